Source: an optimization exercise on an open RTL-to-GDS flow (aim: small area and a short achievable clock period). Production flows keep margins and buffers that such runs may drop.
At most, simulation tests tie the RTL to the original design; equivalence was not proved.
Runs are listed by start time; runs that overlapped did not see each other's results, and the first one shown may already differ from the original design.
The series may have gaps, and a smaller design here may also do less where the tests do not look.
Only the layout flow was run in run 1; the RTL was not checked for function there.
Power is estimated from default activity; no workload was simulated.

[design.v]
module rcore_iu_alu(
    clk,
    rst_n,
    idu_iu_pipe_sel,
    idu_iu_inst_opcode,
    idu_iu_inst_src0,
    idu_iu_inst_src1,
    idu_iu_inst_src2,
    idu_iu_inst_dstid,
    iu_rb_dstid,
    iu_rb_data_vld,
    iu_rb_data
);
input                       clk;
input                       rst_n;
input                       idu_iu_pipe_sel;
input           [7  :0]     idu_iu_inst_opcode;
input           [63 :0]     idu_iu_inst_src0;
input           [63 :0]     idu_iu_inst_src1;
input           [63 :0]     idu_iu_inst_src2;
input           [7  :0]     idu_iu_inst_dstid;
output          [7  :0]     iu_rb_dstid;
output          [63 :0]     iu_rb_data;
output                      iu_rb_data_vld;  
wire                        idu_iu_pipe_sel;
wire            [7  :0]     idu_iu_inst_opcode;
wire            [63 :0]     idu_iu_inst_src0;
wire            [63 :0]     idu_iu_inst_src1;
wire            [63 :0]     idu_iu_inst_src2;
wire            [7  :0]     idu_iu_inst_dstid;
wire            [7  :0]     iu_rb_dstid;
wire            [63 :0]     iu_rb_data;
wire                        iu_rb_data_vld;  
reg             [7  :0]     inst_opcode_r;
reg             [63 :0]     inst_src0_r;
reg             [63 :0]     inst_src1_r;
reg             [63 :0]     inst_src2_r;
reg             [7  :0]     inst_dstid_r;
reg             [63 :0]     result_data_r;
reg                         result_data_vld_r;
wire            [63:0]      adder_dataout_add64;
wire            [63:0]      adder_dataout_sub64;
wire            [31:0]      adder_dataout_add32;
wire            [31:0]      adder_dataout_sub32;
reg             [63:0]      result_data_adder;
always @(posedge clk or negedge rst_n)
begin
    if (!rst_n) begin
        result_data_vld_r       <= 1'b0;
    end
    else begin
        result_data_vld_r       <= idu_iu_pipe_sel;
    end
end
always @(posedge clk or negedge rst_n)
begin
    if (!rst_n) begin
        inst_opcode_r[7:0]      <= 8'b0;
        inst_src0_r[63:0]       <= 64'b0;
        inst_src1_r[63:0]       <= 64'b0;
        inst_src2_r[63:0]       <= 64'b0;
        inst_dstid_r[7:0]       <= 8'b0;
    end
    else if (idu_iu_pipe_sel) begin
        inst_opcode_r[7:0]      <= idu_iu_inst_opcode[7:0];
        inst_src0_r[63:0]       <= idu_iu_inst_src0[63:0];
        inst_src1_r[63:0]       <= idu_iu_inst_src1[63:0];
        inst_src2_r[63:0]       <= idu_iu_inst_src2[63:0];
        inst_dstid_r[7:0]       <= idu_iu_inst_dstid[7:0];
    end
    else begin
        inst_opcode_r[7:0]      <= inst_opcode_r[7:0];
        inst_src0_r[63:0]       <= inst_src0_r[63:0];
        inst_src1_r[63:0]       <= inst_src1_r[63:0];
        inst_src2_r[63:0]       <= inst_src2_r[63:0];
        inst_dstid_r[7:0]       <= inst_dstid_r[7:0];
    end
end
assign adder_dataout_add64[63:0]    = inst_src0_r[63:0] + inst_src1_r[63:0];
assign adder_dataout_add32[31:0]    = inst_src0_r[31:0] + inst_src1_r[31:0];
assign adder_dataout_sub64[63:0]    = inst_src0_r[63:0] - inst_src1_r[63:0];
assign adder_dataout_sub32[31:0]    = inst_src0_r[31:0] - inst_src1_r[31:0];
always @( inst_opcode_r[3:0]
       or adder_dataout_add64[63:0]
       or adder_dataout_add32[31:0]
       or adder_dataout_sub64[63:0]
       or adder_dataout_sub32[31:0])
begin
    case (inst_opcode_r[3:0])
    8'h01:    result_data_adder[63:0] = adder_dataout_add64[63:0];
    8'h02:    result_data_adder[63:0] = {{32{adder_dataout_add32[31]}}, adder_dataout_add32[31:0]};
    8'h03:    result_data_adder[63:0] = adder_dataout_sub64[63:0];
    8'h04:    result_data_adder[63:0] = {{32{adder_dataout_sub32[31]}}, adder_dataout_sub32[31:0]};
    default:          result_data_adder[63:0] = {64{1'bx}};
    endcase
end
assign result_data_r[63:0]      = result_data_adder[63:0];
assign iu_rb_data_vld           = result_data_vld_r;
assign iu_rb_dstid[7:0]         = inst_dstid_r;
assign iu_rb_data[63:0]         = result_data_r[63:0];
endmodule
module rcore_iu_top(
    clk,
    rst_n,
    idu_iu_pipe_sel,
    idu_iu_inst_opcode,
    idu_iu_inst_src0,
    idu_iu_inst_src1,
    idu_iu_inst_src2,
    idu_iu_inst_dstid,
    iu_rb_dstid,
    iu_rb_data_vld,
    iu_rb_data
);
input                       clk;
input                       rst_n;
input           [4  :0]     idu_iu_pipe_sel;
input           [7  :0]     idu_iu_inst_opcode;
input           [63 :0]     idu_iu_inst_src0;
input           [63 :0]     idu_iu_inst_src1;
input           [63 :0]     idu_iu_inst_src2;
input           [7  :0]     idu_iu_inst_dstid;
output          [7  :0]     iu_rb_dstid;
output          [63 :0]     iu_rb_data;
output                      iu_rb_data_vld;
wire            [7  :0]     idu_iu_inst_opcode_w;
wire            [63 :0]     idu_iu_inst_src0_w;
wire            [63 :0]     idu_iu_inst_src1_w;
wire            [63 :0]     idu_iu_inst_src2_w;
wire            [7  :0]     idu_iu_inst_dstid_w;
wire                        idu_iu_pipe_sel_alu;
rcore_iu_alu x_rcore_iu_alu (
  .clk                      (clk),
  .rst_n                    (rst_n),
  .idu_iu_pipe_sel          (idu_iu_pipe_sel_alu),
  .idu_iu_inst_opcode       (idu_iu_inst_opcode_w),
  .idu_iu_inst_src0         (idu_iu_inst_src0_w),
  .idu_iu_inst_src1         (idu_iu_inst_src1_w),
  .idu_iu_inst_src2         (idu_iu_inst_src2_w),
  .idu_iu_inst_dstid        (idu_iu_inst_dstid_w),
  .iu_rb_dstid              (iu_rb_dstid),
  .iu_rb_data_vld           (iu_rb_data_vld),
  .iu_rb_data               (iu_rb_data)
);
assign idu_iu_inst_opcode_w[7:0] = idu_iu_inst_opcode[7:0];
assign idu_iu_inst_src0_w[63:0]  = idu_iu_inst_src0[63 :0];
assign idu_iu_inst_src1_w[63:0]  = idu_iu_inst_src1[63:0];
assign idu_iu_inst_src2_w[63:0]  = idu_iu_inst_src2[63:0];
assign idu_iu_inst_dstid_w[7:0]  = idu_iu_inst_dstid[7:0];
assign idu_iu_pipe_sel_alu       = idu_iu_pipe_sel[0];
endmodule
[run.sh]
#!/bin/bash
# synth_recipe.tcl (not shown) runs the flow's synth.tcl, then flattens the netlist and writes it again
# the make line also repeats each setting of config.mk as NAME=value (left out here)
make -C /OpenROAD-flow-scripts/flow DESIGN_CONFIG=/design/flow/config.mk WORK_HOME=/design/flow/orfs CLKGATE_MAP_FILE= SYNTH_SCRIPT=/design/flow/synth_recipe.tcl finish
[config.mk]
export PLATFORM = sky130hd
export DESIGN_NAME = rcore_iu_top
export DESIGN_NICKNAME = rcore_iu_top
export VERILOG_FILES = /design/flow/design.v
export SDC_FILE = /design/flow/constraint.sdc
export NUM_CORES = 4
export LEC_CHECK = 0
export CAP_MARGIN = 20
export CORE_MARGIN = 2
export CORE_UTILIZATION = 40
export SLEW_MARGIN = 20
[constraint.sdc]
create_clock -name core_clock -period 8.0 [get_ports {clk}]
set_input_delay 1.6000 -clock core_clock [delete_from_list [all_inputs] [get_ports {clk}]]
set_output_delay 1.6000 -clock core_clock [all_outputs]
set_load 0.01 [all_outputs]
==> metrics.md, run 1 <==
| Metric | Value |
|---|---|
| Effective utilization at floorplan | 40.6% |
| Overall die width | ~190 µm |
| Number of standard cells after synthesis | approximately 1700 |
| CP endpoint kind | output port |
| Max clock buf depth | 2 |
| GPL Wtd Cong | between 0.9 and 1 |
| Clock tree root driver cell | sky130_fd_sc_hd__clkbuf_16 |
| Number of port buffers | around 220 |
| WHS Path Cells | 1 |
| Number of pins with negative max-slew slack in the final report | 0 |
| Most common flop cell mapped by yosys | sky130_fd_sc_hd__dfrtp_1 |
| Number of detailed-route iterations in the first pass | 5 |
| Final setup violating endpoints | 0 |
| Count of H-tree levels built during CTS | 4 |
| Path type of the worst min-delay path | reg2reg |
| Worst reg2reg endpoint | x_rcore_iu_alu.inst_src1_r[27] |
| Final core utilization | roughly 51% |
| CTS Buf Count | 17 |
| Fraction of layout cells with a size suffix above 1 | 13.2% |
| Critical Path AT | 6.20 ns |
| Share of the clock period used by the worst path after layout | between 90 and 100% |
| Row count | roughly 70 |
| Part of the total power dissipated in sequential elements | 22.2% |
| Post-Synthesis Cell Area | approximately 14000 µm² |
| Post-Place Cell Area | 16800 µm² |
| Via count | 13872 |
| DRT iter0 DRCs | around 1200 |
| Worst clock skew on the final layout | 0 ns |
| Total of warnings raised by yosys | 2 |
| Antenna violations before repair | 2 |
| Post-Layout Inst Area | 17600 µm² |
| Max-cap viol count | 0 |
| Number of synthesized flops with an enable pin | 0 |
| Max-slew headroom at the worst pin | 32.3% |
| Routed wire length | between 40000 and 50000 µm |
| Area added between synthesis and finish | 25.2% |
| Worst setup slack for register-to-register paths | slightly above 7 ns |
| Fin Hold WS | just over 0.5 ns |
| Floorplan core area | between 30000 and 40000 µm² |
| DIE AREA | 36600 µm² |
| Worst VDD drop | a little under 0.0002 V |
| Clock period minus worst slack | between 7 and 8 ns |
| Synthesized area divided by synthesized cell count | approximately 8.3 µm² |
| Required time of the critical path | between 6 and 7 ns |
| Part of the power in combinational logic | between 50% and 60% |
| Post-detailed-placement half-perimeter wirelength | between 30000 and 40000 µm |
| Setup TNS after final layout | 0 ns |
| Reg2Reg Depth | 3 |
| Number of register bits inferred by synthesis | 141 |
| Final-stage net count | 2242 |
| CP startpoint kind | flop |
| CTS Sinks | approximately 140 |
| DR DRC count | 0 |
| Clock Power Share | a little over a fifth |
| Actual slew at the worst max-slew pin | just over 1 ns |
| Number of unique standard cell types used by synthesis | 74 |
| GRT Resource Usage Total | 26.2% |
| Clock latency at the later pin of the worst-skew pair | approximately 0.45 ns |
| Floorplan die height | 191 µm |
| Category of the critical setup timing path | reg2out |
| Clock tree from TritonCTS | done |
| First element of the critical path | x_rcore_iu_alu.inst_src1_r[4] |
| Max frequency | around 130 MHz |
| Share of total power consumed by net switching | a little over two fifths |
| Number of top-level pins | about 290 |
| Vias per cell | between 5 and 6 |
| Detail-routed net length per standard cell | ~20 µm |
| Termination of the worst setup path | iu_rb_data[63] |
| Launch instance of the worst register-to-register path | x_rcore_iu_alu.inst_src1_r[27] |
| Commonest non-fill, non-tap cell in the layout | sky130_fd_sc_hd__clkdlybuf4s50_1 |
| First-pass GRT wire length | approximately 75000 µm |
| Hold-fix buffers at CTS | 0 |
| FFs w/ async S/R, synth | between 90% and 100% |
| Maximum number of pins on one net before global-route repair | 90 |
| Internal | ~2300 µW |
| Hold Fails Final Rpt | 0 |
| Sequential-to-total area share from yosys stat | 25.2% |
| Power per cell area | ~220 nW/µm² |
| Switch Pwr | about 1600 µW |
| Syn Nets | 2040 |
| Remaining antenna violation count after routing | 0 |
| Leakage | ~0.0073 µW |
| Vias in the first global route | approximately 13000 |
| Global route total overflow | 0 |
| Highest-count cells in the layout ignoring fill and taps | sky130_fd_sc_hd__clkdlybuf4s50_1 (199), sky130_fd_sc_hd__a21oi_1 (155), sky130_fd_sc_hd__o21ai_0 (141), sky130_fd_sc_hd__dfrtp_1 (141), sky130_fd_sc_hd__nand2_1 (136) |
| Status | complete, no violations |
| Critical path peak fanout | 5 |
| Clock transition at the registers of the reported paths | ~0.070 ns |
## cell usage after synthesis, types with 4 or more instances
| cell | n | area (µm²) |
|---|---|---|
| sky130_fd_sc_hd__clkbuf_1 | 77 | 289 |
| sky130_fd_sc_hd__a21o_1 | 31 | 233 |
| sky130_fd_sc_hd__xor2_1 | 47 | 412 |
| sky130_fd_sc_hd__a31o_2 | 6 | 52.6 |
| sky130_fd_sc_hd__ha_1 | 125 | 1560 |
| sky130_fd_sc_hd__nor4_1 | 13 | 81.3 |
| sky130_fd_sc_hd__o41ai_1 | 8 | 70.1 |
| sky130_fd_sc_hd__o211ai_1 | 11 | 82.6 |
| sky130_fd_sc_hd__nand3_1 | 21 | 105 |
| sky130_fd_sc_hd__o221ai_1 | 7 | 61.3 |
| sky130_fd_sc_hd__or2_2 | 4 | 25.0 |
| sky130_fd_sc_hd__nor2b_1 | 15 | 93.8 |
| sky130_fd_sc_hd__inv_1 | 90 | 338 |
| sky130_fd_sc_hd__o31a_1 | 6 | 52.6 |
| sky130_fd_sc_hd__o22ai_1 | 33 | 206 |
| sky130_fd_sc_hd__o221a_2 | 8 | 90.1 |
| sky130_fd_sc_hd__a221o_1 | 9 | 90.1 |
| sky130_fd_sc_hd__or4_1 | 7 | 52.6 |
| sky130_fd_sc_hd__or3_1 | 19 | 119 |
| sky130_fd_sc_hd__a211oi_1 | 13 | 97.6 |
| sky130_fd_sc_hd__dfrtp_1 | 141 | 3530 |
| sky130_fd_sc_hd__and2_1 | 12 | 75.1 |
| sky130_fd_sc_hd__o21ai_0 | 150 | 751 |
| sky130_fd_sc_hd__nor3_1 | 29 | 145 |
| sky130_fd_sc_hd__o31ai_1 | 16 | 120 |
| sky130_fd_sc_hd__a31oi_1 | 13 | 81.3 |
| sky130_fd_sc_hd__and4_1 | 4 | 35.0 |
| sky130_fd_sc_hd__a221oi_1 | 18 | 158 |
| sky130_fd_sc_hd__mux2_2 | 106 | 1190 |
| sky130_fd_sc_hd__nand2_1 | 138 | 518 |
| sky130_fd_sc_hd__a211o_1 | 6 | 52.6 |
| sky130_fd_sc_hd__a21oi_1 | 157 | 786 |
| sky130_fd_sc_hd__nand2b_1 | 17 | 106 |
| sky130_fd_sc_hd__nand4_1 | 26 | 163 |
| sky130_fd_sc_hd__nor2_1 | 116 | 435 |
| sky130_fd_sc_hd__o311ai_0 | 4 | 35.0 |
| sky130_fd_sc_hd__and3_1 | 9 | 56.3 |
| sky130_fd_sc_hd__o21a_1 | 10 | 75.1 |
| sky130_fd_sc_hd__o21bai_1 | 31 | 233 |
| sky130_fd_sc_hd__a22oi_1 | 6 | 45.0 |
| sky130_fd_sc_hd__xnor2_1 | 78 | 683 |
## state kept, by name, indices dropped and copies added, names as in the netlist
| signal | cells |
|---|---|
| x_rcore_iu_alu.inst_opcode_r | 4 |
| x_rcore_iu_alu.result_data_vld_r | 1 |
| x_rcore_iu_alu.inst_src1_r | 64 |
| x_rcore_iu_alu.inst_src0_r | 64 |
| x_rcore_iu_alu.inst_dstid_r | 8 |
## logic make-up (layout without fill, tap and decap cells)
kind of cell / Yosys count / in the layout / synth area share [%]
AO/OA/AOI/OAI: 572 / 572 / 26.0
XOR/XNOR: 125 / 125 / 7.81
adder cells (fa/ha/maj): 128 / 128 / 11.6
buffers and inverters: 172 / 387 / 4.63
flip-flops: 141 / 141 / 25.2
multiplexers: 108 / 108 / 8.66
other: 0 / 1 / 0
AND/OR/NAND/NOR: 451 / 451 / 16.2
## metal layers
metal,vias to the layer above,track usage (%),part of all wire [%]
li1,6653,-,-
met1,6669,35.5,46
met2,457,41.4,45
met3,91,5.31,6.0
met4,2,9.53,3.0
met5,-,0,0.023
## through the flow
| step | worst slack [ns] | std cells | total power [µW] |
|---|---|---|---|
| 2_1_floorplan | 1.13 | 1697 | 2150 |
| 3_3_place_gp | 0.00515 | 2327 | 3010 |
| 3_5_place_dp | 0.0127 | 2327 | 3010 |
| 4_1_cts | 0.00838 | 2360 | 3890 |
| 5_1_grt | -0.0297 | 2368 | 4150 |
| 6_report | 0.196 | 2368 | 3900 |
## critical path, stage by stage, from the launching register on
cell	delay [ns]
sky130_fd_sc_hd__dfrtp_1	0.38
sky130_fd_sc_hd__or4_4	0.60
sky130_fd_sc_hd__nor3_4	0.16
sky130_fd_sc_hd__nand3_2	0.15
sky130_fd_sc_hd__or4_4	0.53
sky130_fd_sc_hd__or3_4	0.42
sky130_fd_sc_hd__nand2b_4	0.18
sky130_fd_sc_hd__buf_4	0.17
sky130_fd_sc_hd__o31ai_2	0.27
sky130_fd_sc_hd__xor2_1	0.20
sky130_fd_sc_hd__ha_1	0.31
sky130_fd_sc_hd__inv_2	0.09
sky130_fd_sc_hd__o21bai_2	0.10
sky130_fd_sc_hd__or4_4	0.54
sky130_fd_sc_hd__a2111oi_4	0.32
sky130_fd_sc_hd__o21ai_2	0.13
sky130_fd_sc_hd__buf_4	0.16
sky130_fd_sc_hd__o21ai_2	0.14
sky130_fd_sc_hd__a21oi_1	0.11
sky130_fd_sc_hd__or3_1	0.40
sky130_fd_sc_hd__nand3_1	0.10
sky130_fd_sc_hd__dlygate4sd2_1	0.28
## power groups by stage
stage,logic (µW),registers [µW],clock network (µW)
global placement,2140,877,0
global route,2380,877,887
detailed placement,2130,878,0
floorplan,1300,852,0
finish,2200,867,839
CTS,2160,867,859
## cell type report
class,count,area (µm²)
Clock inverter,12,161
Sequential cell,141,3530
Antenna cell,1,2.50
Tap cell,455,569
Inverter,90,338
Multi-Input combinational cell,1384,9990
Timing Repair Buffer,265,2530
Fill cell,3391,17000
Clock buffer,20,437
## worst min-delay path by stage
stage                                endpoint                            from  slack (ns)
5_1_grt        x_rcore_iu_alu.inst_dstid_r[0]  x_rcore_iu_alu.inst_dstid_r[0]        0.53
3_3_place_gp   x_rcore_iu_alu.inst_dstid_r[1]  x_rcore_iu_alu.inst_dstid_r[1]        0.49
4_1_cts        x_rcore_iu_alu.inst_dstid_r[0]  x_rcore_iu_alu.inst_dstid_r[0]        0.51
3_5_place_dp   x_rcore_iu_alu.inst_dstid_r[0]  x_rcore_iu_alu.inst_dstid_r[0]        0.50
2_1_floorplan  x_rcore_iu_alu.inst_src0_r[41]  x_rcore_iu_alu.inst_src0_r[41]        0.49
6_report       x_rcore_iu_alu.inst_dstid_r[6]  x_rcore_iu_alu.inst_dstid_r[6]        0.50
## repair_timing
item,CTS,global route
endpoints found under the setup margin,14,20
buffers inserted,1,7
resized for setup,21,41
pin swaps,3,12
==> run 2: changes to the inputs <==
==> design.v (replaced) <==
module rcore_iu_alu(
    clk,
    rst_n,
    idu_iu_pipe_sel,
    idu_iu_inst_opcode,
    idu_iu_inst_src0,
    idu_iu_inst_src1,
    idu_iu_inst_src2,
    idu_iu_inst_dstid,
    iu_rb_dstid,
    iu_rb_data_vld,
    iu_rb_data
);
input                       clk;
input                       rst_n;
input                       idu_iu_pipe_sel;
input           [7  :0]     idu_iu_inst_opcode;
input           [63 :0]     idu_iu_inst_src0;
input           [63 :0]     idu_iu_inst_src1;
input           [63 :0]     idu_iu_inst_src2;
input           [7  :0]     idu_iu_inst_dstid;
output          [7  :0]     iu_rb_dstid;
output          [63 :0]     iu_rb_data;
output                      iu_rb_data_vld;
reg                         result_data_vld_r;
reg             [7  :0]     inst_dstid_r;
reg             [63 :0]     result_sum_r;
reg                         result_w32_r;
wire            [3  :0]     op = idu_iu_inst_opcode[3:0];
wire                        op_sub = op[2] | (op[1] & op[0]);
wire                        op_w32 = ~op[0];
wire            [63 :0]     src1_inv = idu_iu_inst_src1 ^ {64{op_sub}};
wire            [63 :0]     sum      = idu_iu_inst_src0 + src1_inv + {63'b0, op_sub};
always @(posedge clk or negedge rst_n)
begin
    if (!rst_n)
        result_data_vld_r <= 1'b0;
    else
        result_data_vld_r <= idu_iu_pipe_sel;
end
always @(posedge clk)
begin
    inst_dstid_r[7:0]  <= idu_iu_inst_dstid[7:0];
    result_sum_r[63:0] <= sum[63:0];
    result_w32_r       <= op_w32;
end
assign iu_rb_data_vld    = result_data_vld_r;
assign iu_rb_dstid[7:0]  = inst_dstid_r[7:0];
assign iu_rb_data[31:0]  = result_sum_r[31:0];
assign iu_rb_data[63:32] = result_w32_r ? {32{result_sum_r[31]}} : result_sum_r[63:32];
endmodule
module rcore_iu_top(
    clk,
    rst_n,
    idu_iu_pipe_sel,
    idu_iu_inst_opcode,
    idu_iu_inst_src0,
    idu_iu_inst_src1,
    idu_iu_inst_src2,
    idu_iu_inst_dstid,
    iu_rb_dstid,
    iu_rb_data_vld,
    iu_rb_data
);
input                       clk;
input                       rst_n;
input           [4  :0]     idu_iu_pipe_sel;
input           [7  :0]     idu_iu_inst_opcode;
input           [63 :0]     idu_iu_inst_src0;
input           [63 :0]     idu_iu_inst_src1;
input           [63 :0]     idu_iu_inst_src2;
input           [7  :0]     idu_iu_inst_dstid;
output          [7  :0]     iu_rb_dstid;
output          [63 :0]     iu_rb_data;
output                      iu_rb_data_vld;
wire            [7  :0]     idu_iu_inst_opcode_w;
wire            [63 :0]     idu_iu_inst_src0_w;
wire            [63 :0]     idu_iu_inst_src1_w;
wire            [63 :0]     idu_iu_inst_src2_w;
wire            [7  :0]     idu_iu_inst_dstid_w;
wire                        idu_iu_pipe_sel_alu;
rcore_iu_alu x_rcore_iu_alu (
  .clk                      (clk),
  .rst_n                    (rst_n),
  .idu_iu_pipe_sel          (idu_iu_pipe_sel_alu),
  .idu_iu_inst_opcode       (idu_iu_inst_opcode_w),
  .idu_iu_inst_src0         (idu_iu_inst_src0_w),
  .idu_iu_inst_src1         (idu_iu_inst_src1_w),
  .idu_iu_inst_src2         (idu_iu_inst_src2_w),
  .idu_iu_inst_dstid        (idu_iu_inst_dstid_w),
  .iu_rb_dstid              (iu_rb_dstid),
  .iu_rb_data_vld           (iu_rb_data_vld),
  .iu_rb_data               (iu_rb_data)
);
assign idu_iu_inst_opcode_w[7:0] = idu_iu_inst_opcode[7:0];
assign idu_iu_inst_src0_w[63:0]  = idu_iu_inst_src0[63 :0];
assign idu_iu_inst_src1_w[63:0]  = idu_iu_inst_src1[63:0];
assign idu_iu_inst_src2_w[63:0]  = idu_iu_inst_src2[63:0];
assign idu_iu_inst_dstid_w[7:0]  = idu_iu_inst_dstid[7:0];
assign idu_iu_pipe_sel_alu       = idu_iu_pipe_sel[0];
endmodule
==> run 2 against run 1 <==
  * Die area down 52%
  * Clock-buffer cell count down 9
  * Cell area down 49%
==> metrics.md, run 2 <==
| Metric | Value |
|---|---|
| Setup TNS after final layout | 0 ns (unchanged) |
| Pre-CTS setup slack | 1.90 ns (+1.89 ns) |
| Delay of the slowest critical-path stage | 0.71 ns (+0.11 ns) |
| Detail-routed net length per standard cell | 15.9 µm (-22%) |
| CTS-repair resized insts | 0 (-100%) |
| Worst VDD drop | 0.000106 V (-46%) |
| Number of standard cells after synthesis | 845 (-50%) |
| Syn Nets | 1129 (-45%) |
| Antenna violations before repair | 0 (-2) |
| Clock Power Share | 21.2% (-0.3 points) |
| Internal | 1260 µW (-44%) |
| Part of the power in combinational logic | 52.2% (-4.1 points) |
| Number of synthesized flops with an enable pin | 0 (unchanged) |
| Maximum number of pins on one net before global-route repair | 34 (-62%) |
| Most numerous cell types in the synthesized netlist | sky130_fd_sc_hd__xnor2_1 (103), sky130_fd_sc_hd__a21oi_1 (75), sky130_fd_sc_hd__dfxtp_1 (73), sky130_fd_sc_hd__ha_1 (68), sky130_fd_sc_hd__o21ai_0 (66) |
| First element of the critical path | idu_iu_inst_opcode[0] |
| Vias in the first global route | 6087 (-55%) |
| Register bank with the most flops | x_rcore_iu_alu.result_sum_r |
| Row count | 46 (-32%) |
| Floorplan die height | 132 µm (-31%) |
| Count of H-tree levels built during CTS | 3 (-1) |
| CP endpoint kind | flop |
| Total power | 1970 µW (-49%) |
| FFs w/ async S/R, synth | 1.35% (-99 points) |
| DRT iter0 DRCs | 450 (-63%) |
| DIE AREA | 17500 µm² (-52%) |
| Biggest registers after layout | x_rcore_iu_alu.result_sum_r (64), x_rcore_iu_alu.inst_dstid_r (8) |
| Max frequency | 173 MHz (+35%) |
| Postcts setup bufs | 0 (-1) |
| Post-detailed-placement half-perimeter wirelength | 15900 µm (-56%) |
| Area added between synthesis and finish | 35.7% |
| Number of pins with negative max-slew slack in the final report | 0 (unchanged) |
| Hold-fix buffers at CTS | 0 (unchanged) |
| Required time of the critical path | 8.25 ns (+1.85 ns) |
| GRT Resource Usage Total | 22.1% (-4.1 points) |
| Leakage | 0.00379 µW (-48%) |
| CTS Sinks | 74 (-48%) |
| Number of detailed-route iterations in the first pass | 5 (unchanged) |
| Critical path peak fanout | 27 (+22) |
| Critical path cell sequence | clkdlybuf4s50_1, a21oi_4, buf_4, xnor2_1, ha_1, a211oi_1, o21ai_0, a31oi_1, o21ai_0, a21oi_1, o221ai_1, a41o_1, a221oi_1, xnor2_1 |
| Clock transition at the registers of the reported paths | 0.06 ns (about the same) |
| Fraction of layout cells with a size suffix above 1 | 2.99% (-10 points) |
| Max-cap viol count | 0 (unchanged) |
| Critical Path AT | 6.03 ns (-0.17 ns) |
| Setup repair after global routing missed its margin | false |
| Cell with the biggest individual delay on the critical path | sky130_fd_sc_hd__a21oi_4 |
| Post-Synthesis Cell Area | 6600 µm² (-53%) |
| Number of buffers and inverters on the critical path | 2 (-2) |
| Clock tree root driver cell | sky130_fd_sc_hd__clkbuf_16 |
| Number of port buffers | 214 (-0.47%) |
| Number of top-level pins | 288 (unchanged) |
| Proportion of netlist area held by the largest area contributor | 22.1% (-3.0 points) |
| Library cell with the largest summed area after synthesis | sky130_fd_sc_hd__dfxtp_1 |
| Commonest non-fill, non-tap cell in the layout | sky130_fd_sc_hd__clkdlybuf4s50_1 |
| Vias per cell | 5.16 (-12%) |
| First-pass GRT wire length | 31300 µm (-58%) |
| Share of the clock period used by the worst path after layout | 72.2% (-25 points) |
| Final core utilization | 56.0% (+5.2 points) |
| Clock period minus worst slack | 5.78 ns (-2.03 ns) |
| Path type of the worst min-delay path | in2async |
| Highest-count cells in the layout ignoring fill and taps | sky130_fd_sc_hd__clkdlybuf4s50_1 (214), sky130_fd_sc_hd__xnor2_1 (103), sky130_fd_sc_hd__a21oi_1 (74) |
| Remaining antenna violation count after routing | 0 (unchanged) |
| Share of total power consumed by net switching | 36.0% (-6.0 points) |
| Main area contributors after synthesis | sky130_fd_sc_hd__dfxtp_1 (22%), sky130_fd_sc_hd__xnor2_1 (14%), sky130_fd_sc_hd__ha_1 (13%) |
| CP startpoint kind | input pin |
| Effective utilization at floorplan | 41.2% (+0.67 points) |
| Total of warnings raised by yosys | 1 (-1) |
| Crit path max-delay family | compound AO/OA/AOI/OAI gates |
| Part of the total power dissipated in sequential elements | 26.6% (+4.4 points) |
| GPL Wtd Cong | 0.887 (-3.9%) |
| Max clock buf depth | 2 (unchanged) |
| Via count | 6299 (-55%) |
| Final-stage net count | 1284 (-43%) |
| Most common flop cell mapped by yosys | sky130_fd_sc_hd__dfxtp_1 |
| Number of unique standard cell types used by synthesis | 65 (-12%) |
| Max-slew headroom at the worst pin | 40.9% (+8.6 points) |
| Routed wire length | 19500 µm (-60%) |
| Clock tree from TritonCTS | done |
| Status | complete, no violations |
| Number of flip-flops under the largest register name | 64 |
| Switch Pwr | 710 µW (-57%) |
| Category of the critical setup timing path | in2reg |
| Power per cell area | 220 nW/µm² (-0.95%) |
| Actual slew at the worst max-slew pin | 0.885 ns (-0.128 ns) |
| CTS Buf Count | 9 (-8) |
| Sequential-to-total area share from yosys stat | 22.5% (-2.7 points) |
| Synthesized area divided by synthesized cell count | 7.81 µm² (-5.4%) |
| Global route total overflow | 0 (unchanged) |
| Hold Fails Final Rpt | 0 (unchanged) |
| Number of register bits inferred by synthesis | 74 (-48%) |
| DR DRC count | 0 (unchanged) |
| Floorplan core area | 16000 µm² (-54%) |
| Overall die width | 132 µm (-31%) |
| Post-route worst setup slack | 2.22 ns (+2.03 ns) |
| Most used standard cell by instance count after synthesis | sky130_fd_sc_hd__xnor2_1 |
| Final setup violating endpoints | 0 (unchanged) |
| Number of diodes | 0 (-1) |
-- run 2: final cells by class --
class / count / area, µm²
Timing Repair Buffer: 217 / 2160
Clock inverter: 5 / 52.6
Clock buffer: 11 / 253
Multi-Input combinational cell: 643 / 4520
Tap cell: 216 / 270
Fill cell: 1588 / 7040
Sequential cell: 74 / 1490
Inverter: 55 / 206
-- run 2: path summary, 6_finish.rpt --
| path | end | cells past startpoint |
|---|---|---|
| setup / recovery | x_rcore_iu_alu.result_sum_r[62] | 14 |
| hold / removal | x_rcore_iu_alu.result_data_vld_r | 1 |
| max in group asynchronous | x_rcore_iu_alu.result_data_vld_r | 1 |
| min in group core_clock | x_rcore_iu_alu.result_data_vld_r | 1 |
-- run 2: metal layers --
layer | GRT usage, % | share of wire [%] | up-vias
met5 | 0 | 0 | -
met4 | 8.18 | 2.3 | 0
met3 | 3.60 | 4.6 | 27
met2 | 36.0 | 45 | 193
met1 | 29.5 | 48 | 2843
li1 | - | - | 3236
-- run 2: kinds of logic after synthesis --
group                      count (synthesis)  share of synthesized area (%)
and+or+nand+nor                          191                           13.8
DFF                                       74                           22.5
xor gates and xnor gates                 125                           16.6
adders and majority gates                 69                           13.2
buffers and inverters                    128                           9.10
AOI/OAI and AO/OA                        258                           24.8
-- run 2: power groups by stage --
stage               Sequential [µW]  Combinational [µW]  Clock [µW]
finish                          525                1030         418
global route                    536                1130         446
CTS                             526                1030         431
detailed placement              533                1030           0
global placement                533                1030           0
floorplan                       526                 668           0
-- run 2: stage by stage --
| step | std cells | hold WS (ns) | cell area, µm² |
|---|---|---|---|
| 4_1_cts | 1221 | 1.39 | 8960 |
| 2_1_floorplan | 845 | 1.30 | 6600 |
| 6_report | 1221 | 1.40 | 8960 |
| 3_3_place_gp | 1205 | 1.75 | 8650 |
| 3_5_place_dp | 1205 | 1.76 | 8650 |
| 5_1_grt | 1221 | 1.39 | 8960 |
==> run 3: changes to the inputs <==
==> flow/run.sh (new file) <==
#!/bin/bash
# Standard ORFS layout, with the ports buffered by the smallest plain buffer
# instead of the delay buffer buffer_ports picks by default.
set -euo pipefail
export BUFFER_PORTS_ARGS="-buffer_cell sky130_fd_sc_hd__buf_1"
bash standard.sh > standard.log 2>&1
==> standard.sh (new file) <==
#!/bin/bash
# synth_recipe.tcl (not shown) runs the flow's synth.tcl, then flattens the netlist and writes it again
# the make line also repeats each setting of config.mk as NAME=value (left out here)
make -C /OpenROAD-flow-scripts/flow DESIGN_CONFIG=/design/flow/config.mk WORK_HOME=/design/flow/orfs CLKGATE_MAP_FILE= SYNTH_SCRIPT=/design/flow/synth_recipe.tcl "${@:-finish}"
removed: run.sh
==> run 3 against run 2 <==
  * Cell area is 15% lower
  * Die area stayed put
  * Total power is 9.7% lower
  * Maximum frequency up 10%
  * Still clean on timing, DRC and antenna
  * Synthesized cell count is the same
  * Highest routed layer unchanged
  * Wire length down 7.2%
  * Combinational power decreased by 19%
  * Clock-buffer cell count is the same
  * Critical path type unchanged
==> metrics.md, run 3 <==
| Metric | Value |
|---|---|
| Post-detailed-placement half-perimeter wirelength | 14700 µm (-7.2%) |
| Critical path peak fanout | 33 (+22%) |
| Post-Place Cell Area | 7310 µm² (-16%) |
| Maximum number of pins on one net before global-route repair | 34 (unchanged) |
| Most common flop cell mapped by yosys | sky130_fd_sc_hd__dfxtp_1 |
| DR DRC count | 0 (unchanged) |
| Category of the critical setup timing path | in2reg |
| Area added between synthesis and finish | 15.3% |
| Effective utilization at floorplan | 41.2% (unchanged) |
| Register bank with the most flops | x_rcore_iu_alu.result_sum_r |
| Share of the clock period used by the worst path after layout | 65.4% (-6.8 points) |
| Total of warnings raised by yosys | 1 (unchanged) |
| Power per cell area | 234 nW/µm² (+6.3%) |
| Fraction of layout cells with a size suffix above 1 | 2.89% (-0.097 points) |
| GRT Resource Usage Total | 20.1% (-2.0 points) |
| Clock tree root driver cell | sky130_fd_sc_hd__clkbuf_16 |
| Clock period minus worst slack | 5.23 ns (-0.546 ns) |
| Count of H-tree levels built during CTS | 3 (unchanged) |
| Postcts setup bufs | 0 (unchanged) |
| Vias per cell | 5.18 (+0.40%) |
| Number of pins with negative max-slew slack in the final report | 0 (unchanged) |
| Number of port buffers | 214 (unchanged) |
| Number of top-level pins | 288 (unchanged) |
| Required time of the critical path | 8.25 ns (about the same) |
| Overall die width | 132 µm (unchanged) |
| Setup TNS after final layout | 0 ns (unchanged) |
| CP endpoint kind | flop |
| Routed wire length | 18100 µm (-7.2%) |
| Max frequency | 191 MHz (+10%) |
| Most numerous cell types in the synthesized netlist | sky130_fd_sc_hd__xnor2_1 (103), sky130_fd_sc_hd__a21oi_1 (75), sky130_fd_sc_hd__dfxtp_1 (73), sky130_fd_sc_hd__ha_1 (68), sky130_fd_sc_hd__o21ai_0 (66) |
| Post-Layout Inst Area | 7610 µm² (-15%) |
| FFs w/ async S/R, synth | 1.35% (unchanged) |
| Critical Path AT | 5.49 ns (-0.54 ns) |
| CP startpoint kind | input pin |
| GPL Wtd Cong | 0.870 (-1.9%) |
| Proportion of netlist area held by the largest area contributor | 22.1% (unchanged) |
| Path type of the worst min-delay path | in2async |
| Hold-fix buffers at CTS | 0 (unchanged) |
| Main area contributors after synthesis | sky130_fd_sc_hd__dfxtp_1 (22%), sky130_fd_sc_hd__xnor2_1 (14%), sky130_fd_sc_hd__ha_1 (13%) |
| Actual slew at the worst max-slew pin | 1.01 ns (+0.126 ns) |
| Syn Nets | 1129 (unchanged) |
| Number of unique standard cell types used by synthesis | 65 (unchanged) |
| Max-cap viol count | 0 (unchanged) |
| Final setup violating endpoints | 0 (unchanged) |
| Post-Synthesis Cell Area | 6600 µm² (unchanged) |
| Detail-routed net length per standard cell | 14.8 µm (-7.1%) |
| Library cell with the largest summed area after synthesis | sky130_fd_sc_hd__dfxtp_1 |
| Max clock buf depth | 2 (unchanged) |
| Hold Fails Final Rpt | 0 (unchanged) |
| Row count | 46 (unchanged) |
| Global route total overflow | 0 (unchanged) |
| Number of synthesized flops with an enable pin | 0 (unchanged) |
| Final core utilization | 47.6% (-8.4 points) |
| CTS Buf Count | 9 (unchanged) |
| Leakage | 0.00320 µW (-15%) |
| Status | complete, no violations |
| Clock tree from TritonCTS | done |
| First-pass GRT wire length | 28500 µm (-8.9%) |
| Number of diodes | 0 (unchanged) |
| Via count | 6319 (+0.32%) |
| Layout fillers | 1722 (+8.4%) |
| Number of register bits inferred by synthesis | 74 (unchanged) |
| CTS Sinks | 74 (unchanged) |
| Clock transition at the registers of the reported paths | 0.06 ns (about the same) |
| Synthesized area divided by synthesized cell count | 7.81 µm² (unchanged) |
| Biggest registers after layout | x_rcore_iu_alu.result_sum_r (64), x_rcore_iu_alu.inst_dstid_r (8) |
| Highest-count cells in the layout ignoring fill and taps | sky130_fd_sc_hd__buf_1 (214), sky130_fd_sc_hd__xnor2_1 (103), sky130_fd_sc_hd__a21oi_1 (74) |
| DIE AREA | 17500 µm² (unchanged) |
| Number of flip-flops under the largest register name | 64 (unchanged) |
| Sequential-to-total area share from yosys stat | 22.5% (unchanged) |
| Final-stage net count | 1283 (-0.078%) |
| Setup repair after global routing missed its margin | false |
| CTS-repair resized insts | 0 (unchanged) |
| Floorplan die height | 132 µm (unchanged) |
| Worst VDD drop | 0.000107 V (+0.65%) |
| Max-slew headroom at the worst pin | 32.5% (-8.3 points) |
| Remaining antenna violation count after routing | 0 (unchanged) |
| DRT iter0 DRCs | 294 (-35%) |
| Most used standard cell by instance count after synthesis | sky130_fd_sc_hd__xnor2_1 |
| Commonest non-fill, non-tap cell in the layout | sky130_fd_sc_hd__buf_1 |
| Floorplan core area | 16000 µm² (unchanged) |
| Antenna violations before repair | 0 (unchanged) |
| Number of detailed-route iterations in the first pass | 5 (unchanged) |
| Vias in the first global route | 5725 (-5.9%) |
| Number of standard cells after synthesis | 845 (unchanged) |
==> run 3: cell count changes in the layout (fill, tap and decap cells not counted) <==
cell,delta
sky130_fd_sc_hd__buf_4,-1
sky130_fd_sc_hd__clkdlybuf4s50_1,-214
sky130_fd_sc_hd__buf_1,+214
==> run 3: layout make-up <==
| type | instances | area (µm²) | share of cell area (%) |
|---|---|---|---|
| Clock buffer | 11 | 253 | 3.32 |
| Sequential cell | 74 | 1490 | 19.5 |
| Clock inverter | 5 | 52.6 | 0.690 |
| Timing Repair Buffer | 216 | 818 | 10.8 |
| Tap cell | 216 | 270 | 3.55 |
| Multi-Input combinational cell | 643 | 4520 | 59.4 |
| Inverter | 55 | 206 | 2.71 |
==> run 3: where the power goes <==
| group | internal, µW | switching [µW] | total (µW) |
|---|---|---|---|
| clock | 257 | 166 | 423 |
| sequential | 494 | 34.7 | 528 |
| combinational | 329 | 501 | 831 |
| total | 1080 | 703 | 1780 |
==> run 3: final timing paths <==
kind	startpoint	end	slack [ns]
max in group asynchronous	rst_n	x_rcore_iu_alu.result_data_vld_r	6.90
setup / recovery	idu_iu_inst_opcode[1]	x_rcore_iu_alu.result_sum_r[62]	2.77
hold / removal	rst_n	x_rcore_iu_alu.result_data_vld_r	1.00
min in group core_clock	idu_iu_inst_dstid[0]	x_rcore_iu_alu.inst_dstid_r[0]	1.34
==> run 3: worst max-delay path, stage by stage <==
cell and delay, ns:
sky130_fd_sc_hd__buf_1 0.11, sky130_fd_sc_hd__a21oi_4 0.43, sky130_fd_sc_hd__buf_4 0.54, sky130_fd_sc_hd__xnor2_1 0.13, sky130_fd_sc_hd__ha_1 0.40, sky130_fd_sc_hd__a211oi_1 0.25
sky130_fd_sc_hd__o21ai_0 0.17, sky130_fd_sc_hd__a31oi_1 0.33, sky130_fd_sc_hd__o21ai_0 0.17, sky130_fd_sc_hd__a21oi_1 0.22, sky130_fd_sc_hd__o221ai_1 0.20, sky130_fd_sc_hd__a41o_1 0.34
sky130_fd_sc_hd__a221oi_1 0.33, sky130_fd_sc_hd__xnor2_1 0.19
==> run 3: layer usage <==
layer	part of all wire (%)	track usage (%)	up-vias
met5	0	0	-
met4	1.9	6.39	0
met3	5.1	3.60	28
met2	45	32.2	208
met1	48	27.3	2848
li1	-	-	3235
==> run 3: metrics by stage <==
stage / hold WS (ns) / total power [µW] / setup slack, ns / cells
final: 1.00 / 1780 / 2.77 / 1220
after global routing: 0.994 / 1910 / 2.48 / 1220
after CTS: 0.986 / 1800 / 2.83 / 1220
after detailed placement: 1.36 / 1370 / 2.47 / 1204
after global placement: 1.36 / 1360 / 2.49 / 1204
after floorplan: 1.30 / 1190 / 2.94 / 845
==> run 3: cells by family (layout without fill, tap and decap cells) <==
kind of cell | after synthesis | after routing | synth area share, %
AO/OA/AOI/OAI | 258 | 258 | 24.8
AND/OR/NAND/NOR | 191 | 191 | 13.8
buffers and inverters | 128 | 287 | 9.10
XOR/XNOR | 125 | 125 | 16.6
flip-flops | 74 | 74 | 22.5
adder cells (fa/ha/maj) | 69 | 69 | 13.2
==> run 4: changes to the inputs <==
==> run.sh (new file) <==
#!/bin/bash
# synth_recipe.tcl (not shown) runs the flow's synth.tcl, then flattens the netlist and writes it again
# the make line also repeats each setting of config.mk as NAME=value (left out here)
make -C /OpenROAD-flow-scripts/flow DESIGN_CONFIG=/design/flow/config.mk WORK_HOME=/design/flow/orfs CLKGATE_MAP_FILE= SYNTH_SCRIPT=/design/flow/synth_recipe.tcl finish
--- a/config.mk
+++ b/config.mk
@@ -10,2 +10,3 @@
 export CORE_UTILIZATION = 40
+export SETUP_SLACK_MARGIN = 4
 export SLEW_MARGIN = 20
removed: flow/run.sh
removed: standard.sh
==> run 4 against run 3 <==
  * Still clean on timing, DRC and antenna
  * Die area stayed put
  * Total power is 23% higher
  * Cell area is 40% higher
  * Maximum frequency is 22% higher
  * Combinational power is 54% higher
  * First-iteration DRC count is 36% higher
  * Clock-buffer cell count is 1 higher
  * Wire length is 21% higher
  * Worst hold slack better by 0.39 ns
  * Critical path depth is 2 lower
  * Critical endpoint is now x_rcore_iu_alu.result_sum_r[60]
==> metrics.md, run 4 <==
| Metric | Value |
|---|---|
| Status | complete, no violations |
| Post-detailed-placement half-perimeter wirelength | 15700 µm (+6.5%) |
| Max frequency | 234 MHz (+22%) |
| Detail-routed net length per standard cell | 16.9 µm (+14%) |
| Floorplan core area | 16000 µm² (unchanged) |
| Area added between synthesis and finish | 61.5% |
| Number of diodes | 0 (unchanged) |
| Critical path peak fanout | 4 (-88%) |
| Clock period minus worst slack | 4.28 ns (-0.954 ns) |
| FFs w/ async S/R, synth | 1.35% (unchanged) |
| Number of detailed-route iterations in the first pass | 5 (unchanged) |
| CP startpoint kind | input pin |
| CTS Buf Count | 9 (unchanged) |
| Required time of the critical path | 8.21 ns (-0.04 ns) |
| Max-cap viol count | 0 (unchanged) |
| Path type of the worst min-delay path | in2async |
| Critical path cell sequence | clkdlybuf4s50_1, xnor2_2, ha_1, o21a_1, o311a_1, a31o_4, o2bb2ai_4, o41a_1, a31o_4, a31o_4, a41oi_2, a311oi_2 |
| Final setup violating endpoints | 0 (unchanged) |
| Category of the critical setup timing path | in2reg |
| Layout fillers | 1432 (-17%) |
| Number of synthesized flops with an enable pin | 0 (unchanged) |
| Syn Nets | 1129 (unchanged) |
| Clock tree from TritonCTS | done |
| Leakage | 0.00445 µW (+39%) |
| DIE AREA | 17500 µm² (unchanged) |
| Power per cell area | 206 nW/µm² (-12%) |
| Maximum number of pins on one net before global-route repair | 34 (unchanged) |
| Overall die width | 132 µm (unchanged) |
| Main area contributors after synthesis | sky130_fd_sc_hd__dfxtp_1 (22%), sky130_fd_sc_hd__xnor2_1 (14%), sky130_fd_sc_hd__ha_1 (13%) |
| GRT Resource Usage Total | 23.8% (+3.8 points) |
| Actual slew at the worst max-slew pin | 0.696 ns (-0.315 ns) |
| Count of H-tree levels built during CTS | 3 (unchanged) |
| Fraction of layout cells with a size suffix above 1 | 22.1% (+19 points) |
| Total of warnings raised by yosys | 1 (unchanged) |
| Max-slew headroom at the worst pin | 53.1% (+21 points) |
| Remaining antenna violation count after routing | 0 (unchanged) |
| Library cell with the largest summed area after synthesis | sky130_fd_sc_hd__dfxtp_1 |
| Register bank with the most flops | x_rcore_iu_alu.result_sum_r |
| Effective utilization at floorplan | 41.2% (unchanged) |
| Number of pins with negative max-slew slack in the final report | 0 (unchanged) |
| Clock tree root driver cell | sky130_fd_sc_hd__clkbuf_16 |
| CTS Sinks | 74 (unchanged) |
| Setup repair after global routing missed its margin | true |
| Number of register bits inferred by synthesis | 74 (unchanged) |
| Hold-fix buffers at CTS | 0 (unchanged) |
| Cell with the biggest individual delay on the critical path | sky130_fd_sc_hd__clkdlybuf4s50_1 |
| Number of standard cells after synthesis | 845 (unchanged) |
| Total area of sequential cells | 1490 µm² (unchanged) |
| Highest-count cells in the layout ignoring fill and taps | sky130_fd_sc_hd__clkdlybuf4s50_1 (206), sky130_fd_sc_hd__xnor2_1 (87), sky130_fd_sc_hd__dfxtp_1 (73) |
| Commonest non-fill, non-tap cell in the layout | sky130_fd_sc_hd__clkdlybuf4s50_1 |
| Number of flip-flops under the largest register name | 64 (unchanged) |
| Max clock buf depth | 2 (unchanged) |
| Clock transition at the registers of the reported paths | 0.06 ns (about the same) |
| Most used standard cell by instance count after synthesis | sky130_fd_sc_hd__xnor2_1 |
| Final core utilization | 66.6% (+19 points) |
| Vias in the first global route | 6493 (+13%) |
| Number of top-level pins | 288 (unchanged) |
| Hold Fails Final Rpt | 0 (unchanged) |
| Proportion of netlist area held by the largest area contributor | 22.1% (unchanged) |
| Most common flop cell mapped by yosys | sky130_fd_sc_hd__dfxtp_1 |
| GPL Wtd Cong | 0.869 (-0.14%) |
| DRT iter0 DRCs | 401 (+36%) |
| Routed wire length | 21900 µm (+21%) |
| Critical Path AT | 4.48 ns (-1.01 ns) |
| Share of the clock period used by the worst path after layout | 53.5% (-12 points) |
| Biggest registers after layout | x_rcore_iu_alu.result_sum_r (64), x_rcore_iu_alu.inst_dstid_r (8) |
| Most numerous cell types in the synthesized netlist | sky130_fd_sc_hd__xnor2_1 (103), sky130_fd_sc_hd__a21oi_1 (75), sky130_fd_sc_hd__dfxtp_1 (73), sky130_fd_sc_hd__ha_1 (68), sky130_fd_sc_hd__o21ai_0 (66) |
| Sequential-to-total area share from yosys stat | 22.5% (unchanged) |
| Delay of the slowest critical-path stage | 0.44 ns (-0.10 ns) |
| Antenna violations before repair | 0 (unchanged) |
| Via count | 6763 (+7.0%) |
| Post-Synthesis Cell Area | 6600 µm² (unchanged) |
| Row count | 46 (unchanged) |
| CP endpoint kind | flop |
| Vias per cell | 5.21 (+0.67%) |
| Number of unique standard cell types used by synthesis | 65 (unchanged) |
| Multi-input gate area | 5510 µm² (+22%) |
| Global route total overflow | 0 (unchanged) |
| Number of port buffers | 214 (unchanged) |
| Floorplan die height | 132 µm (unchanged) |
| Setup TNS after final layout | 0 ns (unchanged) |
| Final-stage net count | 1361 (+6.1%) |
| DR DRC count | 0 (unchanged) |
| Worst VDD drop | 0.000108 V (+1.2%) |
| Total power | 2200 µW (+23%) |
| Synthesized area divided by synthesized cell count | 7.81 µm² (unchanged) |
| First-pass GRT wire length | 33700 µm (+18%) |
| Most prevalent standard cell on the critical path | sky130_fd_sc_hd__a31o_4 |
-- run 4: area by class of cell --
class | count | area share (%)
Sequential cell | 74 | 13.9
Clock buffer | 12 | 2.22
Tap cell | 216 | 2.54
Timing Repair Buffer | 293 | 27.3
Multi-Input combinational cell | 644 | 51.7
Clock inverter | 3 | 0.399
Inverter | 55 | 1.94
-- run 4: what timing repair did --
item | CTS | global route
gates cloned | 2 | 0
pin swaps | 67 | 39
resized for setup | 169 | 67
setup endpoints to repair | 91 | 34
buffers inserted | 56 | 19
-- run 4: worst max-delay path, delay by kind of cell --
family,cells,cell delay (ns)
AO/OA/AOI/OAI,9,1.95
XOR/XNOR,1,0.15
buffers and inverters,1,0.44
adder cells (fa/ha/maj),1,0.34
-- run 4: final timing paths --
kind / slack (ns) / endpoint / start / depth (start not counted)
max in group asynchronous: 6.51 / x_rcore_iu_alu.result_data_vld_r / rst_n / 1
min: 1.39 / x_rcore_iu_alu.result_data_vld_r / rst_n / 1
min in group core_clock: 1.57 / x_rcore_iu_alu.result_w32_r / idu_iu_inst_opcode[0] / 3
max: 3.72 / x_rcore_iu_alu.result_sum_r[60] / idu_iu_inst_src1[3] / 12
-- run 4: metal layers --
metal,vias up,GRT usage (%),share of wire [%]
li1,3395,-,-
met1,3113,31.0,45
met2,230,39.1,47
met3,25,6.25,6.7
met4,0,6.51,1.8
met5,-,0,0
-- run 4: power breakdown --
part | internal (µW) | switching (µW)
logic | 658 | 620
clock network | 240 | 156
registers | 494 | 30.0
total | 1390 | 806
-- run 4: logic make-up after synthesis --
kind of cell    count (synthesis)  share of synthesized area, %
buf+inv                       128                          9.10
flops                          74                          22.5
xor+xnor                      125                          16.6
simple gates                  191                          13.8
compound gates                258                          24.8
fa+ha+maj                      69                          13.2
-- run 4: through the flow --
step | cells | hold slack (ns) | instance area, µm² | setup WS (ns)
final | 1297 | 1.39 | 10700 | 3.72
after CTS | 1278 | 1.38 | 10100 | 3.68
after detailed placement | 1205 | 1.75 | 8710 | 1.85
after global placement | 1205 | 1.75 | 8710 | 1.91
after floorplan | 845 | 1.30 | 6720 | 3.51
after global routing | 1297 | 1.38 | 10700 | 3.68
==> run 5: changes to the inputs <==
==> flow/run.sh (new file) <==
#!/bin/bash
# The standard ORFS layout (standard.sh) with these changes:
#  - ports buffered by sky130_fd_sc_hd__buf_1 instead of the delay buffer buffer_ports picks;
#  - extra ORFS settings given on the make command line: ADDER_MAP_FILE= SETUP_SLACK_MARGIN=4.5
set -euo pipefail
export BUFFER_PORTS_ARGS="-buffer_cell sky130_fd_sc_hd__buf_1"
bash standard.sh ADDER_MAP_FILE= SETUP_SLACK_MARGIN=4.5 finish > standard.log 2>&1
==> standard.sh (new file) <==
#!/bin/bash
# synth_recipe.tcl (not shown) runs the flow's synth.tcl, then flattens the netlist and writes it again
# the make line also repeats each setting of config.mk as NAME=value (left out here)
make -C /OpenROAD-flow-scripts/flow DESIGN_CONFIG=/design/flow/config.mk WORK_HOME=/design/flow/orfs CLKGATE_MAP_FILE= SYNTH_SCRIPT=/design/flow/synth_recipe.tcl "${@:-finish}"
--- a/config.mk
+++ b/config.mk
@@ -10,3 +10,2 @@
 export CORE_UTILIZATION = 40
-export SETUP_SLACK_MARGIN = 4
 export SLEW_MARGIN = 20
removed: run.sh
==> run 5 against run 4 <==
  * Critical path depth increased by 2
  * First-iteration DRC count is 110% higher
  * Clock-buffer cell count fell by 3
  * Worst setup slack better by 0.12 ns
  * Core utilization down 11 points
  * Sequential power down 1%
  * Synthesized area rose by 61%
  * Combinational power up 6%
  * Total power is 4.3% higher
  * Via count increased by 73%
==> metrics.md, run 5 <==
| Metric | Value |
|---|---|
| Most numerous cell types in the synthesized netlist | sky130_fd_sc_hd__xnor2_1 (199), sky130_fd_sc_hd__nand2_1 (135), sky130_fd_sc_hd__nor2_1 (106), sky130_fd_sc_hd__o21ai_0 (88), sky130_fd_sc_hd__nand3_1 (83) |
| Vias per cell | 5.72 (+9.7%) |
| GRT Resource Usage Total | 24.6% (+0.75 points) |
| Synthesized area divided by synthesized cell count | 7.24 µm² (-7.3%) |
| DIE AREA | 28000 µm² (+59%) |
| Sequential-to-total area share from yosys stat | 14.0% (-8.6 points) |
| Antenna violations before repair | 1 (+1) |
| DR DRC count | 0 (unchanged) |
| Final-stage net count | 1915 (+41%) |
| Delay of the slowest critical-path stage | 0.37 ns (-0.07 ns) |
| Number of port buffers | 214 (unchanged) |
| Critical path cell sequence | buf_12, a21oi_4, buf_8, buf_12, buf_4, nor4_1, a22oi_2, nor3b_1, and2_1, nand2_1, o21ai_4, a31oi_4, o41ai_2, xor2_1 |
| Clock period minus worst slack | 4.16 ns (-0.121 ns) |
| Share of the clock period used by the worst path after layout | 52.0% (-1.5 points) |
| CP startpoint kind | input pin |
| Biggest registers after layout | x_rcore_iu_alu.result_sum_r (64), x_rcore_iu_alu.inst_dstid_r (8) |
| Via count | 11672 (+73%) |
| DRT iter0 DRCs | 852 (+110%) |
| Most used standard cell by instance count after synthesis | sky130_fd_sc_hd__xnor2_1 |
| Library cell with the largest summed area after synthesis | sky130_fd_sc_hd__xnor2_1 |
| Global route total overflow | 0 (unchanged) |
| Setup TNS after final layout | 0 ns (unchanged) |
| First-pass GRT wire length | 55800 µm (+66%) |
| Commonest non-fill, non-tap cell in the layout | sky130_fd_sc_hd__buf_1 |
| Fraction of layout cells with a size suffix above 1 | 26.3% (+4.2 points) |
| Vias in the first global route | 10614 (+63%) |
| Count of H-tree levels built during CTS | 3 (unchanged) |
| Remaining antenna violation count after routing | 0 (unchanged) |
| Internal | 1290 µW (-7.0%) |
| Register bank with the most flops | x_rcore_iu_alu.result_sum_r |
| Number of synthesized flops with an enable pin | 0 (unchanged) |
| Number of standard cells after synthesis | 1472 (+74%) |
| Number of top-level pins | 288 (unchanged) |
| Clock Power Share | 18.0% (about the same) |
| Overall die width | 167 µm (+26%) |
| Number of pins with negative max-slew slack in the final report | 0 (unchanged) |
| Clock transition at the registers of the reported paths | 0.07 ns (about the same) |
| Max-cap viol count | 0 (unchanged) |
| Total of warnings raised by yosys | 1 (unchanged) |
| Required time of the critical path | 8.27 ns (+0.06 ns) |
| Floorplan die height | 167 µm (+26%) |
| Part of the power in combinational logic | 59.5% (+1.3 points) |
| Effective utilization at floorplan | 40.8% (-0.48 points) |
| Post-detailed-placement half-perimeter wirelength | 23400 µm (+49%) |
| Number of flip-flops under the largest register name | 64 (unchanged) |
| Routed wire length | 37100 µm (+70%) |
| FFs w/ async S/R, synth | 1.35% (unchanged) |
| Proportion of netlist area held by the largest area contributor | 16.4% (-5.8 points) |
| Number of unique standard cell types used by synthesis | 96 (+48%) |
| Hold-fix buffers at CTS | 0 (unchanged) |
| Setup repair after global routing missed its margin | true |
| Number of buffers and inverters on the critical path | 4 (+3) |
| Syn Nets | 1687 (+49%) |
| Critical Path AT | 4.43 ns (-0.05 ns) |
| Maximum number of pins on one net before global-route repair | 34 (unchanged) |
| Share of total power consumed by net switching | 43.5% (+6.8 points) |
| Most prevalent standard cell on the critical path | sky130_fd_sc_hd__buf_12 |
| Post-Synthesis Cell Area | 10700 µm² (+61%) |
| Part of the total power dissipated in sequential elements | 22.6% (-1.2 points) |
| Clock tree root driver cell | sky130_fd_sc_hd__clkbuf_16 |
| Number of detailed-route iterations in the first pass | 18 (+13) |
| Worst VDD drop | 0.0000891 V (-17%) |
| Critical path peak fanout | 6 (+2) |
| Path type of the worst min-delay path | in2async |
| Main area contributors after synthesis | sky130_fd_sc_hd__xnor2_1 (16%), sky130_fd_sc_hd__dfxtp_1 (14%), sky130_fd_sc_hd__xor2_1 (6.6%) |
| Actual slew at the worst max-slew pin | 0.675 ns (-0.0207 ns) |
| Most common flop cell mapped by yosys | sky130_fd_sc_hd__dfxtp_1 |
| Highest-count cells in the layout ignoring fill and taps | sky130_fd_sc_hd__buf_1 (177), sky130_fd_sc_hd__xnor2_1 (155), sky130_fd_sc_hd__nand2_1 (127) |
| Switch Pwr | 997 µW (+24%) |
| Final setup violating endpoints | 0 (unchanged) |
| Number of register bits inferred by synthesis | 74 (unchanged) |
| Pre-CTS setup slack | 2.31 ns (+0.460 ns) |
| Max-slew headroom at the worst pin | 54.6% (+1.5 points) |
| CP endpoint kind | flop |
| Area added between synthesis and finish | 36.7% |
| GPL Wtd Cong | 0.857 (-1.3%) |
| Status | complete, no violations |
| Post-route worst setup slack | 3.84 ns (+0.121 ns) |
| Detail-routed net length per standard cell | 18.2 µm (+7.8%) |
| Row count | 59 (+28%) |
| Category of the critical setup timing path | in2reg |
| CTS Buf Count | 9 (unchanged) |
| Cell with the biggest individual delay on the critical path | sky130_fd_sc_hd__nor4_1 |
| Max clock buf depth | 2 (unchanged) |
| Floorplan core area | 26100 µm² (+63%) |
| Power per cell area | 157 nW/µm² (-24%) |
| Clock tree from TritonCTS | done |
| CTS Sinks | 74 (unchanged) |
| Hold Fails Final Rpt | 0 (unchanged) |
| Number of diodes | 0 (unchanged) |
| Crit path max-delay family | simple AND/OR/NAND/NOR gates |
| Leakage | 0.00562 µW (+27%) |
| Max frequency | 241 MHz (+2.9%) |
run 5: what timing repair did:
item | CTS | global route
pin swaps | 98 | 77
cloned | 15 | 2
endpoints found under the setup margin | 89 | 58
setup buffers | 92 | 37
gates resized for setup | 233 | 125
run 5: metal layers:
layer | vias to the layer above | GRT usage, % | wire length [µm]
met5 | - | 0 | 0
met1 | 5546 | 31.4 | 15900
met3 | 72 | 2.29 | 1950
met2 | 454 | 43.9 | 18200
met4 | 0 | 7.26 | 1100
li1 | 5600 | - | -
run 5: cell families after synthesis:
group                    after synthesis  share of synthesized area, %
adder cells (fa/ha/maj)                2                         0.188
buffers and inverters                208                          11.2
AND/OR/NAND/NOR                      488                          22.1
AO/OA/AOI/OAI                        401                          27.4
flip-flops                            74                          14.0
XOR/XNOR                             283                          23.7
multiplexers                          16                          1.56
run 5: metrics by stage:
| step | util [%] | instances | hold WS [ns] | cell area, µm² | power [µW] |
|---|---|---|---|---|---|
| final | 55.7 | 2040 | 0.993 | 14600 | 2290 |
| after global routing | 55.7 | 2040 | 0.994 | 14600 | 2420 |
| after CTS | 52.1 | 2001 | 0.983 | 13600 | 2160 |
| after detailed placement | 42.6 | 1878 | 1.36 | 11100 | 1530 |
| after global placement | 42.6 | 1878 | 1.36 | 11100 | 1510 |
| after floorplan | - | 1472 | 1.30 | 10900 | 1340 |
run 5: power groups by stage:
stage                     Clock (µW)  Sequential, µW  Combinational [µW]
final                            412             517                1360
after global routing             434             527                1460
after CTS                        420             518                1220
after detailed placement           0             524                1000
after global placement             0             523                 990
after floorplan                    0             510                 828
run 5: worst max path at each step:
| stage | slack (ns) | startpoint | end | depth (start not counted) |
|---|---|---|---|---|
| 2_1_floorplan | 3.78 | idu_iu_inst_opcode[1] | x_rcore_iu_alu.result_sum_r[63] | 14 |
| 3_3_place_gp | 2.40 | idu_iu_inst_opcode[0] | x_rcore_iu_alu.result_sum_r[58] | 13 |
| 3_5_place_dp | 2.31 | idu_iu_inst_opcode[0] | x_rcore_iu_alu.result_sum_r[58] | 13 |
| 4_1_cts | 3.86 | idu_iu_inst_opcode[1] | x_rcore_iu_alu.result_sum_r[58] | 13 |
| 5_1_grt | 3.73 | idu_iu_inst_opcode[1] | x_rcore_iu_alu.result_sum_r[61] | 15 |
| 6_report | 3.84 | idu_iu_inst_opcode[1] | x_rcore_iu_alu.result_sum_r[58] | 14 |
run 5: area by class of cell:
cell class / instances / area (µm²)
fillers: 2413 / 11600
multi-input cells: 1194 / 9560
repair buffers: 361 / 2580
flip-flops and latches: 74 / 1490
well taps: 335 / 419
clock buffers: 9 / 225
inverters: 60 / 225
clock inverters: 7 / 60.1
==> run 6: changes to the inputs <==
==> flow/run.sh (replaced) <==
#!/bin/bash
# The standard ORFS layout (standard.sh) with these changes:
#  - ports buffered by sky130_fd_sc_hd__buf_1 instead of the delay buffer buffer_ports picks;
#  - extra ORFS settings given on the make command line: SETUP_SLACK_MARGIN=4.5
set -euo pipefail
export BUFFER_PORTS_ARGS="-buffer_cell sky130_fd_sc_hd__buf_1"
bash standard.sh SETUP_SLACK_MARGIN=4.5 finish > standard.log 2>&1
==> run 6 against run 5 <==
  * Critical path depth increased by 1
  * Critical path type unchanged
  * Largest power group unchanged
  * Global-route usage decreased by 1.8 points
  * Cell area decreased by 34%
  * Sequential share of layout area increased by 5.2 points
  * Worst setup slack got worse by 0.14 ns
  * Critical endpoint is now x_rcore_iu_alu.result_sum_r[60]
==> metrics.md, run 6 <==
| Metric | Value |
|---|---|
| Clock Power Share | 22.8% (+4.8 points) |
| Setup TNS after final layout | 0 ns (unchanged) |
| FFs w/ async S/R, synth | 1.35% (unchanged) |
| Floorplan die height | 132 µm (-21%) |
| Routed wire length | 21000 µm (-43%) |
| Clock period minus worst slack | 4.30 ns (+0.143 ns) |
| Number of pins with negative max-slew slack in the final report | 0 (unchanged) |
| DR DRC count | 0 (unchanged) |
| Number of unique standard cell types used by synthesis | 65 (-32%) |
| Max clock buf depth | 2 (unchanged) |
| Commonest non-fill, non-tap cell in the layout | sky130_fd_sc_hd__buf_1 |
| Count of H-tree levels built during CTS | 3 (unchanged) |
| Placed insts | 1205 (-36%) |
| Remaining antenna violation count after routing | 0 (unchanged) |
| CP endpoint kind | flop |
| Number of detailed-route iterations in the first pass | 5 (-13) |
| Vias per cell | 5.25 (-8.2%) |
| Setup repair after global routing missed its margin | true |
| Sequential-to-total area share from yosys stat | 22.5% (+8.6 points) |
| Category of the critical setup timing path | in2reg |
| Row count | 46 (-22%) |
| Final setup violating endpoints | 0 (unchanged) |
| Library cell with the largest summed area after synthesis | sky130_fd_sc_hd__dfxtp_1 |
| Post-Place Cell Area | 7380 µm² (-34%) |
| Most numerous cell types in the synthesized netlist | sky130_fd_sc_hd__xnor2_1 (103), sky130_fd_sc_hd__a21oi_1 (75), sky130_fd_sc_hd__dfxtp_1 (73), sky130_fd_sc_hd__ha_1 (68), sky130_fd_sc_hd__o21ai_0 (66) |
| Antenna violations before repair | 0 (-1) |
| CTS Buf Count | 9 (unchanged) |
| Number of port buffers | 214 (unchanged) |
| Post-Synthesis Cell Area | 6600 µm² (-38%) |
| CP startpoint kind | input pin |
| Number of synthesized flops with an enable pin | 0 (unchanged) |
| Required time of the critical path | 8.21 ns (-0.06 ns) |
| Part of the total power dissipated in sequential elements | 24.5% (+1.9 points) |
| Main area contributors after synthesis | sky130_fd_sc_hd__dfxtp_1 (22%), sky130_fd_sc_hd__xnor2_1 (14%), sky130_fd_sc_hd__ha_1 (13%) |
| Clock transition at the registers of the reported paths | 0.06 ns (about the same) |
| CTS Sinks | 74 (unchanged) |
| Detail-routed net length per standard cell | 16.0 µm (-12%) |
| Maximum number of pins on one net before global-route repair | 34 (unchanged) |
| Number of standard cells after synthesis | 845 (-43%) |
| Clock tree from TritonCTS | done |
| Total of warnings raised by yosys | 1 (unchanged) |
| Number of diodes | 0 (unchanged) |
| Worst VDD drop | 0.000122 V (+37%) |
| Total area of sequential cells | 1490 µm² (-0.25%) |
| Clock tree root driver cell | sky130_fd_sc_hd__clkbuf_16 |
| Effective utilization at floorplan | 41.2% (+0.48 points) |
| Share of the clock period used by the worst path after layout | 53.7% (+1.8 points) |
| Multi-input gate area | 5560 µm² (-42%) |
| GRT Resource Usage Total | 22.8% (-1.8 points) |
| Final core utilization | 60.3% (+4.5 points) |
| Number of flip-flops under the largest register name | 64 (unchanged) |
| Highest-count cells in the layout ignoring fill and taps | sky130_fd_sc_hd__buf_1 (211), sky130_fd_sc_hd__xnor2_1 (91), sky130_fd_sc_hd__dfxtp_1 (73) |
| Actual slew at the worst max-slew pin | 0.594 ns (-0.0815 ns) |
| Overall die width | 132 µm (-21%) |
| Path type of the worst min-delay path | in2async |
| Number of top-level pins | 288 (unchanged) |
| Share of total power consumed by net switching | 38.4% (-5.1 points) |
| Proportion of netlist area held by the largest area contributor | 22.1% (+5.8 points) |
| Leakage | 0.00396 µW (-30%) |
| GPL Wtd Cong | 0.937 (+9.3%) |
| Max-cap viol count | 0 (unchanged) |
| Biggest registers after layout | x_rcore_iu_alu.result_sum_r (64), x_rcore_iu_alu.inst_dstid_r (8) |
| Area added between synthesis and finish | 46.1% |
| Part of the power in combinational logic | 52.6% (-6.9 points) |
| Critical Path AT | 4.51 ns (+0.08 ns) |
| Hold-fix buffers at CTS | 0 (unchanged) |
| Vias in the first global route | 6477 (-39%) |
| Internal | 1310 µW (+1.4%) |
| Most used standard cell by instance count after synthesis | sky130_fd_sc_hd__xnor2_1 |
| Layout fillers | 1450 (-40%) |
| Via count | 6903 (-41%) |
| Fraction of layout cells with a size suffix above 1 | 24.6% (-1.7 points) |
| Post-Layout Inst Area | 9640 µm² (-34%) |
| Post-detailed-placement half-perimeter wirelength | 14500 µm (-38%) |
| Max-slew headroom at the worst pin | 60.1% (+5.5 points) |
| Global route total overflow | 0 (unchanged) |
| Synthesized area divided by synthesized cell count | 7.81 µm² (+7.9%) |
| Status | complete, no violations |
| Fin Hold WS | 0.997 ns (+0.00358 ns) |
| DRT iter0 DRCs | 418 (-51%) |
| Most common flop cell mapped by yosys | sky130_fd_sc_hd__dfxtp_1 |
| Floorplan core area | 16000 µm² (-39%) |
| Switch Pwr | 820 µW (-18%) |
| Critical path peak fanout | 4 (-2) |
| Syn Nets | 1129 (-33%) |
| DIE AREA | 17500 µm² (-37%) |
| First-pass GRT wire length | 32400 µm (-42%) |
| Hold Fails Final Rpt | 0 (unchanged) |
| Power per cell area | 221 nW/µm² (+41%) |
| Register bank with the most flops | x_rcore_iu_alu.result_sum_r |
| Max frequency | 233 MHz (-3.3%) |
| Number of register bits inferred by synthesis | 74 (unchanged) |
| Number of cells in the finished layout apart from fillers | 1314 (-36%) |
| Final-stage net count | 1377 (-28%) |
==> run 6: area by class of cell <==
type                       count  share of cell area (%)
tap                          216                    2.80
multi-input combinational    644                    57.7
inverter                      55                    2.14
clock buffer                  11                    2.62
timing repair buffer         309                    18.3
clock inverter                 5                    1.04
sequential                    74                    15.4
==> run 6: through the flow <==
step | total power (µW) | setup WS [ns]
after floorplan | 1210 | 3.51
after global placement | 1370 | 2.26
after detailed placement | 1370 | 2.23
after CTS | 2040 | 3.68
after global routing | 2260 | 3.59
final | 2130 | 3.70
==> run 6: timing repair <==
| action | 4_1_cts | 5_1_grt |
|---|---|---|
| buffers inserted | 67 | 24 |
| gates resized for setup | 158 | 88 |
| setup endpoints to repair | 92 | 70 |
| gates cloned | 2 | 0 |
| pin swaps | 86 | 68 |
==> run 6: path summary, 6_finish.rpt <==
kind,from,end,slack (ns),depth (start not counted)
worst max-delay path,idu_iu_inst_opcode[0],x_rcore_iu_alu.result_sum_r[60],3.70,15
worst min-delay path,rst_n,x_rcore_iu_alu.result_data_vld_r,1.0,1
max in group asynchronous,rst_n,x_rcore_iu_alu.result_data_vld_r,6.91,1
min in group core_clock,idu_iu_inst_dstid[6],x_rcore_iu_alu.inst_dstid_r[6],1.34,1
==> run 6: cell families after synthesis <==
group                    count (synthesis)  synth area share (%)
adder cells (fa/ha/maj)                 69                  13.2
XOR/XNOR                               125                  16.6
AND/OR/NAND/NOR                        191                  13.8
AO/OA/AOI/OAI                          258                  24.8
flip-flops                              74                  22.5
buffers and inverters                  128                  9.10
==> run 6: metal layers <==
metal	part of all wire, %	global-route usage [%]
met4	2.0	7.59
met5	0	0
met2	48	37.6
met3	4.4	2.84
met1	46	30.9
==> run 6: critical path, stage by stage <==
cell and delay [ns]:
sky130_fd_sc_hd__buf_12 0.11, sky130_fd_sc_hd__a21oi_4 0.16, sky130_fd_sc_hd__buf_12 0.14, sky130_fd_sc_hd__buf_6 0.11
sky130_fd_sc_hd__xnor2_1 0.06, sky130_fd_sc_hd__ha_1 0.36, sky130_fd_sc_hd__o21a_1 0.24, sky130_fd_sc_hd__o311a_1 0.16
sky130_fd_sc_hd__a31o_4 0.24, sky130_fd_sc_hd__o2bb2ai_4 0.15, sky130_fd_sc_hd__o41a_1 0.39, sky130_fd_sc_hd__a31o_4 0.28
sky130_fd_sc_hd__a31o_4 0.28, sky130_fd_sc_hd__a41oi_2 0.15, sky130_fd_sc_hd__a311oi_2 0.06
==> run 6: power by group through the flow <==
| stage | Combinational [µW] | Clock [µW] | Sequential [µW] |
|---|---|---|---|
| detailed placement | 840 | 0 | 531 |
| global placement | 839 | 0 | 531 |
| finish | 1120 | 487 | 523 |
| global route | 1220 | 510 | 535 |
| CTS | 1020 | 499 | 524 |
| floorplan | 682 | 0 | 526 |
==> run 7: changes to the inputs <==
--- a/design.v
+++ b/design.v
@@ -24,2 +24,252 @@
 output                      iu_rb_data_vld;
+wire            [3  :0]     op = idu_iu_inst_opcode[3:0];
+wire                        op_sub = op[2] | (op[1] & op[0]);
+wire                        op_w32 = ~op[0];
+wire            [63 :0]     a = idu_iu_inst_src0;
+wire            [63 :0]     b = idu_iu_inst_src1 ^ {64{op_sub}};
+wire            [63 :0]     p0 = a ^ b;
+wire            [63 :0]     g0 = a & b;
+wire c_g0 = g0[0] | (p0[0] & op_sub);
+wire g1_1 = g0[1] | (p0[1] & c_g0);
+wire p1_1 = p0[1] & p0[0];
+wire g1_3 = g0[3] | (p0[3] & g0[2]);
+wire p1_3 = p0[3] & p0[2];
+wire g1_5 = g0[5] | (p0[5] & g0[4]);
+wire p1_5 = p0[5] & p0[4];
+wire g1_7 = g0[7] | (p0[7] & g0[6]);
+wire p1_7 = p0[7] & p0[6];
+wire g1_9 = g0[9] | (p0[9] & g0[8]);
+wire p1_9 = p0[9] & p0[8];
+wire g1_11 = g0[11] | (p0[11] & g0[10]);
+wire p1_11 = p0[11] & p0[10];
+wire g1_13 = g0[13] | (p0[13] & g0[12]);
+wire p1_13 = p0[13] & p0[12];
+wire g1_15 = g0[15] | (p0[15] & g0[14]);
+wire p1_15 = p0[15] & p0[14];
+wire g1_17 = g0[17] | (p0[17] & g0[16]);
+wire p1_17 = p0[17] & p0[16];
+wire g1_19 = g0[19] | (p0[19] & g0[18]);
+wire p1_19 = p0[19] & p0[18];
+wire g1_21 = g0[21] | (p0[21] & g0[20]);
+wire p1_21 = p0[21] & p0[20];
+wire g1_23 = g0[23] | (p0[23] & g0[22]);
+wire p1_23 = p0[23] & p0[22];
+wire g1_25 = g0[25] | (p0[25] & g0[24]);
+wire p1_25 = p0[25] & p0[24];
+wire g1_27 = g0[27] | (p0[27] & g0[26]);
+wire p1_27 = p0[27] & p0[26];
+wire g1_29 = g0[29] | (p0[29] & g0[28]);
+wire p1_29 = p0[29] & p0[28];
+wire g1_31 = g0[31] | (p0[31] & g0[30]);
+wire p1_31 = p0[31] & p0[30];
+wire g1_33 = g0[33] | (p0[33] & g0[32]);
+wire p1_33 = p0[33] & p0[32];
+wire g1_35 = g0[35] | (p0[35] & g0[34]);
+wire p1_35 = p0[35] & p0[34];
+wire g1_37 = g0[37] | (p0[37] & g0[36]);
+wire p1_37 = p0[37] & p0[36];
+wire g1_39 = g0[39] | (p0[39] & g0[38]);
+wire p1_39 = p0[39] & p0[38];
+wire g1_41 = g0[41] | (p0[41] & g0[40]);
+wire p1_41 = p0[41] & p0[40];
+wire g1_43 = g0[43] | (p0[43] & g0[42]);
+wire p1_43 = p0[43] & p0[42];
+wire g1_45 = g0[45] | (p0[45] & g0[44]);
+wire p1_45 = p0[45] & p0[44];
+wire g1_47 = g0[47] | (p0[47] & g0[46]);
+wire p1_47 = p0[47] & p0[46];
+wire g1_49 = g0[49] | (p0[49] & g0[48]);
+wire p1_49 = p0[49] & p0[48];
+wire g1_51 = g0[51] | (p0[51] & g0[50]);
+wire p1_51 = p0[51] & p0[50];
+wire g1_53 = g0[53] | (p0[53] & g0[52]);
+wire p1_53 = p0[53] & p0[52];
+wire g1_55 = g0[55] | (p0[55] & g0[54]);
+wire p1_55 = p0[55] & p0[54];
+wire g1_57 = g0[57] | (p0[57] & g0[56]);
+wire p1_57 = p0[57] & p0[56];
+wire g1_59 = g0[59] | (p0[59] & g0[58]);
+wire p1_59 = p0[59] & p0[58];
+wire g1_61 = g0[61] | (p0[61] & g0[60]);
+wire p1_61 = p0[61] & p0[60];
+wire g1_63 = g0[63] | (p0[63] & g0[62]);
+wire p1_63 = p0[63] & p0[62];
+wire g2_3 = g1_3 | (p1_3 & g1_1);
+wire p2_3 = p1_3 & p1_1;
+wire g2_7 = g1_7 | (p1_7 & g1_5);
+wire p2_7 = p1_7 & p1_5;
+wire g2_11 = g1_11 | (p1_11 & g1_9);
+wire p2_11 = p1_11 & p1_9;
+wire g2_15 = g1_15 | (p1_15 & g1_13);
+wire p2_15 = p1_15 & p1_13;
+wire g2_19 = g1_19 | (p1_19 & g1_17);
+wire p2_19 = p1_19 & p1_17;
+wire g2_23 = g1_23 | (p1_23 & g1_21);
+wire p2_23 = p1_23 & p1_21;
+wire g2_27 = g1_27 | (p1_27 & g1_25);
+wire p2_27 = p1_27 & p1_25;
+wire g2_31 = g1_31 | (p1_31 & g1_29);
+wire p2_31 = p1_31 & p1_29;
+wire g2_35 = g1_35 | (p1_35 & g1_33);
+wire p2_35 = p1_35 & p1_33;
+wire g2_39 = g1_39 | (p1_39 & g1_37);
+wire p2_39 = p1_39 & p1_37;
+wire g2_43 = g1_43 | (p1_43 & g1_41);
+wire p2_43 = p1_43 & p1_41;
+wire g2_47 = g1_47 | (p1_47 & g1_45);
+wire p2_47 = p1_47 & p1_45;
+wire g2_51 = g1_51 | (p1_51 & g1_49);
+wire p2_51 = p1_51 & p1_49;
+wire g2_55 = g1_55 | (p1_55 & g1_53);
+wire p2_55 = p1_55 & p1_53;
+wire g2_59 = g1_59 | (p1_59 & g1_57);
+wire p2_59 = p1_59 & p1_57;
+wire g2_63 = g1_63 | (p1_63 & g1_61);
+wire p2_63 = p1_63 & p1_61;
+wire g3_7 = g2_7 | (p2_7 & g2_3);
+wire p3_7 = p2_7 & p2_3;
+wire g3_15 = g2_15 | (p2_15 & g2_11);
+wire p3_15 = p2_15 & p2_11;
+wire g3_23 = g2_23 | (p2_23 & g2_19);
+wire p3_23 = p2_23 & p2_19;
+wire g3_31 = g2_31 | (p2_31 & g2_27);
+wire p3_31 = p2_31 & p2_27;
+wire g3_39 = g2_39 | (p2_39 & g2_35);
+wire p3_39 = p2_39 & p2_35;
+wire g3_47 = g2_47 | (p2_47 & g2_43);
+wire p3_47 = p2_47 & p2_43;
+wire g3_55 = g2_55 | (p2_55 & g2_51);
+wire p3_55 = p2_55 & p2_51;
+wire g3_63 = g2_63 | (p2_63 & g2_59);
+wire p3_63 = p2_63 & p2_59;
+wire g4_15 = g3_15 | (p3_15 & g3_7);
+wire p4_15 = p3_15 & p3_7;
+wire g4_31 = g3_31 | (p3_31 & g3_23);
+wire p4_31 = p3_31 & p3_23;
+wire g4_47 = g3_47 | (p3_47 & g3_39);
+wire p4_47 = p3_47 & p3_39;
+wire g4_63 = g3_63 | (p3_63 & g3_55);
+wire p4_63 = p3_63 & p3_55;
+wire g5_31 = g4_31 | (p4_31 & g4_15);
+wire p5_31 = p4_31 & p4_15;
+wire g5_63 = g4_63 | (p4_63 & g4_47);
+wire p5_63 = p4_63 & p4_47;
+wire g6_63 = g5_63 | (p5_63 & g5_31);
+wire p6_63 = p5_63 & p5_31;
+wire g7_47 = g4_47 | (p4_47 & g5_31);
+wire p7_47 = p4_47 & p5_31;
+wire g8_23 = g3_23 | (p3_23 & g4_15);
+wire p8_23 = p3_23 & p4_15;
+wire g8_39 = g3_39 | (p3_39 & g5_31);
+wire p8_39 = p3_39 & p5_31;
+wire g8_55 = g3_55 | (p3_55 & g7_47);
+wire p8_55 = p3_55 & p7_47;
+wire g9_11 = g2_11 | (p2_11 & g3_7);
+wire p9_11 = p2_11 & p3_7;
+wire g9_19 = g2_19 | (p2_19 & g4_15);
+wire p9_19 = p2_19 & p4_15;
+wire g9_27 = g2_27 | (p2_27 & g8_23);
+wire p9_27 = p2_27 & p8_23;
+wire g9_35 = g2_35 | (p2_35 & g5_31);
+wire p9_35 = p2_35 & p5_31;
+wire g9_43 = g2_43 | (p2_43 & g8_39);
+wire p9_43 = p2_43 & p8_39;
+wire g9_51 = g2_51 | (p2_51 & g7_47);
+wire p9_51 = p2_51 & p7_47;
+wire g9_59 = g2_59 | (p2_59 & g8_55);
+wire p9_59 = p2_59 & p8_55;
+wire g10_5 = g1_5 | (p1_5 & g2_3);
+wire p10_5 = p1_5 & p2_3;
+wire g10_9 = g1_9 | (p1_9 & g3_7);
+wire p10_9 = p1_9 & p3_7;
+wire g10_13 = g1_13 | (p1_13 & g9_11);
+wire p10_13 = p1_13 & p9_11;
+wire g10_17 = g1_17 | (p1_17 & g4_15);
+wire p10_17 = p1_17 & p4_15;
+wire g10_21 = g1_21 | (p1_21 & g9_19);
+wire p10_21 = p1_21 & p9_19;
+wire g10_25 = g1_25 | (p1_25 & g8_23);
+wire p10_25 = p1_25 & p8_23;
+wire g10_29 = g1_29 | (p1_29 & g9_27);
+wire p10_29 = p1_29 & p9_27;
+wire g10_33 = g1_33 | (p1_33 & g5_31);
+wire p10_33 = p1_33 & p5_31;
+wire g10_37 = g1_37 | (p1_37 & g9_35);
+wire p10_37 = p1_37 & p9_35;
+wire g10_41 = g1_41 | (p1_41 & g8_39);
+wire p10_41 = p1_41 & p8_39;
+wire g10_45 = g1_45 | (p1_45 & g9_43);
+wire p10_45 = p1_45 & p9_43;
+wire g10_49 = g1_49 | (p1_49 & g7_47);
+wire p10_49 = p1_49 & p7_47;
+wire g10_53 = g1_53 | (p1_53 & g9_51);
+wire p10_53 = p1_53 & p9_51;
+wire g10_57 = g1_57 | (p1_57 & g8_55);
+wire p10_57 = p1_57 & p8_55;
+wire g10_61 = g1_61 | (p1_61 & g9_59);
+wire p10_61 = p1_61 & p9_59;
+wire g11_2 = g0[2] | (p0[2] & g1_1);
+wire p11_2 = p0[2] & p1_1;
+wire g11_4 = g0[4] | (p0[4] & g2_3);
+wire p11_4 = p0[4] & p2_3;
+wire g11_6 = g0[6] | (p0[6] & g10_5);
+wire p11_6 = p0[6] & p10_5;
+wire g11_8 = g0[8] | (p0[8] & g3_7);
+wire p11_8 = p0[8] & p3_7;
+wire g11_10 = g0[10] | (p0[10] & g10_9);
+wire p11_10 = p0[10] & p10_9;
+wire g11_12 = g0[12] | (p0[12] & g9_11);
+wire p11_12 = p0[12] & p9_11;
+wire g11_14 = g0[14] | (p0[14] & g10_13);
+wire p11_14 = p0[14] & p10_13;
+wire g11_16 = g0[16] | (p0[16] & g4_15);
+wire p11_16 = p0[16] & p4_15;
+wire g11_18 = g0[18] | (p0[18] & g10_17);
+wire p11_18 = p0[18] & p10_17;
+wire g11_20 = g0[20] | (p0[20] & g9_19);
+wire p11_20 = p0[20] & p9_19;
+wire g11_22 = g0[22] | (p0[22] & g10_21);
+wire p11_22 = p0[22] & p10_21;
+wire g11_24 = g0[24] | (p0[24] & g8_23);
+wire p11_24 = p0[24] & p8_23;
+wire g11_26 = g0[26] | (p0[26] & g10_25);
+wire p11_26 = p0[26] & p10_25;
+wire g11_28 = g0[28] | (p0[28] & g9_27);
+wire p11_28 = p0[28] & p9_27;
+wire g11_30 = g0[30] | (p0[30] & g10_29);
+wire p11_30 = p0[30] & p10_29;
+wire g11_32 = g0[32] | (p0[32] & g5_31);
+wire p11_32 = p0[32] & p5_31;
+wire g11_34 = g0[34] | (p0[34] & g10_33);
+wire p11_34 = p0[34] & p10_33;
+wire g11_36 = g0[36] | (p0[36] & g9_35);
+wire p11_36 = p0[36] & p9_35;
+wire g11_38 = g0[38] | (p0[38] & g10_37);
+wire p11_38 = p0[38] & p10_37;
+wire g11_40 = g0[40] | (p0[40] & g8_39);
+wire p11_40 = p0[40] & p8_39;
+wire g11_42 = g0[42] | (p0[42] & g10_41);
+wire p11_42 = p0[42] & p10_41;
+wire g11_44 = g0[44] | (p0[44] & g9_43);
+wire p11_44 = p0[44] & p9_43;
+wire g11_46 = g0[46] | (p0[46] & g10_45);
+wire p11_46 = p0[46] & p10_45;
+wire g11_48 = g0[48] | (p0[48] & g7_47);
+wire p11_48 = p0[48] & p7_47;
+wire g11_50 = g0[50] | (p0[50] & g10_49);
+wire p11_50 = p0[50] & p10_49;
+wire g11_52 = g0[52] | (p0[52] & g9_51);
+wire p11_52 = p0[52] & p9_51;
+wire g11_54 = g0[54] | (p0[54] & g10_53);
+wire p11_54 = p0[54] & p10_53;
+wire g11_56 = g0[56] | (p0[56] & g8_55);
+wire p11_56 = p0[56] & p8_55;
+wire g11_58 = g0[58] | (p0[58] & g10_57);
+wire p11_58 = p0[58] & p10_57;
+wire g11_60 = g0[60] | (p0[60] & g9_59);
+wire p11_60 = p0[60] & p9_59;
+wire g11_62 = g0[62] | (p0[62] & g10_61);
+wire p11_62 = p0[62] & p10_61;
+wire            [63 :0]     carry = {g11_62, g10_61, g11_60, g9_59, g11_58, g10_57, g11_56, g8_55, g11_54, g10_53, g11_52, g9_51, g11_50, g10_49, g11_48, g7_47, g11_46, g10_45, g11_44, g9_43, g11_42, g10_41, g11_40, g8_39, g11_38, g10_37, g11_36, g9_35, g11_34, g10_33, g11_32, g5_31, g11_30, g10_29, g11_28, g9_27, g11_26, g10_25, g11_24, g8_23, g11_22, g10_21, g11_20, g9_19, g11_18, g10_17, g11_16, g4_15, g11_14, g10_13, g11_12, g9_11, g11_10, g10_9, g11_8, g3_7, g11_6, g10_5, g11_4, g2_3, g11_2, g1_1, c_g0, op_sub};
+wire            [63 :0]     sum = p0 ^ carry;
 reg                         result_data_vld_r;
@@ -28,7 +278,2 @@
 reg                         result_w32_r;
-wire            [3  :0]     op = idu_iu_inst_opcode[3:0];
-wire                        op_sub = op[2] | (op[1] & op[0]);
-wire                        op_w32 = ~op[0];
-wire            [63 :0]     src1_inv = idu_iu_inst_src1 ^ {64{op_sub}};
-wire            [63 :0]     sum      = idu_iu_inst_src0 + src1_inv + {63'b0, op_sub};
 always @(posedge clk or negedge rst_n)
==> flow/run.sh (replaced) <==
#!/bin/bash
# The standard ORFS layout (standard.sh) with these changes:
#  - ports buffered by sky130_fd_sc_hd__buf_1 instead of the delay buffer buffer_ports picks;
#  - extra ORFS settings given on the make command line: ABC_AREA=1 ADDER_MAP_FILE= SETUP_SLACK_MARGIN=4
set -euo pipefail
export BUFFER_PORTS_ARGS="-buffer_cell sky130_fd_sc_hd__buf_1"
bash standard.sh ABC_AREA=1 ADDER_MAP_FILE= SETUP_SLACK_MARGIN=4 finish > standard.log 2>&1
==> run 7 against run 6 <==
  * Sequential share of layout area up 4.7 points
  * Critical path depth grew 11
  * Die area decreased by 10%
  * Sequential cell count stayed put
  * Synthesized cell count up 12%
  * Wire length decreased by 29%
  * Clock power is 16% lower
  * Cell area shrank 23%
  * Combinational power down 49%
  * Global-route usage shrank 4.9 points
==> metrics.md, run 7 <==
| Metric | Value |
|---|---|
| Clock period minus worst slack | 3.79 ns (-0.505 ns) |
| Critical Path AT | 4.03 ns (-0.48 ns) |
| GPL Wtd Cong | 0.803 (-14%) |
| Number of pins with negative max-slew slack in the final report | 0 (unchanged) |
| DIE AREA | 15800 µm² (-10%) |
| Max frequency | 264 MHz (+13%) |
| Remaining antenna violation count after routing | 0 (unchanged) |
| Category of the critical setup timing path | in2reg |
| Path type of the worst min-delay path | in2async |
| Max clock buf depth | 2 (unchanged) |
| Share of the clock period used by the worst path after layout | 47.4% (-6.3 points) |
| Number of unique standard cell types used by synthesis | 38 (-42%) |
| Final setup violating endpoints | 0 (unchanged) |
| Global route total overflow | 0 (unchanged) |
| Hold-fix buffers at CTS | 0 (unchanged) |
| First element of the critical path | idu_iu_inst_opcode[1] |
| Fraction of layout cells with a size suffix above 1 | 11.0% (-14 points) |
| Post-Synthesis Cell Area | 5910 µm² (-10%) |
| Routed wire length | 14900 µm (-29%) |
| Detail-routed net length per standard cell | 11.1 µm (-30%) |
| Count of H-tree levels built during CTS | 3 (unchanged) |
| Post-Layout Inst Area | 7400 µm² (-23%) |
| Total of warnings raised by yosys | 1 (unchanged) |
| Final-stage net count | 1366 (-0.80%) |
| Number of top-level pins | 288 (unchanged) |
| Sequential-to-total area share from yosys stat | 25.2% (+2.6 points) |
| Area added between synthesis and finish | 25.3% |
| Post-detailed-placement half-perimeter wirelength | 10500 µm (-28%) |
| Clock tree from TritonCTS | done |
| Number of port buffers | 214 (unchanged) |
| GRT Resource Usage Total | 17.9% (-4.9 points) |
| Termination of the worst setup path | x_rcore_iu_alu.result_sum_r[47] |
| Most used standard cell by instance count after synthesis | sky130_fd_sc_hd__nand2_1 |
| CTS Sinks | 74 (unchanged) |
| Cell with the biggest individual delay on the critical path | sky130_fd_sc_hd__buf_4 |
| Clock tree root driver cell | sky130_fd_sc_hd__clkbuf_16 |
| Setup repair after global routing missed its margin | false |
| Effective utilization at floorplan | 40.8% (-0.44 points) |
| Proportion of netlist area held by the largest area contributor | 24.7% (+2.6 points) |
| Setup TNS after final layout | 0 ns (unchanged) |
| Vias in the first global route | 5070 (-22%) |
| Number of standard cells after synthesis | 945 (+12%) |
| Leakage | 0.00388 µW (-2.0%) |
| Most prevalent standard cell on the critical path | sky130_fd_sc_hd__nand2_1 |
| Max-slew headroom at the worst pin | 45.9% (-14 points) |
| DRT iter0 DRCs | 165 (-61%) |
| Max-cap viol count | 0 (unchanged) |
| Critical path peak fanout | 6 (+2) |
| Number of register bits inferred by synthesis | 74 (unchanged) |
| Number of synthesized flops with an enable pin | 0 (unchanged) |
| Placed insts | 1296 (+7.6%) |
| CP startpoint kind | input pin |
| Most common flop cell mapped by yosys | sky130_fd_sc_hd__dfxtp_1 |
| Overall die width | 126 µm (-5.2%) |
| Antenna violations before repair | 0 (unchanged) |
| DR DRC count | 0 (unchanged) |
| CTS Buf Count | 9 (unchanged) |
| Required time of the critical path | 8.24 ns (+0.03 ns) |
| Main area contributors after synthesis | sky130_fd_sc_hd__dfxtp_1 (25%), sky130_fd_sc_hd__nand2_1 (20%), sky130_fd_sc_hd__xor2_1 (10%) |
| Status | complete, no violations |
| Biggest registers after layout | x_rcore_iu_alu.result_sum_r (64), x_rcore_iu_alu.inst_dstid_r (8) |
| Post-Place Cell Area | 6580 µm² (-11%) |
| Hold Fails Final Rpt | 0 (unchanged) |
| Register bank with the most flops | x_rcore_iu_alu.result_sum_r |
| Floorplan die height | 126 µm (-5.2%) |
| Number of diodes | 0 (unchanged) |
| Power per cell area | 199 nW/µm² (-10%) |
| Via count | 5825 (-16%) |
| Worst VDD drop | 0.000103 V (-15%) |
| CP endpoint kind | flop |
| Commonest non-fill, non-tap cell in the layout | sky130_fd_sc_hd__nand2_1 |
| Fin Hold WS | 1.01 ns (+0.0144 ns) |
| Highest-count cells in the layout ignoring fill and taps | sky130_fd_sc_hd__nand2_1 (302), sky130_fd_sc_hd__buf_1 (211), sky130_fd_sc_hd__inv_1 (156) |
| Floorplan core area | 14500 µm² (-9.5%) |
| Syn Nets | 1160 (+2.7%) |
| Number of detailed-route iterations in the first pass | 6 (+1) |
| Library cell with the largest summed area after synthesis | sky130_fd_sc_hd__dfxtp_1 |
| Maximum number of pins on one net before global-route repair | 37 (+8.8%) |
| Clock transition at the registers of the reported paths | 0.06 ns (about the same) |
| First-pass GRT wire length | 23000 µm (-29%) |
| Synthesized area divided by synthesized cell count | 6.25 µm² (-20%) |
| Number of flip-flops under the largest register name | 64 (unchanged) |
| Actual slew at the worst max-slew pin | 0.810 ns (+0.216 ns) |
| Vias per cell | 4.35 (-17%) |
| Row count | 44 (-4.3%) |
| FFs w/ async S/R, synth | 1.35% (unchanged) |
| Delay of the slowest critical-path stage | 0.16 ns (-0.23 ns) |
| Most numerous cell types in the synthesized netlist | sky130_fd_sc_hd__nand2_1 (320), sky130_fd_sc_hd__inv_1 (159), sky130_fd_sc_hd__dfxtp_1 (73), sky130_fd_sc_hd__xor2_1 (69), sky130_fd_sc_hd__nor2_1 (52) |
| Total power | 1470 µW (-31%) |
| Number of cells in the finished layout apart from fillers | 1340 (+2.0%) |
[run 7: worst min-delay path by stage]
stage,startpoint,to,cells after the start
after floorplan,rst_n,x_rcore_iu_alu.result_data_vld_r,0
after global placement,rst_n,x_rcore_iu_alu.result_data_vld_r,1
after detailed placement,rst_n,x_rcore_iu_alu.result_data_vld_r,1
after CTS,rst_n,x_rcore_iu_alu.result_data_vld_r,1
after global routing,rst_n,x_rcore_iu_alu.result_data_vld_r,1
final,rst_n,x_rcore_iu_alu.result_data_vld_r,1
[run 7: repair_timing]
| action | in CTS | in global routing |
|---|---|---|
| gates cloned | 4 | 7 |
| pin swaps | 2 | 15 |
| resized for setup | 8 | 65 |
| setup buffers | 2 | 15 |
| endpoints found under the setup margin | 44 | 20 |
[run 7: metal layers]
metal  track usage, %  share of wire, %  vias to the layer above  routed length, µm
met2             31.0                48                      140               7210
li1                 -                 -                     3231                  -
met3             5.78               6.3                       17                943
met1             21.2                44                     2437               6560
met4             4.77               1.4                        0                210
met5                0                 0                        -                  0
[run 7: logic make-up (layout without fill, tap and decap cells)]
family / count (synthesis) / after routing / synth area share, %
AO/OA/AOI/OAI: 83 / 83 / 7.84
XOR/XNOR: 109 / 109 / 16.5
buffers and inverters: 211 / 413 / 16.7
flip-flops: 74 / 74 / 25.2
AND/OR/NAND/NOR: 468 / 477 / 33.8
[run 7: area by class of cell]
class                           instances  area, µm²
Clock inverter                          7       76.3
Clock buffer                            9        225
Tap cell                              184        230
Fill cell                            1528       7080
Sequential cell                        74       1490
Inverter                              163        641
Timing Repair Buffer                  232        982
Multi-Input combinational cell        669       3740
Timing Repair inverter                  2       17.5
[run 7: worst max-delay path: cells and delay by family]
kind / cells / cell delay (ns)
and+or+nand+nor: 24 / 2.15
buffers and inverters: 2 / 0.30
[run 7: where the power goes]
part           switching [µW]  internal (µW)
logic                     350            220
clock network             168            244
registers                23.2            468
total                     541            932
[run 7: through the flow]
step                      utilization [%]  worst slack, ns
after global placement               45.4             2.93
final                                51.1             4.21
after detailed placement             45.4             2.95
after global routing                 51.1             3.93
after floorplan                         -             4.23
after CTS                            48.1             4.02
==> run 8: changes to the inputs <==
--- a/design.v
+++ b/design.v
@@ -28,5 +28,13 @@
 wire            [63 :0]     a = idu_iu_inst_src0;
-wire            [63 :0]     b = idu_iu_inst_src1 ^ {64{op_sub}};
 wire            [63 :0]     p0 = a ^ b;
 wire            [63 :0]     g0 = a & b;
+wire                        op_sub_0 = op[2] | (op[1] & op[0]);
+wire                        op_sub_1 = op[2] ^ (op[1] & op[0]);
+wire                        op_sub_2 = (op[2] & ~op[1]) | (op[1] & op[0]);
+wire                        op_sub_3 = (op[2] & ~op[0]) | (op[1] & op[0]);
+wire                        op_sub_4 = (op[2] & ~op[3]) | (op[1] & op[0]);
+wire                        op_sub_5 = op[2] | (op[1] & op[0] & ~op[3]);
+wire                        op_sub_6 = (op[2] & ~op[1] & ~op[0]) | (op[1] & op[0]);
+wire                        op_sub_7 = (op[2] & ~op[3]) | (op[1] & op[0] & ~op[3]);
+wire            [63 :0]     b = idu_iu_inst_src1 ^ {{8{op_sub_7}}, {8{op_sub_6}}, {8{op_sub_5}}, {8{op_sub_4}}, {8{op_sub_3}}, {8{op_sub_2}}, {8{op_sub_1}}, {8{op_sub_0}}};
 wire c_g0 = g0[0] | (p0[0] & op_sub);
==> flow/run.sh (replaced) <==
#!/bin/bash
# The standard ORFS layout (standard.sh) with these changes:
#  - ports buffered by sky130_fd_sc_hd__buf_1 instead of the delay buffer buffer_ports picks;
#  - extra ORFS settings given on the make command line: ABC_AREA=1 ADDER_MAP_FILE= SETUP_SLACK_MARGIN=4.2 CORE_UTILIZATION=65 PLACE_DENSITY=0.75
set -euo pipefail
export BUFFER_PORTS_ARGS="-buffer_cell sky130_fd_sc_hd__buf_1"
bash standard.sh ABC_AREA=1 ADDER_MAP_FILE= SETUP_SLACK_MARGIN=4.2 CORE_UTILIZATION=65 PLACE_DENSITY=0.75 finish > standard.log 2>&1
==> run 8 against run 7 <==
  * Core utilization up 33 points
  * Critical endpoint is now x_rcore_iu_alu.result_sum_r[63]
  * Sequential cell count unchanged
  * Clock-buffer cell count increased by 1
  * Combinational power up 8.8%
  * Largest power group unchanged
  * Die area fell by 38%
  * Cell area is 0.57% lower
  * Still clean on timing, DRC and antenna
  * Largest cell class unchanged
  * Wire length down 0.41%
==> metrics.md, run 8 <==
| Metric | Value |
|---|---|
| Max-slew headroom at the worst pin | 61.3% (+15 points) |
| Number of standard cells after synthesis | 942 (-0.32%) |
| Number of detailed-route iterations in the first pass | 5 (-1) |
| Clock tree from TritonCTS | done |
| Part of the total power dissipated in sequential elements | 35.6% (+2.2 points) |
| Floorplan core area | 8720 µm² (-40%) |
| Library cell with the largest summed area after synthesis | sky130_fd_sc_hd__dfxtp_1 |
| Sequential-to-total area share from yosys stat | 25.3% (+0.19 points) |
| Fraction of synthesized cell area in xor and xnor cells | 16.0% (-0.58 points) |
| Most used standard cell by instance count after synthesis | sky130_fd_sc_hd__nand2_1 |
| Maximum number of pins on one net before global-route repair | 34 (-8.1%) |
| Multiplexer area fraction after synthesis | 0% (unchanged) |
| Combinational family with the most area after synthesis | simple AND/OR/NAND/NOR gates |
| Leakage | 0.00389 µW (+0.14%) |
| Routed wire length | 14900 µm (-0.41%) |
| Number of unique standard cell types used by synthesis | 37 (-2.6%) |
| Pre-CTS setup slack | 2.81 ns (-0.136 ns) |
| Fraction of the mapped netlist area in compound gates | 7.85% (+0.016 points) |
| Global route total overflow | 0 (unchanged) |
| Post-Place Cell Area | 6490 µm² (-1.4%) |
| Post-detailed-placement half-perimeter wirelength | 10700 µm (+2.3%) |
| Switch Pwr | 557 µW (+3.0%) |
| Number of port buffers | 215 (+0.47%) |
| CP startpoint kind | input pin |
| Critical Path AT | 3.89 ns (-0.14 ns) |
| Row count | 34 (-23%) |
| Required time of the critical path | 8.24 ns (about the same) |
| Post-Layout Inst Area | 7360 µm² (-0.57%) |
| Total power | 1410 µW (-4.0%) |
| Max frequency | 274 MHz (+3.9%) |
| Share of the clock period used by the worst path after layout | 45.6% (-1.8 points) |
| DR DRC count | 0 (unchanged) |
| Path type of the worst min-delay path | in2async |
| Area added between synthesis and finish | 25.5% |
| Share of total power consumed by net switching | 39.4% (+2.7 points) |
| Total of warnings raised by yosys | 1 (unchanged) |
| Overall die width | 99.0 µm (-21%) |
| FFs w/ async S/R, synth | 1.35% (unchanged) |
| Vias per cell | 4.84 (+11%) |
| Floorplan die height | 99.0 µm (-21%) |
| CP endpoint kind | flop |
| Post-route worst setup slack | 4.35 ns (+0.144 ns) |
| Setup repair after global routing missed its margin | true |
| Antenna violations before repair | 0 (unchanged) |
| Most common flop cell mapped by yosys | sky130_fd_sc_hd__dfxtp_1 |
| Main area contributors after synthesis | sky130_fd_sc_hd__dfxtp_1 (25%), sky130_fd_sc_hd__nand2_1 (20%), sky130_fd_sc_hd__inv_1 (10%) |
| Most numerous cell types in the synthesized netlist | sky130_fd_sc_hd__nand2_1 (316), sky130_fd_sc_hd__inv_1 (162), sky130_fd_sc_hd__dfxtp_1 (73), sky130_fd_sc_hd__xor2_1 (57), sky130_fd_sc_hd__nand3_1 (50) |
| Synthesized area divided by synthesized cell count | 6.23 µm² (-0.43%) |
| Clock transition at the registers of the reported paths | 0.09 ns (+0.03 ns) |
| Setup TNS after final layout | 0 ns (unchanged) |
| DRT iter0 DRCs | 204 (+24%) |
| Power per cell area | 192 nW/µm² (-3.4%) |
| Count of H-tree levels built during CTS | 3 (unchanged) |
| Critical path peak fanout | 5 (-1) |
| Clock period minus worst slack | 3.65 ns (-0.144 ns) |
| Category of the critical setup timing path | in2reg |
| Proportion of netlist area held by the largest area contributor | 24.9% (+0.18 points) |
| Remaining antenna violation count after routing | 0 (unchanged) |
| Status | complete, no violations |
| Simple-gate share of the synthesized area | 34.9% (+1.1 points) |
| Detail-routed net length per standard cell | 11.8 µm (+5.7%) |
| Actual slew at the worst max-slew pin | 0.580 ns (-0.229 ns) |
| Layout fillers | 602 (-61%) |
| Via count | 6110 (+4.9%) |
| Number of pins with negative max-slew slack in the final report | 0 (unchanged) |
| Vias in the first global route | 5166 (+1.9%) |
| Final setup violating endpoints | 0 (unchanged) |
| Max-cap viol count | 0 (unchanged) |
| Clock tree root driver cell | sky130_fd_sc_hd__clkbuf_8 |
| First-pass GRT wire length | 22100 µm (-4.1%) |
| Register bank with the most flops | x_rcore_iu_alu.result_sum_r |
| Area share of fa/ha/maj cells after synthesis | 0% (unchanged) |
| Part of the power in combinational logic | 43.8% (+5.1 points) |
| Number of synthesized flops with an enable pin | 0 (unchanged) |
| CTS Buf Count | 9 (unchanged) |
| GRT Resource Usage Total | 27.8% (+9.9 points) |
| Effective utilization at floorplan | 67.2% (+26 points) |
| Post-Synthesis Cell Area | 5860 µm² (-0.74%) |
| Hold Fails Final Rpt | 0 (unchanged) |
| Worst VDD drop | 0.000133 V (+29%) |
| Commonest non-fill, non-tap cell in the layout | sky130_fd_sc_hd__nand2_1 |
| Final-stage net count | 1364 (-0.15%) |
| Number of flip-flops under the largest register name | 64 (unchanged) |
| Number of top-level pins | 288 (unchanged) |
| Max clock buf depth | 2 (unchanged) |
| Fraction of layout cells with a size suffix above 1 | 14.2% (+3.2 points) |
| Clock Power Share | 20.6% (-7.3 points) |
| DIE AREA | 9800 µm² (-38%) |
| Highest-count cells in the layout ignoring fill and taps | sky130_fd_sc_hd__nand2_1 (284), sky130_fd_sc_hd__buf_1 (211), sky130_fd_sc_hd__inv_1 (161) |
| Number of register bits inferred by synthesis | 74 (unchanged) |
| CTS Sinks | 74 (unchanged) |
| Number of diodes | 0 (unchanged) |
| Internal | 857 µW (-8.0%) |
| GPL Wtd Cong | 0.898 (+12%) |
| Hold-fix buffers at CTS | 0 (unchanged) |
| Syn Nets | 1157 (-0.26%) |
| Biggest registers after layout | x_rcore_iu_alu.result_sum_r (64), x_rcore_iu_alu.inst_dstid_r (8) |
==> run 8: cell count changes in the layout (fill, tap and decap cells not counted), moves of 5 or more <==
cell | before | now
sky130_fd_sc_hd__inv_1 | 156 | 161
sky130_fd_sc_hd__nand3_1 | 34 | 41
sky130_fd_sc_hd__xor2_1 | 68 | 51
sky130_fd_sc_hd__nand2_1 | 302 | 284
sky130_fd_sc_hd__nand2_2 | 30 | 43
sky130_fd_sc_hd__clkbuf_8 | 0 | 9
sky130_fd_sc_hd__clkbuf_16 | 9 | 1
sky130_fd_sc_hd__nand3_2 | 2 | 8
sky130_fd_sc_hd__a21oi_1 | 19 | 14
sky130_fd_sc_hd__nand3b_1 | 22 | 17
sky130_fd_sc_hd__xnor2_1 | 33 | 46
sky130_fd_sc_hd__nor2_2 | 8 | 15
sky130_fd_sc_hd__nor2_1 | 44 | 28
==> run 8: through the flow <==
step                      hold slack, ns  cells  utilization [%]
after global routing               0.980   1262             84.4
after detailed placement            1.37   1221             74.4
after global placement              1.36   1221             74.4
after floorplan                     1.30    942                -
after CTS                          0.976   1240             77.9
final                              0.987   1262             84.4
==> run 8: layout make-up <==
cell class                      count  area (µm²)  share of cell area [%]
Timing Repair Buffer              235        1030                    14.0
Clock buffer                       10         128                    1.73
Tap cell                          108         135                    1.84
Clock inverter                      6        65.1                   0.884
Sequential cell                    74        1490                    20.2
Inverter                          164         628                    8.53
Multi-Input combinational cell    665        3880                    52.8
==> run 8: critical path, stage by stage <==
cell	delay, ns
sky130_fd_sc_hd__clkbuf_2	0.12
sky130_fd_sc_hd__inv_1	0.13
sky130_fd_sc_hd__nand2_4	0.11
sky130_fd_sc_hd__nand2_8	0.12
sky130_fd_sc_hd__buf_4	0.11
sky130_fd_sc_hd__xor2_1	0.14
sky130_fd_sc_hd__nand2_1	0.09
sky130_fd_sc_hd__nand2_1	0.11
sky130_fd_sc_hd__o21ai_0	0.11
sky130_fd_sc_hd__nand2_1	0.12
sky130_fd_sc_hd__nand2_1	0.06
sky130_fd_sc_hd__nand2_1	0.05
sky130_fd_sc_hd__nand2_1	0.10
sky130_fd_sc_hd__a21oi_2	0.21
sky130_fd_sc_hd__nand2_4	0.08
sky130_fd_sc_hd__nand2_2	0.08
sky130_fd_sc_hd__nand2_4	0.06
sky130_fd_sc_hd__nand2_1	0.07
sky130_fd_sc_hd__nand2_2	0.07
sky130_fd_sc_hd__nand2_2	0.07
sky130_fd_sc_hd__nand2_2	0.06
sky130_fd_sc_hd__nand2_2	0.07
sky130_fd_sc_hd__nand2_1	0.05
sky130_fd_sc_hd__nand2_1	0.05
sky130_fd_sc_hd__nand2_1	0.05
==> run 8: power by group through the flow <==
stage                     Combinational, µW  Clock, µW  Sequential [µW]
after floorplan                         457          0              502
after global placement                  541          0              508
after detailed placement                549          0              510
after CTS                               561        293              503
after global routing                    695        311              514
final                                   620        291              504
==> run 8: what timing repair did <==
item                                    CTS  global route
buffers inserted                          1            18
endpoints found under the setup margin   86            22
cloned                                    2             4
resized for setup                        20            95
pin swaps                                 3            31
==> run 8: worst max path at each step <==
stage,startpoint,cells after the start,endpoint,slack (ns)
global placement,idu_iu_inst_opcode[0],26,x_rcore_iu_alu.result_sum_r[63],2.87
finish,idu_iu_inst_opcode[3],25,x_rcore_iu_alu.result_sum_r[63],4.35
CTS,idu_iu_inst_opcode[2],26,x_rcore_iu_alu.result_sum_r[63],4.20
floorplan,idu_iu_inst_opcode[0],24,x_rcore_iu_alu.result_sum_r[63],4.29
detailed placement,idu_iu_inst_opcode[0],26,x_rcore_iu_alu.result_sum_r[63],2.81
global route,idu_iu_inst_opcode[3],25,x_rcore_iu_alu.result_sum_r[63],4.09
==> run 8: kinds of logic after synthesis <==
group,after synthesis
xor+xnor,106
compound gates,81
buf+inv,208
flops,74
simple gates,473
==> run 8: layer usage <==
layer / wire length, µm / vias to the layer above / global-route usage (%)
li1: - / 3239 / -
met4: 324 / 0 / 9.38
met1: 5970 / 2642 / 32.1
met3: 1220 / 27 / 7.23
met5: 0 / - / 0
met2: 7350 / 202 / 49.7

==> re-timing with driven ports <==
How much do the figures lean on ideal ports? The routed layouts below were timed once more, with nothing changed but the port constraints. Step 1 assumes that a clkbuf_16 drives the clock port and a buf_2 every other input. Step 2 adds t to the input delays and takes it off the output delays; t is the mean of the earliest and latest rising clock arrival at the registers after step 1. Input paths then give back, and output paths get back, about the clock's delay inside the block. a / b / c = ideal / step 1 / step 2; a / b = the first two.
| run | shift t [ns] | setup slack, ns | worst register clock-pin slew, ns |
|---|---|---|---|
| run 1 | 0.503 | 0.196 / 0.143 / 0.646 | 0.07 / 0.07 |
| run 2 | 0.379 | 2.223 / 2.236 / 1.858 | 0.07 / 0.07 |
| run 3 | 0.387 | 2.769 / 2.788 / 2.401 | 0.07 / 0.07 |
| run 4 | 0.388 | 3.723 / 3.727 / 3.339 | 0.06 / 0.06 |
| run 5 | 0.393 | 3.844 / 3.826 / 3.433 | 0.07 / 0.07 |
| run 6 | 0.383 | 3.701 / 3.692 / 3.309 | 0.06 / 0.06 |
| run 7 | 0.377 | 4.205 / 4.215 / 3.839 | 0.06 / 0.06 |
| run 8 | 0.381 | 4.349 / 4.331 / 3.950 | 0.09 / 0.09 |
After both steps setup and hold are still met in every run listed. For run 5, which loses most, drivers alone change the setup slack by -0.018 ns; drivers and shift together by -0.411 ns.
